Context: an optimization exercise on an open-source flow, tuned for a short achievable clock period and few clock cycles. The choices shown serve that exercise and are no tape-out recipe. RTL that was checked went through simulation tests only; none was proved equivalent to the original. The runs stand in the order in which they began. Some may have run side by side, so a run need not build on the results above it, and the first need not be the original design. The series may have gaps, and a smaller design here may also do less where the tests do not look. The RTL of runs 1 to 3 was laid out without a check of its function.

`flow/config.mk`:
```
export PLATFORM = sky130hd
export DESIGN_NAME = MIPS
export DESIGN_NICKNAME = MIPS
export VERILOG_FILES = /design/flow/design.v
export SDC_FILE = /design/flow/constraint.sdc
export NUM_CORES = 4
export LEC_CHECK = 0
export CAP_MARGIN = 20
export CORE_MARGIN = 2
export CORE_UTILIZATION = 40
export SLEW_MARGIN = 20
```
`flow/constraint.sdc`:
```
create_clock -name core_clock -period 100.0 [get_ports {clk}]
set_input_delay 20.0000 -clock core_clock [delete_from_list [all_inputs] [get_ports {clk}]]
set_output_delay 20.0000 -clock core_clock [all_outputs]
set_load 0.01 [all_outputs]
```
`flow/design.v`:
```
module MUX #(parameter busSIZE=4) (input [busSIZE-1:0] in1, in2, in3, in4, input [1:0] select, output reg [busSIZE-1:0] out);
	always @ (select, in1, in2, in3, in4) begin 
		case(select)
		2'b00: out<=in1;
		2'b01: out<=in2;
		2'b10: out<=in3;
		2'b11: out<=in4;
		default: out<=in1;
		endcase
	end 
endmodule 
module MUX2input #(parameter busSIZE=5) (input [busSIZE-1:0] in1, in2, input select, output [busSIZE-1:0] out);
	assign out = select == 1'b0 ? in1 : in2;
endmodule 
module adder #(parameter SIZE = 32) (input [SIZE-1:0] a, b, output [SIZE-1:0] out, output c);
	assign {c, out}  = a + b;
endmodule  
module shiftLeft #(parameter SIZE = 16, parameter SIZEOUT = 32)(input [SIZE-1:0] val, input [4:0] sh, output [SIZEOUT-1:0] result);
	assign result = val<<sh;
endmodule 
module signExtend #(parameter SIZE = 16) (input [SIZE-1:0] val, output [31:0] extended);
  assign extended = { {(32-SIZE){val[SIZE-1]}} ,val[SIZE-1:0]};
endmodule
module register #(parameter SIZE=32) (input [SIZE-1:0] val, input clk, rst, ld, output reg[SIZE-1:0] out);
  always @ (posedge clk, posedge rst) begin 
    if(rst ==1'b1) out<={(SIZE){1'b0}};
    else if(ld ==1'b1) out <= val;
    else out<={(SIZE){1'b0}};
  end 
endmodule
module registerfile(
  input clk,
	input [4:0] readReg1, readReg2, writeReg, 
	input [31:0] writeData,
	input regWrite, 
	output [31:0] readData1, readData2);
	reg [31:0] regfile [1:31];
	always @(posedge clk) begin 
		if(regWrite == 1'b1 && writeReg != 5'd0)
  		  regfile[writeReg] <= writeData; 
	end 
	assign readData1 = (readReg1 == 5'd0) ? 32'b0 : regfile[readReg1];
	assign readData2 = (readReg2 == 5'd0) ? 32'b0 : regfile[readReg2];
endmodule
module ALU(input clk, hiloWrite,
     input [31:0] a, b, 
     input [3:0] ALUOp,
  output reg [31:0] result,
  output Zero);
  reg  [31:0]hiReg , loReg;
  always @ (ALUOp, a, b, hiReg, loReg) begin 
    case(ALUOp) 
      4'b0000: result = a + b;
      4'b0001: result = a-b; 
      4'b0010: result = a | b;
      4'b0011: result = a & b;      
      4'b0100: result = a ^ b;
      4'b0101: result = (a>b)? 32'b01: 32'b0;
      4'b0111: result = hiReg;
      4'b1000: result = loReg;
      default: result = 32'b0;
    endcase 
  end 
  always @ (posedge clk) begin
    if (hiloWrite) begin
      if (ALUOp == 4'b0110) {hiReg, loReg} <= a * b;
      else if (ALUOp == 4'b1001) {hiReg, loReg} <= (b == 32'b0) ? {32'hFFFFFFFF, a} : {a / b, a % b};
    end
  end
  assign Zero = (result==32'b0)? 1'b1: 1'b0;
endmodule
module controller( input [5:0] opcode,func,
        input zero,
        output reg RegDst, Branch, MemRead, MemWrite, MemToReg, ALUsrc, regWrite, IsJal,IsLui,
        output reg [1:0]PCselect,
        output reg [3:0] ALUop
        );
always @ (opcode , func, zero) begin
  RegDst <=0;
  Branch <=0; 
  MemRead<=1; 
  MemWrite<=0;
  MemToReg <=0; 
  ALUsrc<=0; 
  regWrite<=0; 
  IsJal<=0; 
  IsLui<=0; 
  PCselect<=2'b0;
  ALUop<=4'b0;
	case (opcode) 
		0 : case (func) 
				32 : begin 
					 	regWrite <=1;
					 	ALUsrc <=1;
					 	PCselect<=2'b00;
					 	RegDst <= 1;
					 	ALUop<=4'b0;
					 	MemToReg<=0;
					 	IsJal<=0; 
            			IsLui<=0; 
					 end	
				34 : begin
						 regWrite <=1;
					 	 ALUsrc <=1;
					   	 ALUop<=4'b0001;
					   	 PCselect<=2'b00;
					   	 RegDst <= 1;
					 	 MemToReg<=0;
					 	 IsJal<=0; 
					 	 IsLui<=0; 
					 end
				36 : begin
						regWrite <=1;
						RegDst <= 1;
					 	ALUsrc <=1;
					 	ALUop<=4'b0011;
					 	PCselect<=2'b00;
					 	MemToReg<=0;
					 	IsJal<=0; 
           			 	IsLui<=0; 
					 end	 	
				37 : begin
					 	regWrite <=1;
					 	ALUsrc <=1;
					 	RegDst <= 1;
					 	ALUop<=4'b0010;
					 	PCselect<=2'b00;
					 	MemToReg<=0;
					 	IsJal<=0; 
            			IsLui<=0; 
					 end
				38 : begin
						regWrite <=1;
						PCselect<=2'b00;
					 	ALUsrc <=1;
					 	ALUop<=4'b0100;
					 	MemToReg<=0;
					 	IsJal<=0; 
					 	RegDst <= 1;
            			IsLui<=0; 
					 end
				42 : begin
						regWrite <=1;
						RegDst <=1;
					 	ALUsrc <=1;
					 	ALUop<=4'b0101;
					 	MemToReg<=0;
					 	IsJal<=0; 
            			IsLui<=0; 
            			PCselect <= 2'b00;
					 end
				24 : begin
						regWrite <=0;
					 	ALUsrc <=1;
					 	RegDst <= 0;
					 	PCselect<=2'b00;
					 	ALUop<=4'b0110;
					 	MemToReg<=0;
					 	IsJal<=0; 
            			IsLui<=0; 
					 end
				26 : begin
						regWrite <=0;
					 	ALUsrc <=1;
					 	PCselect<=2'b00;
					 	RegDst <= 0;
					 	ALUop<=4'b1001;
					 	MemToReg<=0;
					 	IsJal<=0; 
            			IsLui<=0; 
					 end 
				8  : begin
					 PCselect <= 2'b10;
				  end 
				18 : begin
						 regWrite <=1;
					 	 ALUsrc <=1;
					 	 RegDst <= 1;
					 	 PCselect<=2'b00;
					 	 ALUop<=4'b1000;
					 	 MemToReg<=0;
					 	 IsJal<=0; 
             			 IsLui<=0; 
					 end
				16 : begin
						 regWrite <=1;
					 	ALUsrc <=1;
					 	ALUop<=4'b0111;
					 	MemToReg<=0;
					 	IsJal<=0;
					 	RegDst <= 1;
					 	PCselect<=2'b00; 
            			IsLui<=0; 
					 end	
		endcase
		35 : begin
						 regWrite <=1;
					 	ALUsrc <=0;
					 	ALUop<=4'b0000;
					 	MemToReg<=1;
					 	MemRead <=1;
					 	IsJal<=0; 
					 	PCselect<=2'b00;
            			IsLui<=0; 
			 end
		43 : begin
				  		regWrite <=0;
					 	ALUsrc <=0;
					 	ALUop<=4'b0000;
					 	MemToReg<=1;
					 	PCselect<=2'b00;
					 	MemWrite<=1;
					 	IsJal<=0; 
            			IsLui<=0;  
			 end
			10 : begin
						regWrite <=1;
					 	ALUsrc <=0;
					 	RegDst <=0;
					 	ALUop<=4'b0101;
					 	MemToReg<=0;
					 	IsJal<=0; 
            			IsLui<=0; 
            			PCselect <=2'b00;
					 end	 
		15 : begin
				 regWrite <=1;
				 RegDst <=0;
				 ALUsrc <= 0;
				 MemToReg <= 0;
				IsJal<=0; 
          		IsLui<=1; 
			 end	 
	     	2 : begin 
	     	   regWrite <=0;
			   PCselect <= 2'b11;
	     	  end
		    3 : begin
			 	   regWrite <=1;
				   PCselect <= 2'b11;
					IsJal<=1; 
            		IsLui<=0;
            		RegDst <= 0; 
     			 end
	     	 8 : begin
				    regWrite <=1;
					 	ALUsrc <=0;
					 	ALUop<=4'b0;
					 	RegDst <=0;
					 	PCselect <= 2'b00;
					 	MemToReg<=0;
					 	IsJal<=0; 
            			IsLui<=0; 
			      end 
		4  : begin 
				RegDst <= 0;
				ALUsrc <= 1;
				ALUop<=4'b1;
				 if(zero) PCselect <= 2'b01;
				 else PCselect <= 2'b00;
			 end
		5  : begin
				RegDst <= 0;
				ALUsrc <= 1;
				ALUop<=4'b1;
				 if(~zero) PCselect <= 2'b01;
				 else PCselect <= 2'b00;
			 end
	endcase
 end
endmodule
module datapath(
    input RegDst, Branch, MemRead, MemWrite, MemToReg, ALUsrc, regWrite, IsJal,IsLui,
    input [1:0]PCselect,
    input [3:0] ALUOp, 
    input clk, rst,
    output zero,
    output [31:0] Instruction,
    output [31:0] imem_addr,
    input  [31:0] imem_rdata,
    output [31:0] dmem_addr,
    output [31:0] dmem_wdata,
    output dmem_we,
    input  [31:0] dmem_rdata
  );
  wire [31:0] A, B, ResultALU;
  wire [31:0] PCprev, PCcurr, PC4, PCbeq, beqoffset, BeqAddress;
  wire junk1, junk2;
  wire [1:0] writeRegMuxSelect,writeRegDataSelect;
  wire [4:0] writeRegister;
  wire [31:0] regReadData1, regReadData2, regWriteData;
  wire [31:0] memReadData;
  wire [31:0] ALUMemResult;
  wire [27:0] J4;
  wire [31:0] Jaddress;
  wire [31:0] luiValue; 
  assign imem_addr = PCcurr;
  assign Instruction = imem_rdata;
  assign dmem_addr = ResultALU;
  assign dmem_wdata = regReadData2;
  assign dmem_we = MemWrite & ~rst;
  assign memReadData = dmem_rdata;
  MUX2input #(32) memoutMUX(ResultALU, memReadData, MemToReg, ALUMemResult); 
  assign writeRegDataSelect = {IsJal, IsLui};
  assign writeRegMuxSelect = {RegDst, IsJal};
  MUX #(5) writeRegMUX(Instruction[20:16],5'b11111 ,Instruction[15:11], 5'b0, writeRegMuxSelect, writeRegister);
  MUX #(32) regWriteDataMux(ALUMemResult, luiValue, PC4, 32'b0, writeRegDataSelect, regWriteData);
  registerfile regfile(clk,Instruction[25:21], Instruction[20:16], writeRegister, regWriteData, regWrite & ~rst, regReadData1, regReadData2);
  ALU alu(clk, ~rst, A, B, ALUOp, ResultALU, zero);
  assign A = regReadData1;
  MUX2input #(32) aluMUX(BeqAddress, regReadData2, ALUsrc, B);
  signExtend #(16) SE(Instruction[15:0], BeqAddress);
  shiftLeft #(32, 32) sl(BeqAddress, 5'd2, beqoffset);
  adder beqAdder (PC4, beqoffset, PCbeq, junk2);
  register PCregister(PCprev, clk, rst , 1'b1, PCcurr); 
  adder PCAdder (PCcurr, 32'b100, PC4, junk1);
  MUX #(32) PCMux( PC4,PCbeq, regReadData1, Jaddress, PCselect, PCprev);
  shiftLeft #(26, 28) slJ(Instruction[25:0], 5'd2, J4);
  assign Jaddress = {PC4[31:28] , J4};
  shiftLeft #(16, 32) lowerHalf(Instruction[15:0], 5'd16, luiValue);
endmodule
module MIPS(
	input clk, rst,
	output [31:0] imem_addr,
	input  [31:0] imem_rdata,
	output [31:0] dmem_addr,
	output [31:0] dmem_wdata,
	output dmem_we,
	input  [31:0] dmem_rdata);
	wire Zero; 
	wire [31:0] Instruction;
	wire [3:0] ALUop;
	wire [5:0] opcode, func;  
	wire [1:0] PCselect;	 
	wire RegDst, Branch, MemRead, MemWrite, MemToReg, ALUsrc, regWrite, IsJal, IsLui;
  assign opcode = {Instruction[31:26]};
  assign func = {Instruction[5:0]};
	datapath cpuDP(RegDst, Branch, MemRead, MemWrite, MemToReg, ALUsrc, regWrite, IsJal,IsLui, PCselect, ALUop, clk, rst, Zero, Instruction,
		imem_addr, imem_rdata, dmem_addr, dmem_wdata, dmem_we, dmem_rdata);
	controller cpuControl(opcode,func,Zero, RegDst, Branch, MemRead, MemWrite, MemToReg, ALUsrc, regWrite, IsJal,IsLui, PCselect,ALUop);
endmodule
```
`flow/run.sh`:
```
#!/bin/bash
# synth_recipe.tcl (not shown) runs the flow's synth.tcl, then flattens the netlist and writes it again
# the make line also repeats each setting of config.mk as NAME=value (left out here)
make -C /OpenROAD-flow-scripts/flow DESIGN_CONFIG=/design/flow/config.mk WORK_HOME=/design/flow/orfs CLKGATE_MAP_FILE= SYNTH_SCRIPT=/design/flow/synth_recipe.tcl finish
```
==> out/metrics.csv, run 1 <==
stage;metric;value;unit
run_status;outcome;finished clean;
die;start_util;40.12;%
sta;finalCriticalPeriod;96120;ps
placement;post-place-ws;-2166;ps
setup_path;r2r_end;cpuDP.alu.loReg[27];
route;wl_per_cell;32.41;um
sta;tightestPinTransition;1412;ps
setup_path;crit_top_cell;o21a_1;
die;coreArea;299000;sq um
cells_and_area;nNetsFinal;14410;
clocking;clk_pin_slew_worst_paths;70;ps
clocking;cts.sinks;1088;
cells_and_area;drive_gt1_share;14.51;%
grt;grt_pass1_wl;756.4;mm
logic_synthesis;syn_avg_cell_area;9.877;sq um
placement;gp_congestion;1.038;
flow_run;drv_cap;0;
route;vias_per_cell;6.341;
clocking;numCtsBuffers;109;
setup_path;critPathKind;primary input to flip-flop;
logic_synthesis;synth-edff-count;1056;
setup_path;critPathLaunchType;primary input;
sta;hold_slack;551.8;ps
grt;grt_usage;34.82;%
setup_path;worst_path_largest_cell_delay;720;ps
clocking;cts_tree;done;
logic_synthesis;yosys_most_used_dff;edfxtp_1;
sta;slew_headroom;5.478;%
setup_path;crit_buf_inv;36;
logic_synthesis;synth-seq-cells;1088;
logic_synthesis;yosysUniqueCellTypes;123;
setup_path;r2r_setup_slack;23300;ps
grt;grt_pass1_vias;101900;
setup_path;worstRegToRegCells;354;
sta;fmax;0.01040;GHz
clocking;clock_path_buffers;3;
min_path;holdPathEnd;cpuDP.PCregister.out[0];
die;die_area;304300;sq um
sta;slew_violations;0;
setup_path;end_kind;flip-flop;
route;dr.pass1.iters;6;
setup_path;cp.arrival;96760;ps
route;wl;538.0;mm
clocking;ctsHtreeMaxLevel;3;
die;num_rows;201;
logic_synthesis;synth-seq-area-share;27.10;%
min_path;holdCritStartpoint;cpuDP.PCregister.out[0];
sta;setup_viol;0;
sta;hold_violations;0;
sta;period_share;96.12;%
die;die_h;551.6;um
logic_synthesis;syn_area;120000;sq um
clocking;cts_root_buffer;clkbuf_16;
logic_synthesis;synth-async-reset-ratio;2.941;%
setup_path;cp.required;100640;ps
setup_path;critPathTopFamily;compound AO/OA/AOI/OAI gates;
grt;grt_overflow;0;
min_path;holdPathStages;2;
route;route.detailed.drc;0;
grt;grt_antenna_before_repair;35;
cells_and_area;final_area;135000;sq um
min_path;min_path_type;flip-flop to flip-flop;
setup_path;slowest_stage;o41ai_2;
clocking;postCtsHoldBufs;0;
route;vias;105200;
sta;setup_slack;3876;ps
placement;placed_cell_area;130200;sq um
grt;grt_max_degree;66;
cells_and_area;area_growth;12.53;%
logic_synthesis;syn_inst;12150;
die;ios;163;
placement;dpl.hpwl;401.8;mm
placement;portBuffers;162;
route;ant_nets;0;
setup_path;rr_startpoint;cpuDP.regfile.regfile[15][18];
logic_synthesis;ys_warn_count;6;
setup_path;path_max_fanout;27;
sta;finalClockSkew;53.31;ps
die;die_w;551.6;um
route;detail_route.iter0.violations;13740;
clocking;clk_latency;790;ps
==> timing repair <==
item	4_1_cts	5_1_grt
resized for setup	24	175
cloned	0	0
setup buffers	3	27
pin swaps	1	30
endpoints found under the setup margin	33	34
==> cells by family (layout without fill, tap and decap cells) <==
| group | count (synthesis) | in the layout | share of synthesized area (%) |
|---|---|---|---|
| buffers and inverters | 1905 | 2375 | 6.346 |
| AND/OR/NAND/NOR | 3514 | 3514 | 13.26 |
| AO/OA/AOI/OAI | 2563 | 2563 | 14.70 |
| adder cells (fa/ha/maj) | 1820 | 1820 | 24.61 |
| XOR/XNOR | 452 | 452 | 3.300 |
| flip-flops | 1088 | 1088 | 27.10 |
| other | 0 | 24 | 0 |
| multiplexers | 804 | 804 | 10.68 |
==> through the flow <==
step | utilization [%] | setup TNS [ps] | std cells
after global routing | 45.13 | -5286 | 16570
after global placement | 43.53 | -13390 | 16340
final | 45.15 | 0 | 16600
after detailed placement | 43.54 | -63950 | 16340
after CTS | 44.80 | 0 | 16540
after floorplan | - | 0 | 12150
==> flip-flops by register name, summed over array words and instances, names as in the netlist <==
name	cells
cpuDP.PCregister.out	32
cpuDP.alu.hiReg	32
cpuDP.alu.loReg	32
cpuDP.regfile.regfile	992
==> synthesized netlist by cell type (all sizes together) (31+ instances only) <==
| master | count | share of area, % |
|---|---|---|
| inv | 1272 | 4.0 |
| a221o | 34 | 0.28 |
| nand4 | 82 | 0.45 |
| a21o | 227 | 1.4 |
| xnor2 | 269 | 2.0 |
| mux4 | 369 | 6.9 |
| fa | 900 | 15 |
| a21oi | 577 | 2.4 |
| o31ai | 67 | 0.47 |
| nor2 | 914 | 2.9 |
| o21bai | 44 | 0.28 |
| buf | 216 | 1.1 |
| dfrtp | 32 | 0.67 |
| mux2i | 329 | 2.7 |
| nand3 | 174 | 0.75 |
| o21a | 192 | 1.2 |
| o22ai | 92 | 0.48 |
| and2 | 65 | 0.34 |
| o21ai | 426 | 1.8 |
| mux2 | 106 | 0.99 |
| a22o | 60 | 0.44 |
| nand2b | 85 | 0.44 |
| a211oi | 113 | 0.74 |
| o221ai | 39 | 0.31 |
| or3 | 93 | 0.49 |
| clkbuf | 403 | 1.3 |
| and3 | 70 | 0.37 |
| nor2b | 76 | 0.40 |
| edfxtp | 1056 | 26 |
| or2 | 53 | 0.28 |
| a22oi | 110 | 0.69 |
| a31oi | 109 | 0.60 |
| nor4 | 55 | 0.31 |
| a21boi | 31 | 0.19 |
| ha | 920 | 9.6 |
| xor2 | 183 | 1.3 |
| a221oi | 49 | 0.37 |
| nor3 | 269 | 1.1 |
| nand2 | 1453 | 4.5 |
| o211ai | 84 | 0.55 |
==> layer usage <==
| metal | vias up | track usage [%] | part of all wire (%) |
|---|---|---|---|
| met5 | - | 0 | 0.062 |
| met4 | 28 | 23.24 | 8.3 |
| met3 | 1658 | 8.505 | 11 |
| met2 | 6524 | 53.70 | 44 |
| met1 | 52760 | 43.36 | 37 |
| li1 | 44280 | - | - |
==> tightest hold or removal path, stage by stage, from the launching register on <==
cell	delay, ps
dfrtp_1	380
nand3_1	70
o21ai_0	70
==> worst max path at each step <==
stage	cells past startpoint	slack, ps	from	endpoint
after floorplan	391	20	imem_rdata[16]	cpuDP.alu.loReg[20]
after global placement	361	-710	imem_rdata[20]	cpuDP.alu.loReg[17]
after detailed placement	357	-2170	imem_rdata[20]	cpuDP.alu.loReg[17]
after CTS	367	20	imem_rdata[30]	cpuDP.alu.loReg[27]
after global routing	374	-340	imem_rdata[30]	cpuDP.alu.loReg[31]
final	360	3880	imem_rdata[20]	cpuDP.alu.loReg[27]
==> cells in the final DEF, fill, tap and decap left out, drive strengths merged, types with 135 or more instances in the layout <==
master         instances
nand3                174
mux2i                329
clkdlybuf4s50        152
nor2                 914
buf                  734
a21oi                577
mux4                 369
inv                 1276
nor3                 269
fa                   900
o21ai                426
edfxtp              1056
xnor2                269
nand2               1453
a21o                 227
xor2                 183
ha                   920
o21a                 192
clkbuf               135
==> layout make-up <==
cell class                 instances  area, sq um
antenna                           24        60.06
clock buffer                     134         2843
clock inverter                    68        819.5
fill                           28440       164000
inverter                        1286         4830
multi-input combinational       9153        81590
sequential                      1088        32510
tap                             3958         4952
timing repair buffer             887         7390
Power of run 1 is not shown: default switching activity piles up to over one toggle a cycle in this logic, so the estimate is an artifact.
==> run 2: changes to the inputs <==
--- a/flow/design.v
+++ b/flow/design.v
@@ -329,13 +329,224 @@
 	input  [31:0] dmem_rdata);
-	wire Zero; 
-	wire [31:0] Instruction;
-	wire [3:0] ALUop;
-	wire [5:0] opcode, func;  
-	wire [1:0] PCselect;	 
-	wire RegDst, Branch, MemRead, MemWrite, MemToReg, ALUsrc, regWrite, IsJal, IsLui;
-  assign opcode = {Instruction[31:26]};
-  assign func = {Instruction[5:0]};
-	datapath cpuDP(RegDst, Branch, MemRead, MemWrite, MemToReg, ALUsrc, regWrite, IsJal,IsLui, PCselect, ALUop, clk, rst, Zero, Instruction,
-		imem_addr, imem_rdata, dmem_addr, dmem_wdata, dmem_we, dmem_rdata);
-	controller cpuControl(opcode,func,Zero, RegDst, Branch, MemRead, MemWrite, MemToReg, ALUsrc, regWrite, IsJal,IsLui, PCselect,ALUop);
+  reg [31:0] e_pc, e_pc4;
+  reg        e_rw, e_we, e_beq, e_bne, e_jmp, e_jr, e_mult, e_div, e_hilo;
+  reg [31:0] e_a, e_b, e_imm, e_tgt;
+  reg [4:0]  e_rd;
+  reg        e_useimm, e_add, e_sub, e_and, e_or, e_xor, e_sgt, e_lui, e_link, e_hi, e_lo, e_load;
+  reg [31:0] hi, lo;
+  wire       dv_busy;
+  wire [31:0] dv_q, dv_r;
+  wire       dv_done;
+  wire stall = e_hilo & dv_busy;
+  wire eq    = (e_a == e_b);
+  wire taken = e_jmp | (e_beq & eq) | (e_bne & ~eq);
+  assign imem_addr = taken ? e_tgt : e_jr ? e_a : stall ? e_pc : e_pc4;
+  assign dmem_addr  = e_a + e_imm;
+  assign dmem_wdata = e_b;
+  assign dmem_we    = e_we;
+  wire [31:0] op2 = e_useimm ? e_imm : e_b;
+  wire [31:0] alu =
+      ({32{e_add}}  & (e_a + op2))
+    | ({32{e_sub}}  & (e_a - op2))
+    | ({32{e_and}}  & (e_a & op2))
+    | ({32{e_or}}   & (e_a | op2))
+    | ({32{e_xor}}  & (e_a ^ op2))
+    | ({32{e_sgt}}  & {31'b0, (e_a > op2)})
+    | ({32{e_lui}}  & {e_imm[15:0], 16'b0})
+    | ({32{e_link}} & e_pc4)
+    | ({32{e_hi}}   & hi)
+    | ({32{e_lo}}   & lo);
+  wire [31:0] result = e_load ? dmem_rdata : alu;
+  wire        wr_en  = e_rw & ~stall;
+  reg [31:0] rf [1:31];
+  always @(posedge clk) begin
+    if (wr_en) rf[e_rd] <= result;
+  end
+  wire [63:0] prod;
+  mul32 u_mul(.a(e_a), .b(e_b), .p(prod));
+  always @(posedge clk) begin
+    if (e_mult & ~dv_busy) {hi, lo} <= prod;
+    else if (dv_done) begin hi <= dv_q; lo <= dv_r; end
+  end
+  div32 u_div(.clk(clk), .rst(rst), .start(e_div & ~dv_busy), .a(e_a), .b(e_b),
+              .busy(dv_busy), .done(dv_done), .q(dv_q), .r(dv_r));
+  wire [31:0] ir = imem_rdata;
+  wire [5:0] op = ir[31:26];
+  wire [5:0] fn = ir[5:0];
+  wire [4:0] rs = ir[25:21];
+  wire [4:0] rt = ir[20:16];
+  wire [4:0] rd = ir[15:11];
+  wire isR    = (op == 6'd0);
+  wire d_add  = isR & (fn == 6'd32);
+  wire d_sub  = isR & (fn == 6'd34);
+  wire d_and  = isR & (fn == 6'd36);
+  wire d_or   = isR & (fn == 6'd37);
+  wire d_xor  = isR & (fn == 6'd38);
+  wire d_slt  = isR & (fn == 6'd42);
+  wire d_mult = isR & (fn == 6'd24);
+  wire d_div  = isR & (fn == 6'd26);
+  wire d_mfhi = isR & (fn == 6'd16);
+  wire d_mflo = isR & (fn == 6'd18);
+  wire d_jr   = isR & (fn == 6'd8);
+  wire d_addi = (op == 6'd8);
+  wire d_slti = (op == 6'd10);
+  wire d_lui  = (op == 6'd15);
+  wire d_lw   = (op == 6'd35);
+  wire d_sw   = (op == 6'd43);
+  wire d_beq  = (op == 6'd4);
+  wire d_bne  = (op == 6'd5);
+  wire d_j    = (op == 6'd2);
+  wire d_jal  = (op == 6'd3);
+  wire d_writes = d_add | d_sub | d_and | d_or | d_xor | d_slt | d_mfhi | d_mflo
+                | d_addi | d_slti | d_lui | d_lw | d_jal;
+  wire [4:0] d_dest = d_jal ? 5'd31 : isR ? rd : rt;
+  wire [31:0] d_pc4 = imem_addr + 32'd4;
+  wire [31:0] d_tgt = (d_j | d_jal) ? {d_pc4[31:28], ir[25:0], 2'b00}
+                                    : d_pc4 + {{14{ir[15]}}, ir[15:0], 2'b00};
+  wire [31:0] rf_a = (rs == 5'd0) ? 32'b0 : rf[rs];
+  wire [31:0] rf_b = (rt == 5'd0) ? 32'b0 : rf[rt];
+  wire [31:0] d_a  = (wr_en && e_rd == rs) ? result : rf_a;
+  wire [31:0] d_b  = (wr_en && e_rd == rt) ? result : rf_b;
+  always @(posedge clk) begin
+    e_a      <= d_a;
+    e_b      <= d_b;
+    e_imm    <= {{16{ir[15]}}, ir[15:0]};
+    e_tgt    <= d_tgt;
+    e_rd     <= d_dest;
+    e_useimm <= d_addi | d_slti | d_lw | d_sw;
+    e_add    <= d_add | d_addi;
+    e_sub    <= d_sub;
+    e_and    <= d_and;
+    e_or     <= d_or;
+    e_xor    <= d_xor;
+    e_sgt    <= d_slt | d_slti;
+    e_lui    <= d_lui;
+    e_link   <= d_jal;
+    e_hi     <= d_mfhi;
+    e_lo     <= d_mflo;
+    e_load   <= d_lw;
+  end
+  always @(posedge clk or posedge rst) begin
+    if (rst) begin
+      e_pc   <= 32'b0;
+      e_pc4  <= 32'b0;
+      e_rw   <= 1'b0;
+      e_we   <= 1'b0;
+      e_beq  <= 1'b0;
+      e_bne  <= 1'b0;
+      e_jmp  <= 1'b0;
+      e_jr   <= 1'b0;
+      e_mult <= 1'b0;
+      e_div  <= 1'b0;
+      e_hilo <= 1'b0;
+    end else begin
+      e_pc   <= imem_addr;
+      e_pc4  <= d_pc4;
+      e_rw   <= d_writes & (d_dest != 5'd0);
+      e_we   <= d_sw;
+      e_beq  <= d_beq;
+      e_bne  <= d_bne;
+      e_jmp  <= d_j | d_jal;
+      e_jr   <= d_jr;
+      e_mult <= d_mult;
+      e_div  <= d_div;
+      e_hilo <= d_mult | d_div | d_mfhi | d_mflo;
+    end
+  end
+endmodule
+module mul32(input [31:0] a, input [31:0] b, output [63:0] p);
+  wire [63:0] pp [0:31];
+  genvar i;
+  generate
+    for (i = 0; i < 32; i = i + 1) begin : g_pp
+      assign pp[i] = {32'b0, a & {32{b[i]}}} << i;
+    end
+  endgenerate
+  wire [63:0] l1 [0:21];
+  wire [63:0] l2 [0:14];
+  wire [63:0] l3 [0:9];
+  wire [63:0] l4 [0:6];
+  wire [63:0] l5 [0:4];
+  wire [63:0] l6 [0:3];
+  wire [63:0] l7 [0:2];
+  wire [63:0] l8 [0:1];
+  generate
+    for (i = 0; i < 10; i = i + 1) begin : g_l1
+      csa u(pp[3*i], pp[3*i+1], pp[3*i+2], l1[2*i], l1[2*i+1]);
+    end
+    assign l1[20] = pp[30];
+    assign l1[21] = pp[31];
+    for (i = 0; i < 7; i = i + 1) begin : g_l2
+      csa u(l1[3*i], l1[3*i+1], l1[3*i+2], l2[2*i], l2[2*i+1]);
+    end
+    assign l2[14] = l1[21];
+    for (i = 0; i < 5; i = i + 1) begin : g_l3
+      csa u(l2[3*i], l2[3*i+1], l2[3*i+2], l3[2*i], l3[2*i+1]);
+    end
+    for (i = 0; i < 3; i = i + 1) begin : g_l4
+      csa u(l3[3*i], l3[3*i+1], l3[3*i+2], l4[2*i], l4[2*i+1]);
+    end
+    assign l4[6] = l3[9];
+    for (i = 0; i < 2; i = i + 1) begin : g_l5
+      csa u(l4[3*i], l4[3*i+1], l4[3*i+2], l5[2*i], l5[2*i+1]);
+    end
+    assign l5[4] = l4[6];
+    csa u6(l5[0], l5[1], l5[2], l6[0], l6[1]);
+    assign l6[2] = l5[3];
+    assign l6[3] = l5[4];
+    csa u7(l6[0], l6[1], l6[2], l7[0], l7[1]);
+    assign l7[2] = l6[3];
+    csa u8(l7[0], l7[1], l7[2], l8[0], l8[1]);
+  endgenerate
+  assign p = l8[0] + l8[1];
+endmodule
+module csa(input [63:0] x, y, z, output [63:0] s, c);
+  assign s = x ^ y ^ z;
+  assign c = {((x & y) | (x & z) | (y & z)), 1'b0} ;
+endmodule
+module div32 #(parameter STEPS = 8) (
+  input clk, rst, start,
+  input [31:0] a, b,
+  output reg busy,
+  output done,
+  output [31:0] q, r);
+  localparam CYC = (32 + STEPS - 1) / STEPS;
+  reg [31:0] sq, sr, sd;
+  reg [5:0]  cnt;
+  wire [31:0] q0 = busy ? sq : a;
+  wire [31:0] r0 = busy ? sr : 32'b0;
+  wire [31:0] d  = busy ? sd : b;
+  reg  [31:0] qn, rn;
+  reg  [32:0] t;
+  integer k;
+  always @* begin
+    qn = q0;
+    rn = r0;
+    for (k = 0; k < STEPS; k = k + 1) begin
+      t  = {rn, qn[31]} - {1'b0, d};
+      rn = t[32] ? {rn[30:0], qn[31]} : t[31:0];
+      qn = {qn[30:0], ~t[32]};
+    end
+  end
+  assign q = qn;
+  assign r = rn;
+  assign done = busy ? (cnt == CYC - 1) : (start && CYC == 1);
+  always @(posedge clk) begin
+    if (busy | start) begin
+      sq <= qn;
+      sr <= rn;
+      if (start) sd <= b;
+    end
+  end
+  always @(posedge clk or posedge rst) begin
+    if (rst) begin
+      busy <= 1'b0;
+      cnt  <= 6'd0;
+    end else if (start) begin
+      busy <= (CYC > 1);
+      cnt  <= 6'd1;
+    end else if (busy) begin
+      busy <= (cnt != CYC - 1);
+      cnt  <= cnt + 6'd1;
+    end
+  end
 endmodule
==> run 2 against run 1 <==
Critical path depth down 226. Utilization fell by 0.73 points. Via count down 18%. First-iteration DRC count is 38% lower. Critical endpoint is now lo[21].
==> out/metrics.csv, run 2 <==
stage;metric;value;unit
setup_path;critPathKind;flip-flop to flip-flop;
cells_and_area;area_growth;10.53;%
clocking;ctsHtreeMaxLevel;4;
grt;grt_max_degree;154;
route;vias_per_cell;5.986;
setup_path;r2r_end;lo[21];
cells_and_area;nNetsFinal;12200;
logic_synthesis;synth_compound_area_share;10.57;%
cells_and_area;largest_reg_flops;992;
die;die_area;290800;sq um
clocking;postCtsHoldBufs;0;
min_path;holdPathEnd;u_div.sd[9];
clocking;cts_tree;done;
route;ant_nets;0;
logic_synthesis;syn_area;114600;sq um
setup_path;critPathLaunchType;flip-flop;
min_path;min_path_type;flip-flop to flip-flop;
flow_run;drv_cap;0;
die;num_rows;196;
die;die_h;539.3;um
sta;period_share;37.26;%
logic_synthesis;ys_warn_count;3;
clocking;cts.sinks;1359;
placement;portBuffers;162;
grt;grt_antenna_before_repair;27;
sta;tns;0;ps
cells_and_area;final_cell_mix;1203 x inv_1, 1152 x edfxtp_1, 920 x fa_1;
logic_synthesis;synth-edff-count;1152;
logic_synthesis;syn_avg_cell_area;10.95;sq um
logic_synthesis;yosysUniqueCellTypes;96;
route;dr.pass1.iters;6;
sta;tightestPinTransition;1271;ps
cells_and_area;final_common_cell;inv_1;
sta;slew_violations;0;
setup_path;rr_startpoint;u_div.busy;
logic_synthesis;yosysTopAreaCellShare;30.18;%
setup_path;cp.required;100490;ps
logic_synthesis;yosysMostFrequentCell;inv_1;
setup_path;path_max_fanout;153;
grt;grt_usage;28.67;%
die;start_util;40.19;%
cells_and_area;final_area;126700;sq um
setup_path;cp.arrival;37750;ps
clocking;clk_latency;840;ps
logic_synthesis;synth_top_family_by_area;adder cells;
logic_synthesis;netlist_top_cells_area;edfxtp_1 30%, fa_1 16%, mux4_2 8.0%;
route;detail_route.iter0.violations;8453;
cells_and_area;register_area;39160;sq um
grt;grt_pass1_vias;87710;
setup_path;worstRegToRegCells;134;
logic_synthesis;synth-seq-area-share;34.14;%
placement;gp_congestion;1.019;
sta;finalClockSkew;98.61;ps
cells_and_area;final_util;44.42;%
die;coreArea;285200;sq um
setup_path;worst_path_largest_cell_delay;640;ps
logic_synthesis;synthXorXnorAreaFrac;2.989;%
sta;rsz0062_at_grt;false;
cells_and_area;multiInputGateArea;69310;sq um
logic_synthesis;synth_common_cells;1205 x inv_1, 1152 x edfxtp_1, 920 x fa_1;
placement;dpl.hpwl;302.4;mm
logic_synthesis;synth-simple-area-share;10.33;%
setup_path;r2r_setup_slack;62740;ps
clocking;clk_pin_slew_worst_paths;60;ps
sta;slew_headroom;14.66;%
route;vias;86330;
min_path;holdPathStages;0;
route;wl_per_cell;29.28;um
clocking;cts_resized;0;
logic_synthesis;synthAdderAreaFrac;23.60;%
clocking;cts_root_buffer;clkbuf_16;
die;die_w;539.3;um
logic_synthesis;yosys_most_used_dff;edfxtp_1;
clocking;postCtsSetupBuffers;0;
run_status;outcome;finished clean;
grt;grt_pass1_wl;608.5;mm
sta;hold_violations;0;
grt;grt_overflow;0;
logic_synthesis;synth-seq-cells;1359;
logic_synthesis;synth-async-reset-ratio;5.740;%
route;route.detailed.drc;0;
sta;finalCriticalPeriod;37260;ps
setup_path;slowest_stage;a31oi_1;
cells_and_area;drive_gt1_share;11.90;%
cells_and_area;nFillCells;26300;
clocking;numCtsBuffers;148;
sta;setup_viol;0;
setup_path;crit_top_cell;o21ai_0;
logic_synthesis;synth_mux_area_share;12.58;%
die;ios;163;
clocking;clock_path_buffers;3;
placement;placed_cell_area;121700;sq um
logic_synthesis;syn_inst;10470;
sta;fmax;0.02684;GHz
min_path;holdCritStartpoint;e_b[9];
sta;hold_slack;478.7;ps
setup_path;end_kind;flip-flop;
logic_synthesis;yosysTopAreaCell;edfxtp_1;
route;wl;422.4;mm
cells_and_area;largest_register;rf;
[run 2: area by class of cell]
type	instances	area share (%)
multi-input cells	7346	54.70
flip-flops and latches	1359	30.91
well taps	3762	3.715
inverters	1208	3.580
clock buffers	189	3.149
repair buffers	465	3.135
clock inverters	86	0.7940
diodes	8	0.01580
[run 2: how the worst max path moves through the flow]
stage / start / to / slack, ps / depth (start not counted)
final: u_div.busy / lo[21] / 62740 / 134
after detailed placement: u_div.busy / lo[4] / 63210 / 134
after global placement: u_div.busy / lo[8] / 63620 / 134
after floorplan: u_div.busy / lo[29] / 67860 / 145
after global routing: u_div.busy / lo[21] / 60510 / 134
after CTS: u_div.busy / lo[21] / 63070 / 134
[run 2: logic make-up after synthesis]
| kind of cell | Yosys count |
|---|---|
| flops | 1359 |
| mux | 908 |
| xor+xnor | 389 |
| fa+ha+maj | 1610 |
| simple gates | 2548 |
| compound gates | 1891 |
| buf+inv | 1766 |
[run 2: stage by stage]
stage	std cells	setup slack, ps
4_1_cts	14420	63070
5_1_grt	14420	60510
3_3_place_gp	14140	63620
2_1_floorplan	10470	67860
6_report	14420	62740
3_5_place_dp	14140	63210
[run 2: per-layer routing]
metal	part of all wire (%)	up-vias	GRT usage [%]
met4	7.8	14	18.93
li1	-	36820	-
met5	0.025	-	0
met1	38	44440	35.92
met2	46	4056	45.89
met3	7.8	1005	4.634
[run 2: worst max-delay path, delay by kind of cell (launching register included)]
family	cells	cell delay (ps)
AO/OA/AOI/OAI	74	18390
buffers and inverters	12	5120
AND/OR/NAND/NOR	26	4740
multiplexers	11	4070
adder cells (fa/ha/maj)	8	3150
flip-flops	1	530
XOR/XNOR	3	520
Power of run 2 is left out for the same reason.
==> run 3: changes to the inputs <==
--- a/flow/config.mk
+++ b/flow/config.mk
@@ -7,2 +7,3 @@
 export LEC_CHECK = 0
+export ABC_CLOCK_PERIOD_IN_PS = 1000
 export CAP_MARGIN = 20
==> run 3 against run 2 <==
Still clean. Area after synthesis unchanged. Non-clock buffer count unchanged. Count of clock-buffer cells in the layout unchanged. Final cell count unchanged. Synthesized cell count unchanged. Sequential cell count unchanged. Clock skew unchanged. Sequential share of layout area unchanged. Critical endpoint unchanged.
==> out/metrics.csv, run 3 <==
stage;metric;value;unit
placement;gp_congestion;1.019;
die;die_w;539.3;um
logic_synthesis;synth-seq-area-share;34.14;%
logic_synthesis;yosysTopAreaCellShare;30.18;%
logic_synthesis;netlist_top_cells_area;edfxtp_1 30%, fa_1 16%, mux4_2 8.0%;
min_path;holdPathEnd;u_div.sd[9];
route;wl;422.4;mm
clocking;clock_path_buffers;3;
logic_synthesis;synth-async-reset-ratio;5.740;%
setup_path;end_kind;flip-flop;
setup_path;critPathKind;flip-flop to flip-flop;
setup_path;path_max_fanout;153;
cells_and_area;final_area;126700;sq um
logic_synthesis;ys_warn_count;3;
route;ant_nets;0;
die;start_util;40.19;%
sta;tightestPinTransition;1271;ps
run_status;outcome;finished clean;
grt;grt_antenna_before_repair;27;
setup_path;r2r_end;lo[21];
clocking;cts_root_buffer;clkbuf_16;
logic_synthesis;yosys_most_used_dff;edfxtp_1;
placement;placed_cell_area;121700;sq um
cells_and_area;final_cell_mix;1203 x inv_1, 1152 x edfxtp_1, 920 x fa_1;
clocking;cts.sinks;1359;
setup_path;r2r_setup_slack;62740;ps
cells_and_area;nFillCells;26300;
clocking;cts_tree;done;
cells_and_area;area_growth;10.53;%
route;vias;86330;
setup_path;slowest_stage;a31oi_1;
clocking;postCtsSetupBuffers;0;
route;vias_per_cell;5.986;
clocking;ctsHtreeMaxLevel;4;
clocking;clk_pin_slew_worst_paths;60;ps
grt;grt_usage;28.67;%
min_path;holdCritStartpoint;e_b[9];
die;ios;163;
logic_synthesis;syn_inst;10470;
sta;finalClockSkew;98.61;ps
grt;grt_pass1_wl;608.5;mm
cells_and_area;final_common_cell;inv_1;
clocking;clk_latency;840;ps
clocking;numCtsBuffers;148;
setup_path;crit_top_cell;o21ai_0;
sta;finalCriticalPeriod;37260;ps
logic_synthesis;yosysMostFrequentCell;inv_1;
die;die_h;539.3;um
logic_synthesis;syn_area;114600;sq um
clocking;cts_resized;0;
logic_synthesis;synth-edff-count;1152;
logic_synthesis;syn_avg_cell_area;10.95;sq um
die;num_rows;196;
route;route.detailed.drc;0;
grt;grt_overflow;0;
setup_path;worst_path_largest_cell_delay;640;ps
clocking;postCtsHoldBufs;0;
sta;setup_viol;0;
sta;period_share;37.26;%
die;coreArea;285200;sq um
sta;tns;0;ps
logic_synthesis;synth_common_cells;1205 x inv_1, 1152 x edfxtp_1, 920 x fa_1;
route;wl_per_cell;29.28;um
sta;slew_headroom;14.66;%
setup_path;worstRegToRegCells;134;
setup_path;cp.arrival;37750;ps
die;die_area;290800;sq um
route;detail_route.iter0.violations;8453;
min_path;holdPathStages;0;
cells_and_area;drive_gt1_share;11.90;%
setup_path;rr_startpoint;u_div.busy;
placement;dpl.hpwl;302.4;mm
logic_synthesis;yosysUniqueCellTypes;96;
min_path;min_path_type;flip-flop to flip-flop;
sta;hold_violations;0;
route;dr.pass1.iters;6;
logic_synthesis;yosysTopAreaCell;edfxtp_1;
placement;portBuffers;162;
cells_and_area;nNetsFinal;12200;
cells_and_area;largest_register;rf;
cells_and_area;largest_reg_flops;992;
sta;fmax;0.02684;GHz
grt;grt_pass1_vias;87710;
setup_path;critPathLaunchType;flip-flop;
sta;rsz0062_at_grt;false;
logic_synthesis;synth-seq-cells;1359;
flow_run;drv_cap;0;
sta;slew_violations;0;
grt;grt_max_degree;154;
setup_path;cp.required;100490;ps
run 3: cell counts after synthesis:
No cell type changed its count.
run 3: metrics by stage:
step | util, % | std cells | worst slack [ps] | hold WS (ps)
CTS | 44.41 | 14420 | 63070 | 473.7
finish | 44.42 | 14420 | 62740 | 478.7
floorplan | - | 10470 | 67860 | 453.0
global placement | 42.64 | 14140 | 63620 | 468.2
detailed placement | 42.66 | 14140 | 63210 | 461.9
global route | 44.42 | 14420 | 60510 | 487.3
run 3: cells by family after synthesis:
kind of cell             Yosys count  synth area share (%)
flip-flops                      1359                 34.14
adder cells (fa/ha/maj)         1610                 23.60
AND/OR/NAND/NOR                 2548                 10.33
AO/OA/AOI/OAI                   1891                 10.57
buffers and inverters           1766                 5.795
XOR/XNOR                         389                 2.989
multiplexers                     908                 12.58
run 3: metal layers:
metal / up-vias / global-route usage (%) / wire length (um)
li1: 36820 / - / -
met1: 44440 / 35.92 / 162000
met2: 4056 / 45.89 / 194400
met3: 1005 / 4.634 / 32920
met4: 14 / 18.93 / 32860
met5: - / 0 / 106
run 3: worst max-delay path by stage:
stage                from     end  slack (ps)
2_1_floorplan  u_div.busy  lo[29]       67860
6_report       u_div.busy  lo[21]       62740
3_3_place_gp   u_div.busy   lo[8]       63620
4_1_cts        u_div.busy  lo[21]       63070
5_1_grt        u_div.busy  lo[21]       60510
3_5_place_dp   u_div.busy   lo[4]       63210
run 3: worst max-delay path, delay by kind of cell (launching register included):
family / cells / cell delay, ps
compound gates: 74 / 18390
xor+xnor: 3 / 520
fa+ha+maj: 8 / 3150
buf+inv: 12 / 5120
flops: 1 / 530
mux: 11 / 4070
simple gates: 26 / 4740
run 3: cell type report:
class	instances	area [sq um]	share of cell area (%)
multi-input cells	7346	69310	54.70
repair buffers	465	3971	3.135
flip-flops and latches	1359	39160	30.91
well taps	3762	4707	3.715
clock inverters	86	1006	0.7940
clock buffers	189	3990	3.149
inverters	1208	4536	3.580
diodes	8	20.02	0.01580
Power of run 3 is left out for the same reason.
==> run 4: changes to the inputs <==
--- a/flow/design.v
+++ b/flow/design.v
@@ -329,44 +329,34 @@
 	input  [31:0] dmem_rdata);
-  reg [31:0] e_pc, e_pc4;
-  reg        e_rw, e_we, e_beq, e_bne, e_jmp, e_jr, e_mult, e_div, e_hilo;
-  reg [31:0] e_a, e_b, e_imm, e_tgt;
+  genvar gi;
+  integer i;
+  reg [31:0] pc;        
+  reg [31:0] pc_out;    
+  reg        e_rw, e_we, e_mult, e_div;
+  reg [31:0] e_a, e_b, e_op2, e_imm, e_addr, e_pc4;
   reg [4:0]  e_rd;
-  reg        e_useimm, e_add, e_sub, e_and, e_or, e_xor, e_sgt, e_lui, e_link, e_hi, e_lo, e_load;
-  reg [31:0] hi, lo;
-  wire       dv_busy;
-  wire [31:0] dv_q, dv_r;
-  wire       dv_done;
-  wire stall = e_hilo & dv_busy;
-  wire eq    = (e_a == e_b);
-  wire taken = e_jmp | (e_beq & eq) | (e_bne & ~eq);
-  assign imem_addr = taken ? e_tgt : e_jr ? e_a : stall ? e_pc : e_pc4;
-  assign dmem_addr  = e_a + e_imm;
+  reg        e_add, e_sub, e_and, e_or, e_xor, e_sgt, e_lui, e_link, e_hi, e_lo, e_load;
+  wire [31:0] hi, lo;
+  wire [31:0] rf [0:31];
+  assign imem_addr  = pc_out;
+  assign dmem_addr  = e_addr;
   assign dmem_wdata = e_b;
   assign dmem_we    = e_we;
-  wire [31:0] op2 = e_useimm ? e_imm : e_b;
-  wire [31:0] alu =
-      ({32{e_add}}  & (e_a + op2))
-    | ({32{e_sub}}  & (e_a - op2))
-    | ({32{e_and}}  & (e_a & op2))
-    | ({32{e_or}}   & (e_a | op2))
-    | ({32{e_xor}}  & (e_a ^ op2))
-    | ({32{e_sgt}}  & {31'b0, (e_a > op2)})
-    | ({32{e_lui}}  & {e_imm[15:0], 16'b0})
-    | ({32{e_link}} & e_pc4)
-    | ({32{e_hi}}   & hi)
-    | ({32{e_lo}}   & lo);
+  wire [31:0] alu;
+  alu32 u_alu(.a(e_a), .b(e_op2), .imm(e_imm[15:0]), .pc4(e_pc4), .hi(hi), .lo(lo),
+              .s_add(e_add), .s_sub(e_sub), .s_and(e_and), .s_or(e_or), .s_xor(e_xor),
+              .s_sgt(e_sgt), .s_lui(e_lui), .s_link(e_link), .s_hi(e_hi), .s_lo(e_lo),
+              .y(alu));
   wire [31:0] result = e_load ? dmem_rdata : alu;
-  wire        wr_en  = e_rw & ~stall;
-  reg [31:0] rf [1:31];
-  always @(posedge clk) begin
-    if (wr_en) rf[e_rd] <= result;
-  end
-  wire [63:0] prod;
-  mul32 u_mul(.a(e_a), .b(e_b), .p(prod));
-  always @(posedge clk) begin
-    if (e_mult & ~dv_busy) {hi, lo} <= prod;
-    else if (dv_done) begin hi <= dv_q; lo <= dv_r; end
-  end
-  div32 u_div(.clk(clk), .rst(rst), .start(e_div & ~dv_busy), .a(e_a), .b(e_b),
-              .busy(dv_busy), .done(dv_done), .q(dv_q), .r(dv_r));
+  assign rf[0] = 32'b0;
+  generate
+    for (gi = 1; gi < 32; gi = gi + 1) begin : g_rf
+      reg [31:0] q;
+      always @(posedge clk)
+        if (e_rw && e_rd == gi) q <= result;
+      assign rf[gi] = q;
+    end
+  endgenerate
+  wire md_busy, md_last;
+  muldiv u_md(.clk(clk), .rst(rst), .start_mul(e_mult), .start_div(e_div),
+              .a(e_a), .b(e_op2), .busy(md_busy), .last(md_last), .hi(hi), .lo(lo));
   wire [31:0] ir = imem_rdata;
@@ -401,53 +391,180 @@
   wire [4:0] d_dest = d_jal ? 5'd31 : isR ? rd : rt;
-  wire [31:0] d_pc4 = imem_addr + 32'd4;
-  wire [31:0] d_tgt = (d_j | d_jal) ? {d_pc4[31:28], ir[25:0], 2'b00}
-                                    : d_pc4 + {{14{ir[15]}}, ir[15:0], 2'b00};
-  wire [31:0] rf_a = (rs == 5'd0) ? 32'b0 : rf[rs];
-  wire [31:0] rf_b = (rt == 5'd0) ? 32'b0 : rf[rt];
-  wire [31:0] d_a  = (wr_en && e_rd == rs) ? result : rf_a;
-  wire [31:0] d_b  = (wr_en && e_rd == rt) ? result : rf_b;
-  always @(posedge clk) begin
-    e_a      <= d_a;
-    e_b      <= d_b;
-    e_imm    <= {{16{ir[15]}}, ir[15:0]};
-    e_tgt    <= d_tgt;
-    e_rd     <= d_dest;
-    e_useimm <= d_addi | d_slti | d_lw | d_sw;
-    e_add    <= d_add | d_addi;
-    e_sub    <= d_sub;
-    e_and    <= d_and;
-    e_or     <= d_or;
-    e_xor    <= d_xor;
-    e_sgt    <= d_slt | d_slti;
-    e_lui    <= d_lui;
-    e_link   <= d_jal;
-    e_hi     <= d_mfhi;
-    e_lo     <= d_mflo;
-    e_load   <= d_lw;
+  wire busy_next = (md_busy & ~md_last) | e_mult | e_div;
+  wire stall = (d_mult | d_div | d_mfhi | d_mflo) & busy_next;
+  wire [31:0] simm = {{16{ir[15]}}, ir[15:0]};
+  reg [31:0] rf_a, rf_b;
+  always @* begin
+    rf_a = 32'b0;
+    rf_b = 32'b0;
+    for (i = 1; i < 32; i = i + 1) begin
+      rf_a = rf_a | ({32{rs == i}} & rf[i]);
+      rf_b = rf_b | ({32{rt == i}} & rf[i]);
+    end
+  end
+  wire byp_a = e_rw && (e_rd == rs);
+  wire byp_b = e_rw && (e_rd == rt);
+  wire [31:0] d_a = byp_a ? result : rf_a;
+  wire [31:0] d_b = byp_b ? result : rf_b;
+  wire [31:0] addr_rf, addr_byp;
+  ksadd #(32) u_addr(.a(rf_a), .b(simm), .cin(1'b0), .s(addr_rf), .cout());
+  ksadd #(32) u_addb(.a(result), .b(simm), .cin(1'b0), .s(addr_byp), .cout());
+  wire [31:0] d_addr = byp_a ? addr_byp : addr_rf;
+  wire [31:0] pc4 = pc + 32'd4;
+  wire [15:0] bt_lo;
+  wire        bt_c;
+  wire [13:0] bt_h  = pc4[31:18];
+  wire [13:0] bt_hp = bt_h + 14'd1;
+  wire [13:0] bt_hm = bt_h - 14'd1;
+  ksadd #(16) u_btgt(.a(pc4[17:2]), .b(ir[15:0]), .cin(1'b0), .s(bt_lo), .cout(bt_c));
+  wire [31:0] btgt = {(bt_c & ~ir[15]) ? bt_hp : (~bt_c & ir[15]) ? bt_hm : bt_h, bt_lo, 2'b00};
+  wire [31:0] jtgt = {pc4[31:28], ir[25:0], 2'b00};
+  reg  [3:0]  jb_v;
+  reg  [1:0]  jb_ptr;
+  wire [3:0]  jb_m, jb_k;
+  wire [29:0] jb_t [0:3];
+  wire        jb_ins = d_j & ~(|jb_k);
+  generate
+    for (gi = 0; gi < 4; gi = gi + 1) begin : g_jb
+      reg [29:0] tag, tgt;
+      always @(posedge clk)
+        if (jb_ins && jb_ptr == gi) begin
+          tag <= pc[31:2];
+          tgt <= jtgt[31:2];
+        end
+      assign jb_m[gi] = jb_v[gi] && tag == pc4[31:2];
+      assign jb_k[gi] = jb_v[gi] && tag == pc[31:2];
+      assign jb_t[gi] = {30{jb_m[gi]}} & tgt;
+    end
+  endgenerate
+  wire        jb_hit = |jb_m;
+  wire [29:0] jb_hit_tgt = jb_t[0] | jb_t[1] | jb_t[2] | jb_t[3];
+  always @(posedge clk or posedge rst) begin
+    if (rst) begin
+      jb_v   <= 4'b0;
+      jb_ptr <= 2'd0;
+    end else if (jb_ins) begin
+      jb_v[jb_ptr] <= 1'b1;
+      jb_ptr <= jb_ptr + 2'd1;
+    end
   end
+  wire [31:0] pc_ft = jb_hit ? {jb_hit_tgt, 2'b00} : pc4;
+  wire [31:0] pc_fast = stall ? pc : (d_j | d_jal) ? jtgt : pc_ft;
+  wire eq_rr = (rf_a == rf_b);
+  wire eq_xb = (result == rf_b);
+  wire eq_ax = (rf_a == result);
+  wire eq = byp_a ? (byp_b | eq_xb) : (byp_b ? eq_ax : eq_rr);
+  wire [31:0] pc_nt = d_jr ? d_a : pc_fast;
+  wire [31:0] pc_eq = d_beq ? btgt : pc_nt;
+  wire [31:0] pc_ne = d_bne ? btgt : pc_nt;
+  wire [31:0] pc_next = eq ? pc_eq : pc_ne;
   always @(posedge clk or posedge rst) begin
     if (rst) begin
-      e_pc   <= 32'b0;
-      e_pc4  <= 32'b0;
+      pc     <= 32'b0;
       e_rw   <= 1'b0;
       e_we   <= 1'b0;
-      e_beq  <= 1'b0;
-      e_bne  <= 1'b0;
-      e_jmp  <= 1'b0;
-      e_jr   <= 1'b0;
       e_mult <= 1'b0;
       e_div  <= 1'b0;
-      e_hilo <= 1'b0;
     end else begin
-      e_pc   <= imem_addr;
-      e_pc4  <= d_pc4;
-      e_rw   <= d_writes & (d_dest != 5'd0);
+      pc     <= pc_next;
+      e_rw   <= d_writes & (d_dest != 5'd0) & ~stall;
       e_we   <= d_sw;
-      e_beq  <= d_beq;
-      e_bne  <= d_bne;
-      e_jmp  <= d_j | d_jal;
-      e_jr   <= d_jr;
-      e_mult <= d_mult;
-      e_div  <= d_div;
-      e_hilo <= d_mult | d_div | d_mfhi | d_mflo;
+      e_mult <= d_mult & ~stall;
+      e_div  <= d_div & ~stall;
+    end
+  end
+  always @(posedge clk) begin
+    pc_out <= rst ? 32'b0 : pc_next;
+    e_a    <= d_a;
+    e_b    <= d_b;
+    e_op2  <= (d_addi | d_slti) ? simm : d_b;
+    e_imm  <= simm;
+    e_addr <= d_addr;
+    e_pc4  <= pc4;
+    e_rd   <= d_dest;
+    e_add  <= d_add | d_addi;
+    e_sub  <= d_sub;
+    e_and  <= d_and;
+    e_or   <= d_or;
+    e_xor  <= d_xor;
+    e_sgt  <= d_slt | d_slti;
+    e_lui  <= d_lui;
+    e_link <= d_jal;
+    e_hi   <= d_mfhi;
+    e_lo   <= d_mflo;
+    e_load <= d_lw;
+  end
+endmodule
+module alu32(input [31:0] a, b, input [15:0] imm, input [31:0] pc4, hi, lo,
+  input s_add, s_sub, s_and, s_or, s_xor, s_sgt, s_lui, s_link, s_hi, s_lo,
+  output [31:0] y);
+  assign y =
+      ({32{s_add}}  & (a + b))
+    | ({32{s_sub}}  & (a - b))
+    | ({32{s_and}}  & (a & b))
+    | ({32{s_or}}   & (a | b))
+    | ({32{s_xor}}  & (a ^ b))
+    | ({32{s_sgt}}  & {31'b0, (a > b)})
+    | ({32{s_lui}}  & {imm, 16'b0})
+    | ({32{s_link}} & pc4)
+    | ({32{s_hi}}   & hi)
+    | ({32{s_lo}}   & lo);
+endmodule
+module muldiv #(parameter STEPS = 8) (
+  input clk, rst, start_mul, start_div,
+  input [31:0] a, b,
+  output reg busy,
+  output last,
+  output reg [31:0] hi, lo);
+  localparam CYC = (32 + STEPS - 1) / STEPS;
+  reg        is_div;
+  reg [31:0] sq, sr, sd;
+  reg [5:0]  cnt;
+  wire [63:0] prod;
+  mul32 u_mul(.a(sq), .b(sd), .p(prod));
+  wire [31:0] qs [0:STEPS];
+  wire [31:0] rs [0:STEPS];
+  assign qs[0] = sq;
+  assign rs[0] = sr;
+  genvar k;
+  generate
+    for (k = 0; k < STEPS; k = k + 1) begin : g_step
+      wire [32:0] t;
+      wire ge;
+      ksadd #(33) u(.a({rs[k], qs[k][31]}), .b(~{1'b0, sd}), .cin(1'b1), .s(t), .cout(ge));
+      assign rs[k+1] = ge ? t[31:0] : {rs[k][30:0], qs[k][31]};
+      assign qs[k+1] = {qs[k][30:0], ge};
+    end
+  endgenerate
+  assign last = busy & (~is_div | (cnt == CYC - 1));
+  always @(posedge clk) begin
+    if (start_mul | start_div) begin
+      sq <= a;
+      sr <= 32'b0;
+      sd <= b;
+    end else if (busy) begin
+      sq <= qs[STEPS];
+      sr <= rs[STEPS];
+    end
+    if (last) begin
+      if (is_div) begin
+        hi <= qs[STEPS];
+        lo <= rs[STEPS];
+      end else begin
+        hi <= prod[63:32];
+        lo <= prod[31:0];
+      end
+    end
+  end
+  always @(posedge clk or posedge rst) begin
+    if (rst) begin
+      busy   <= 1'b0;
+      is_div <= 1'b0;
+      cnt    <= 6'd0;
+    end else if (start_mul | start_div) begin
+      busy   <= 1'b1;
+      is_div <= start_div;
+      cnt    <= 6'd0;
+    end else if (busy) begin
+      busy <= ~last;
+      cnt  <= cnt + 6'd1;
     end
@@ -455,2 +572,26 @@
 endmodule
+module ksadd #(parameter W = 32) (input [W-1:0] a, b, input cin, output [W-1:0] s, output cout);
+  localparam L = (W <= 2) ? 1 : (W <= 4) ? 2 : (W <= 8) ? 3 : (W <= 16) ? 4 : (W <= 32) ? 5 : (W <= 64) ? 6 : 7;
+  wire [W-1:0] g [0:L];
+  wire [W-1:0] p [0:L];
+  wire [W-1:0] x = a ^ b;
+  assign g[0] = (a & b) | {{(W-1){1'b0}}, x[0] & cin};
+  assign p[0] = x;
+  genvar l, k;
+  generate
+    for (l = 0; l < L; l = l + 1) begin : g_lvl
+      for (k = 0; k < W; k = k + 1) begin : g_bit
+        if (k >= (1 << l)) begin : g_op
+          assign g[l+1][k] = g[l][k] | (p[l][k] & g[l][k - (1 << l)]);
+          assign p[l+1][k] = p[l][k] & p[l][k - (1 << l)];
+        end else begin : g_pass
+          assign g[l+1][k] = g[l][k];
+          assign p[l+1][k] = p[l][k];
+        end
+      end
+    end
+  endgenerate
+  assign s = x ^ {g[L][W-2:0], cin};
+  assign cout = g[L][W-1];
+endmodule
 module mul32(input [31:0] a, input [31:0] b, output [63:0] p);
@@ -499,3 +640,3 @@
   endgenerate
-  assign p = l8[0] + l8[1];
+  ksadd #(64) u_fin(.a(l8[0]), .b(l8[1]), .cin(1'b0), .s(p), .cout());
 endmodule
@@ -503,50 +644,3 @@
   assign s = x ^ y ^ z;
-  assign c = {((x & y) | (x & z) | (y & z)), 1'b0} ;
-endmodule
-module div32 #(parameter STEPS = 8) (
-  input clk, rst, start,
-  input [31:0] a, b,
-  output reg busy,
-  output done,
-  output [31:0] q, r);
-  localparam CYC = (32 + STEPS - 1) / STEPS;
-  reg [31:0] sq, sr, sd;
-  reg [5:0]  cnt;
-  wire [31:0] q0 = busy ? sq : a;
-  wire [31:0] r0 = busy ? sr : 32'b0;
-  wire [31:0] d  = busy ? sd : b;
-  reg  [31:0] qn, rn;
-  reg  [32:0] t;
-  integer k;
-  always @* begin
-    qn = q0;
-    rn = r0;
-    for (k = 0; k < STEPS; k = k + 1) begin
-      t  = {rn, qn[31]} - {1'b0, d};
-      rn = t[32] ? {rn[30:0], qn[31]} : t[31:0];
-      qn = {qn[30:0], ~t[32]};
-    end
-  end
-  assign q = qn;
-  assign r = rn;
-  assign done = busy ? (cnt == CYC - 1) : (start && CYC == 1);
-  always @(posedge clk) begin
-    if (busy | start) begin
-      sq <= qn;
-      sr <= rn;
-      if (start) sd <= b;
-    end
-  end
-  always @(posedge clk or posedge rst) begin
-    if (rst) begin
-      busy <= 1'b0;
-      cnt  <= 6'd0;
-    end else if (start) begin
-      busy <= (CYC > 1);
-      cnt  <= 6'd1;
-    end else if (busy) begin
-      busy <= (cnt != CYC - 1);
-      cnt  <= cnt + 6'd1;
-    end
-  end
+  assign c = {((x[62:0] & y[62:0]) | (x[62:0] & z[62:0]) | (y[62:0] & z[62:0])), 1'b0};
 endmodule
==> flow/flow/run.sh (new file) <==
#!/bin/bash
# The standard layout (standard.sh, unchanged synthesis), with these
# differences in how timing repair works; the clock period and constraints
# are the design's:
#  - the repair steps are asked to leave a setup margin well above zero, so
#    they keep improving the paths to and from the ports;
#  - the port buffers are buf_8 cells, and repair may resize cells across
#    footprints.
# make's full output goes to standard_make.log here; ORFS keeps each step's
# own log under orfs/logs.
set -euo pipefail
bash standard.sh SETUP_SLACK_MARGIN=78.5 MATCH_CELL_FOOTPRINT=0 \
  "BUFFER_PORTS_ARGS=-buffer_cell sky130_fd_sc_hd__buf_8" finish > standard_make.log 2>&1
==> flow/standard.sh (new file) <==
#!/bin/bash
# synth_recipe.tcl (not shown) runs the flow's synth.tcl, then flattens the netlist and writes it again
# the make line also repeats each setting of config.mk as NAME=value (left out here)
make -C /OpenROAD-flow-scripts/flow DESIGN_CONFIG=/design/flow/config.mk WORK_HOME=/design/flow/orfs CLKGATE_MAP_FILE= SYNTH_SCRIPT=/design/flow/synth_recipe.tcl "${@:-finish}"
--- a/flow/config.mk
+++ b/flow/config.mk
@@ -7,6 +7,6 @@
 export LEC_CHECK = 0
-export ABC_CLOCK_PERIOD_IN_PS = 1000
 export CAP_MARGIN = 20
 export CORE_MARGIN = 2
-export CORE_UTILIZATION = 40
+export CORE_UTILIZATION = 55
 export SLEW_MARGIN = 20
+export SYNTH_HIERARCHICAL = 1
removed: flow/run.sh
==> run 4 against run 3 <==
The flow now stops in global routing. Area after synthesis rose by 32%. Synthesized cell count up 27%.
==> out/metrics.csv, run 4 <==
stage;metric;value;unit
clocking;cts.sinks;1666;
clocking;clock_path_buffers;4;
run_status;outcome;aborted with a tool error;
run_status;haltStage;global routing;
grt;grt_max_degree;70;
clocking;cts_root_buffer;clkbuf_16;
die;die_h;528.6;um
placement;dpl.hpwl;452.1;mm
die;start_util;55.32;%
logic_synthesis;syn_area;151400;sq um
die;ios;163;
logic_synthesis;ys_warn_count;13;
clocking;numCtsBuffers;178;
clocking;postCtsHoldBufs;0;
logic_synthesis;syn_avg_cell_area;11.36;sq um
placement;gp_congestion;1.057;
grt;grt_usage;50.94;%
logic_synthesis;syn_inst;13330;
die;num_rows;192;
clocking;ctsHtreeMaxLevel;4;
run_status;toolErrorMsg;[ERROR GRT-0232] Routing congestion too high. Check the congestion heatmap in the GUI.;
placement;portBuffers;162;
die;die_w;528.6;um
grt;grt_overflow;1;
==> run 4: worst min-delay path by stage <==
stage	depth (start not counted)	endpoint
CTS	0	e_pc4[1]
detailed placement	0	e_pc4[1]
global placement	0	e_pc4[1]
floorplan	0	e_pc4[0]
==> run 4: timing repair <==
item,in CTS
endpoints found under the setup margin,520
setup buffers,427
resized for setup,913
hold endpoints to repair,0
pin swaps,196
cloned,87
==> run 4: layer usage <==
metal | global-route usage (%) | GRT overflow
met1 | 60.53 | 0
met2 | 68.40 | 0
met3 | 27.89 | 1
met4 | 35.23 | 0
met5 | 15.26 | 0
==> run 4: through the flow <==
| stage | std cells | worst slack (ps) | instance area (sq um) | hold slack [ps] | util, % |
|---|---|---|---|---|---|
| 2_1_floorplan | 14370 | 76490 | 157500 | 347.4 | - |
| 3_3_place_gp | 17610 | 74180 | 162600 | 402.6 | 59.42 |
| 3_5_place_dp | 17610 | 73770 | 162600 | 404.9 | 59.44 |
| 4_1_cts | 18450 | 76480 | 178100 | 409.1 | 65.09 |
Testbench counts for the RTL of run 4, summed over its fixed seeds: cycles 28,997.
==> run 5: changes to the inputs <==
--- a/flow/design.v
+++ b/flow/design.v
@@ -331,6 +331,10 @@
   integer i;
-  reg [31:0] pc;        
-  reg [31:0] pc_out;    
+  reg [31:0] pa, pb;            
+  reg [7:0]  pq;                
+  reg [31:0] pa_o, pb_o;        
+  reg [31:0] pq_o;              
   reg        e_rw, e_we, e_mult, e_div;
-  reg [31:0] e_a, e_b, e_op2, e_imm, e_addr, e_pc4;
+  reg [31:0] e_a, e_b, e_op2, e_imm, e_pc4;
+  reg [15:0] e_alo, e_ahi0, e_ahi1;   
+  reg        e_ac, e_ac2;             
   reg [4:0]  e_rd;
@@ -339,4 +343,10 @@
   wire [31:0] rf [0:31];
-  assign imem_addr  = pc_out;
-  assign dmem_addr  = e_addr;
+  wire [31:0] pc = (&pq) ? pa : pb;
+  genvar gb;
+  generate
+    for (gb = 0; gb < 4; gb = gb + 1) begin : g_ia
+      assign imem_addr[8*gb+7:8*gb] = (&pq_o[8*gb+7:8*gb]) ? pa_o[8*gb+7:8*gb] : pb_o[8*gb+7:8*gb];
+    end
+  endgenerate
+  assign dmem_addr  = {e_ac2 ? e_ahi1[15:8] : e_ahi0[15:8], e_ac ? e_ahi1[7:0] : e_ahi0[7:0], e_alo};
   assign dmem_wdata = e_b;
@@ -394,19 +404,23 @@
   wire [31:0] simm = {{16{ir[15]}}, ir[15:0]};
-  reg [31:0] rf_a, rf_b;
-  always @* begin
-    rf_a = 32'b0;
-    rf_b = 32'b0;
-    for (i = 1; i < 32; i = i + 1) begin
-      rf_a = rf_a | ({32{rs == i}} & rf[i]);
-      rf_b = rf_b | ({32{rt == i}} & rf[i]);
+  wire [31:0] rv [1:31];
+  generate
+    for (gi = 1; gi < 32; gi = gi + 1) begin : g_rv
+      assign rv[gi] = (e_rw && e_rd == gi) ? result : rf[gi];
     end
-  end
-  wire byp_a = e_rw && (e_rd == rs);
-  wire byp_b = e_rw && (e_rd == rt);
-  wire [31:0] d_a = byp_a ? result : rf_a;
-  wire [31:0] d_b = byp_b ? result : rf_b;
-  wire [31:0] addr_rf, addr_byp;
-  ksadd #(32) u_addr(.a(rf_a), .b(simm), .cin(1'b0), .s(addr_rf), .cout());
-  ksadd #(32) u_addb(.a(result), .b(simm), .cin(1'b0), .s(addr_byp), .cout());
-  wire [31:0] d_addr = byp_a ? addr_byp : addr_rf;
+  endgenerate
+  wire [31:0] rf_a, rf_b;
+  rfsel u_sela(.sel(rs), .rf0(32'b0), .rfv({rv[31], rv[30], rv[29], rv[28], rv[27], rv[26], rv[25], rv[24],
+               rv[23], rv[22], rv[21], rv[20], rv[19], rv[18], rv[17], rv[16], rv[15], rv[14], rv[13], rv[12],
+               rv[11], rv[10], rv[9], rv[8], rv[7], rv[6], rv[5], rv[4], rv[3], rv[2], rv[1]}), .y(rf_a));
+  rfsel u_selb(.sel(rt), .rf0(32'b0), .rfv({rv[31], rv[30], rv[29], rv[28], rv[27], rv[26], rv[25], rv[24],
+               rv[23], rv[22], rv[21], rv[20], rv[19], rv[18], rv[17], rv[16], rv[15], rv[14], rv[13], rv[12],
+               rv[11], rv[10], rv[9], rv[8], rv[7], rv[6], rv[5], rv[4], rv[3], rv[2], rv[1]}), .y(rf_b));
+  wire [31:0] d_a = rf_a;
+  wire [31:0] d_b = rf_b;
+  wire [15:0] d_alo;
+  wire        d_ac;
+  ksadd #(16) u_addr(.a(d_a[15:0]), .b(ir[15:0]), .cin(1'b0), .s(d_alo), .cout(d_ac));
+  wire        d_ac2 = (d_a[15] & ir[15]) | ((d_a[15] ^ ir[15]) & ~d_alo[15]);
+  wire [15:0] d_ahi0, d_ahi1;
+  hisel #(16) u_ahi(.h(d_a[31:16]), .s(ir[15]), .h0(d_ahi0), .h1(d_ahi1));
   wire [31:0] pc4 = pc + 32'd4;
@@ -414,7 +428,5 @@
   wire        bt_c;
-  wire [13:0] bt_h  = pc4[31:18];
-  wire [13:0] bt_hp = bt_h + 14'd1;
-  wire [13:0] bt_hm = bt_h - 14'd1;
   ksadd #(16) u_btgt(.a(pc4[17:2]), .b(ir[15:0]), .cin(1'b0), .s(bt_lo), .cout(bt_c));
-  wire [31:0] btgt = {(bt_c & ~ir[15]) ? bt_hp : (~bt_c & ir[15]) ? bt_hm : bt_h, bt_lo, 2'b00};
+  wire [13:0] bt_h0, bt_h1;    
+  hisel #(14) u_bhi(.h(pc4[31:18]), .s(ir[15]), .h0(bt_h0), .h1(bt_h1));
   wire [31:0] jtgt = {pc4[31:28], ir[25:0], 2'b00};
@@ -451,13 +463,25 @@
   wire [31:0] pc_fast = stall ? pc : (d_j | d_jal) ? jtgt : pc_ft;
-  wire eq_rr = (rf_a == rf_b);
-  wire eq_xb = (result == rf_b);
-  wire eq_ax = (rf_a == result);
-  wire eq = byp_a ? (byp_b | eq_xb) : (byp_b ? eq_ax : eq_rr);
+  wire [31:0] bit_eq = ~(d_a ^ d_b);
+  wire [7:0]  d_pq;
+  wire [31:0] d_pq_o;
+  wire [63:0] bit_eq2 = {bit_eq, bit_eq};
+  generate
+    for (gi = 0; gi < 8; gi = gi + 1) begin : g_eq
+      assign d_pq[gi]   = bit_eq[gi] & bit_eq[gi + 8] & bit_eq[gi + 16] & bit_eq[gi + 24];
+      for (gb = 0; gb < 4; gb = gb + 1) begin : g_eqo
+        assign d_pq_o[8 * gb + gi] = &bit_eq2[4 * gi + gb + 3 : 4 * gi + gb];
+      end
+    end
+  endgenerate
   wire [31:0] pc_nt = d_jr ? d_a : pc_fast;
-  wire [31:0] pc_eq = d_beq ? btgt : pc_nt;
-  wire [31:0] pc_ne = d_bne ? btgt : pc_nt;
-  wire [31:0] pc_next = eq ? pc_eq : pc_ne;
+  wire [13:0] pc_eq_h0 = d_beq ? bt_h0 : pc_nt[31:18];
+  wire [13:0] pc_eq_h1 = d_beq ? bt_h1 : pc_nt[31:18];
+  wire [13:0] pc_ne_h0 = d_bne ? bt_h0 : pc_nt[31:18];
+  wire [13:0] pc_ne_h1 = d_bne ? bt_h1 : pc_nt[31:18];
+  wire [31:0] pc_eq = {bt_c ? pc_eq_h1 : pc_eq_h0, d_beq ? {bt_lo, pc4[1:0]} : pc_nt[17:0]};
+  wire [31:0] pc_ne = {bt_c ? pc_ne_h1 : pc_ne_h0, d_bne ? {bt_lo, pc4[1:0]} : pc_nt[17:0]};
   always @(posedge clk or posedge rst) begin
     if (rst) begin
-      pc     <= 32'b0;
+      pa     <= 32'b0;
+      pb     <= 32'b0;
       e_rw   <= 1'b0;
@@ -467,3 +491,4 @@
     end else begin
-      pc     <= pc_next;
+      pa     <= pc_eq;
+      pb     <= pc_ne;
       e_rw   <= d_writes & (d_dest != 5'd0) & ~stall;
@@ -475,3 +500,6 @@
   always @(posedge clk) begin
-    pc_out <= rst ? 32'b0 : pc_next;
+    pq     <= d_pq;
+    pa_o   <= rst ? 32'b0 : pc_eq;
+    pb_o   <= rst ? 32'b0 : pc_ne;
+    pq_o   <= d_pq_o;
     e_a    <= d_a;
@@ -480,3 +508,7 @@
     e_imm  <= simm;
-    e_addr <= d_addr;
+    e_alo  <= d_alo;
+    e_ac   <= d_ac;
+    e_ac2  <= d_ac2;
+    e_ahi0 <= d_ahi0;
+    e_ahi1 <= d_ahi1;
     e_pc4  <= pc4;
@@ -496,2 +528,21 @@
 endmodule
+module rfsel(input [4:0] sel, input [31:0] rf0, input [32*31-1:0] rfv, output [31:0] y);
+  wire [31:0] r [0:31];
+  assign r[0] = rf0;
+  genvar g;
+  generate
+    for (g = 1; g < 32; g = g + 1) begin : g_r
+      assign r[g] = rfv[32*g-1 : 32*(g-1)];
+    end
+  endgenerate
+  wire [31:0] m [0:7];
+  generate
+    for (g = 0; g < 8; g = g + 1) begin : g_m
+      assign m[g] = sel[1] ? (sel[0] ? r[4*g+3] : r[4*g+2]) : (sel[0] ? r[4*g+1] : r[4*g]);
+    end
+  endgenerate
+  wire [7:0] oh = 8'b1 << sel[4:2];
+  assign y = ({32{oh[0]}} & m[0]) | ({32{oh[1]}} & m[1]) | ({32{oh[2]}} & m[2]) | ({32{oh[3]}} & m[3])
+           | ({32{oh[4]}} & m[4]) | ({32{oh[5]}} & m[5]) | ({32{oh[6]}} & m[6]) | ({32{oh[7]}} & m[7]);
+endmodule
 module alu32(input [31:0] a, b, input [15:0] imm, input [31:0] pc4, hi, lo,
@@ -573,8 +624,20 @@
 module ksadd #(parameter W = 32) (input [W-1:0] a, b, input cin, output [W-1:0] s, output cout);
+  wire [W-1:0] g, t, x;
+  ks_gt  #(W) u_gt(.a(a), .b(b), .g(g), .t(t));
+  ks_x   #(W) u_x(.a(a), .b(b), .x(x));
+  ks_pre #(W) u_pre(.g(g), .t(t), .x(x), .cin(cin), .s(s), .cout(cout));
+endmodule
+module ks_gt #(parameter W = 32) (input [W-1:0] a, b, output [W-1:0] g, t);
+  assign g = a & b;
+  assign t = a | b;
+endmodule
+module ks_x #(parameter W = 32) (input [W-1:0] a, b, output [W-1:0] x);
+  assign x = a ^ b;
+endmodule
+module ks_pre #(parameter W = 32) (input [W-1:0] g, t, x, input cin, output [W-1:0] s, output cout);
   localparam L = (W <= 2) ? 1 : (W <= 4) ? 2 : (W <= 8) ? 3 : (W <= 16) ? 4 : (W <= 32) ? 5 : (W <= 64) ? 6 : 7;
-  wire [W-1:0] g [0:L];
-  wire [W-1:0] p [0:L];
-  wire [W-1:0] x = a ^ b;
-  assign g[0] = (a & b) | {{(W-1){1'b0}}, x[0] & cin};
-  assign p[0] = x;
+  wire [W-1:0] gg [0:L];
+  wire [W-1:0] pp [0:L];
+  assign gg[0] = g | {{(W-1){1'b0}}, t[0] & cin};
+  assign pp[0] = t;
   genvar l, k;
@@ -584,7 +647,7 @@
         if (k >= (1 << l)) begin : g_op
-          assign g[l+1][k] = g[l][k] | (p[l][k] & g[l][k - (1 << l)]);
-          assign p[l+1][k] = p[l][k] & p[l][k - (1 << l)];
+          assign gg[l+1][k] = gg[l][k] | (pp[l][k] & gg[l][k - (1 << l)]);
+          assign pp[l+1][k] = pp[l][k] & pp[l][k - (1 << l)];
         end else begin : g_pass
-          assign g[l+1][k] = g[l][k];
-          assign p[l+1][k] = p[l][k];
+          assign gg[l+1][k] = gg[l][k];
+          assign pp[l+1][k] = pp[l][k];
         end
@@ -593,4 +656,10 @@
   endgenerate
-  assign s = x ^ {g[L][W-2:0], cin};
-  assign cout = g[L][W-1];
+  assign s = x ^ {gg[L][W-2:0], cin};
+  assign cout = gg[L][W-1];
+endmodule
+module hisel #(parameter W = 16) (input [W-1:0] h, input s, output [W-1:0] h0, h1);
+  wire [W-1:0] hp = h + 1'b1;
+  wire [W-1:0] hm = h - 1'b1;
+  assign h0 = s ? hm : h;
+  assign h1 = s ? h : hp;
 endmodule
==> flow/run.sh (new file) <==
#!/bin/bash
# synth_recipe.tcl (not shown) runs the flow's synth.tcl, then flattens the netlist and writes it again
# the make line also repeats each setting of config.mk as NAME=value (left out here)
make -C /OpenROAD-flow-scripts/flow DESIGN_CONFIG=/design/flow/config.mk WORK_HOME=/design/flow/orfs CLKGATE_MAP_FILE= SYNTH_SCRIPT=/design/flow/synth_recipe.tcl finish
--- a/flow/config.mk
+++ b/flow/config.mk
@@ -7,6 +7,6 @@
 export LEC_CHECK = 0
-export CAP_MARGIN = 20
+export CAP_MARGIN = 40
 export CORE_MARGIN = 2
-export CORE_UTILIZATION = 55
-export SLEW_MARGIN = 20
+export CORE_UTILIZATION = 40
+export SLEW_MARGIN = 30
 export SYNTH_HIERARCHICAL = 1
removed: flow/flow/run.sh
removed: flow/standard.sh
==> run 5 against run 4 <==
The run now finishes clean. Area after synthesis increased by 8.5%. Synthesized cell count increased by 28%.
==> out/metrics.csv, run 5 <==
stage;metric;value;unit
logic_synthesis;syn_avg_cell_area;9.650;sq um
setup_path;crit_top_cell;buf_4;
route;wl_per_cell;27.42;um
grt;grt_usage;30.48;%
route;dr.pass1.iters;7;
sta;finalCriticalPeriod;26020;ps
route;wl;645.5;mm
clocking;cts.sinks;1788;
grt;grt_antenna_before_repair;34;
setup_path;critPathKind;flip-flop to flip-flop;
clocking;clock_path_buffers;4;
cells_and_area;multiInputGateArea;123000;sq um
route;vias;135500;
cells_and_area;largest_register;g_rf.q;
sta;setup_slack;73980;ps
setup_path;crit_buf_inv;13;
cells_and_area;nNetsFinal;19960;
clocking;postCtsHoldBufs;0;
setup_path;cp.arrival;26670;ps
min_path;holdCritStartpoint;e_op2[30];
grt;grt_overflow;0;
sta;rsz0062_at_grt;false;
route;ant_nets;0;
clocking;cts_tree;done;
clocking;clk_pin_slew_worst_paths;60;ps
clocking;cts_root_buffer;clkbuf_16;
setup_path;critPathLaunchType;flip-flop;
cells_and_area;largest_registers;g_rf.q: 992 flops, g_jb.tag: 120 flops, g_jb.tgt: 120 flops;
die;num_rows;235;
setup_path;critPathTopFamily;compound AO/OA/AOI/OAI gates;
sta;tightestPinTransition;1089;ps
setup_path;cp.required;100660;ps
clocking;cts_resized;0;
cells_and_area;final_cell_mix;1892 x fa_1, 1336 x dfxtp_1, 1193 x a21oi_1;
logic_synthesis;syn_area;164200;sq um
setup_path;path_max_fanout;67;
clocking;numCtsBuffers;199;
placement;portBuffers;162;
clocking;clk_latency;980;ps
route;vias_per_cell;5.756;
placement;dpl.hpwl;483.0;mm
clocking;ctsHtreeMaxLevel;4;
min_path;holdPathEnd;u_md.sd[30];
cells_and_area;final_area;183500;sq um
setup_path;rr_startpoint;u_md.sd[7];
die;die_w;644.7;um
min_path;min_path_type;flip-flop to flip-flop;
setup_path;worstRegToRegCells;81;
sta;slew_headroom;27.39;%
grt;grt_pass1_vias;133700;
setup_path;r2r_end;u_md.lo[25];
grt;grt_pass1_wl;932.3;mm
min_path;holdPathStages;0;
sta;tns;0;ps
die;die_area;415600;sq um
sta;hold_violations;0;
placement;post-place-ws;74640;ps
clocking;postCtsSetupBuffers;0;
cells_and_area;largest_reg_flops;992;
cells_and_area;area_growth;11.79;%
cells_and_area;drive_gt1_share;10.89;%
cells_and_area;final_util;44.84;%
logic_synthesis;syn_inst;17010;
run_status;outcome;finished clean;
placement;gp_congestion;1.049;
sta;finalClockSkew;146.8;ps
setup_path;worst_path_largest_cell_delay;940;ps
cells_and_area;nFillCells;39610;
sta;period_share;26.02;%
die;start_util;40.11;%
setup_path;end_kind;flip-flop;
sta;setup_viol;0;
cells_and_area;final_common_cell;fa_1;
sta;slew_violations;0;
sta;fmax;0.03844;GHz
setup_path;r2r_setup_slack;73980;ps
setup_path;slowest_stage;o31ai_1;
route;detail_route.iter0.violations;14420;
die;ios;163;
grt;grt_max_degree;123;
cells_and_area;register_area;39890;sq um
placement;placed_cell_area;176200;sq um
logic_synthesis;ys_warn_count;13;
die;die_h;644.7;um
die;coreArea;409300;sq um
flow_run;drv_cap;0;
route;route.detailed.drc;0;
run 5: routing by layer:
metal  GRT usage (%)  routed length [um]
met1           38.77              255400
met2           47.72              287200
met3           4.941               50620
met4           20.64               52080
met5               0                 172
run 5: stage by stage:
step / cells / hold WS [ps]
after floorplan: 18140 / 434.2
after global placement: 23060 / 450.7
after detailed placement: 23120 / 461.7
after CTS: 23480 / 473.4
after global routing: 23520 / 484.8
final: 23540 / 475.3
run 5: worst max-delay path by stage:
stage,from,end,slack [ps],cells after the start
after floorplan,imem_rdata[29],g_jb[1].tag[0],76550,5
after global placement,imem_rdata[22],e_ac2,73800,14
after detailed placement,dmem_rdata[2],e_ac2,74640,16
after CTS,u_md.sd[7],u_md.lo[31],74550,81
after global routing,u_md.sd[7],u_md.lo[23],72980,83
final,u_md.sd[7],u_md.lo[25],73980,81
run 5: worst reg2reg max path: cells and delay by family, from the launching register on:
family	cells	cell delay, ps
AO/OA/AOI/OAI	50	13380
buffers and inverters	13	5410
AND/OR/NAND/NOR	14	4650
multiplexers	4	1940
flip-flops	1	330
run 5: cell type report:
cell class,count,share of cell area (%)
multi-input cells,14980,67.03
flip-flops and latches,1788,21.74
well taps,5451,3.716
clock buffers,267,3.119
repair buffers,638,3.092
clock inverters,94,0.6722
inverters,287,0.5883
diodes,37,0.05045
Testbench counts for the RTL of run 5, summed over its fixed seeds: cycles 28,997.
Power of run 5 is left out for the same reason.
==> run 6: changes to the inputs <==
--- a/flow/design.v
+++ b/flow/design.v
@@ -334,7 +334,8 @@
   reg [31:0] pa_o, pb_o;        
-  reg [31:0] pq_o;              
+  reg [15:0] pq_o;              
   reg        e_rw, e_we, e_mult, e_div;
   reg [31:0] e_a, e_b, e_op2, e_imm, e_pc4;
-  reg [15:0] e_alo, e_ahi0, e_ahi1;   
-  reg        e_ac, e_ac2;             
+  reg [7:0]  e_alo, e_am0, e_am1;
+  reg        e_c8, e_c8b, e_c16_0, e_c16_1;
+  reg [15:0] e_ahi0, e_ahi1;
   reg [4:0]  e_rd;
@@ -347,6 +348,7 @@
     for (gb = 0; gb < 4; gb = gb + 1) begin : g_ia
-      assign imem_addr[8*gb+7:8*gb] = (&pq_o[8*gb+7:8*gb]) ? pa_o[8*gb+7:8*gb] : pb_o[8*gb+7:8*gb];
+      assign imem_addr[8*gb+7:8*gb] = (&pq_o[4*gb+3:4*gb]) ? pa_o[8*gb+7:8*gb] : pb_o[8*gb+7:8*gb];
     end
   endgenerate
-  assign dmem_addr  = {e_ac2 ? e_ahi1[15:8] : e_ahi0[15:8], e_ac ? e_ahi1[7:0] : e_ahi0[7:0], e_alo};
+  wire a_c16 = e_c8b ? e_c16_1 : e_c16_0;
+  assign dmem_addr  = {a_c16 ? e_ahi1 : e_ahi0, e_c8 ? e_am1 : e_am0, e_alo};
   assign dmem_wdata = e_b;
@@ -419,6 +421,8 @@
   wire [31:0] d_b = rf_b;
-  wire [15:0] d_alo;
-  wire        d_ac;
-  ksadd #(16) u_addr(.a(d_a[15:0]), .b(ir[15:0]), .cin(1'b0), .s(d_alo), .cout(d_ac));
-  wire        d_ac2 = (d_a[15] & ir[15]) | ((d_a[15] ^ ir[15]) & ~d_alo[15]);
+  wire [7:0]  d_alo, d_am0, d_am1;
+  wire        d_c8, d_c16_0, d_c16_1;
+  ksadd #(8) u_addr(.a(d_a[7:0]), .b(ir[7:0]), .cin(1'b0), .s(d_alo), .cout(d_c8));
+  ksadd #(8) u_am0(.a(d_a[15:8]), .b(ir[15:8]), .cin(1'b0), .s(d_am0), .cout(d_c16_0));
+  ksadd #(8) u_am1(.a(d_a[15:8]), .b(ir[15:8]), .cin(1'b1), .s(d_am1), .cout(d_c16_1));
+  wire        d_c8b = (d_a[7] & ir[7]) | ((d_a[7] ^ ir[7]) & ~d_alo[7]);
   wire [15:0] d_ahi0, d_ahi1;
@@ -465,3 +469,3 @@
   wire [7:0]  d_pq;
-  wire [31:0] d_pq_o;
+  wire [15:0] d_pq_o;
   wire [63:0] bit_eq2 = {bit_eq, bit_eq};
@@ -470,4 +474,6 @@
       assign d_pq[gi]   = bit_eq[gi] & bit_eq[gi + 8] & bit_eq[gi + 16] & bit_eq[gi + 24];
-      for (gb = 0; gb < 4; gb = gb + 1) begin : g_eqo
-        assign d_pq_o[8 * gb + gi] = &bit_eq2[4 * gi + gb + 3 : 4 * gi + gb];
+    end
+    for (gi = 0; gi < 4; gi = gi + 1) begin : g_eqo
+      for (gb = 0; gb < 4; gb = gb + 1) begin : g_eqb
+        assign d_pq_o[4 * gb + gi] = &bit_eq2[8 * gi + 2 * gb + 7 : 8 * gi + 2 * gb];
       end
@@ -509,4 +515,8 @@
     e_alo  <= d_alo;
-    e_ac   <= d_ac;
-    e_ac2  <= d_ac2;
+    e_am0  <= d_am0;
+    e_am1  <= d_am1;
+    e_c8   <= d_c8;
+    e_c8b  <= d_c8b;
+    e_c16_0 <= d_c16_0;
+    e_c16_1 <= d_c16_1;
     e_ahi0 <= d_ahi0;
@@ -543,3 +553,4 @@
   endgenerate
-  wire [7:0] oh = 8'b1 << sel[4:2];
+  wire [7:0] oh;
+  dec3 u_dec(.s(sel[4:2]), .oh(oh));
   assign y = ({32{oh[0]}} & m[0]) | ({32{oh[1]}} & m[1]) | ({32{oh[2]}} & m[2]) | ({32{oh[3]}} & m[3])
@@ -547,2 +558,5 @@
 endmodule
+module dec3(input [2:0] s, output [7:0] oh);
+  assign oh = 8'b1 << s;
+endmodule
 module alu32(input [31:0] a, b, input [15:0] imm, input [31:0] pc4, hi, lo,
==> flow/flow/run.sh (new file) <==
#!/bin/bash
# The standard layout (standard.sh, unchanged synthesis), with these
# differences in how timing repair works; the clock period and constraints
# are the design's:
#  - the repair steps are asked to leave a setup margin well above zero, so
#    they keep improving the paths to and from the ports;
#  - the port buffers are buf_8 cells, and repair may resize cells across
#    footprints.
# make's full output goes to standard_make.log here; ORFS keeps each step's
# own log under orfs/logs.
set -euo pipefail
bash standard.sh SETUP_SLACK_MARGIN=78.5 MATCH_CELL_FOOTPRINT=0 \
  "BUFFER_PORTS_ARGS=-buffer_cell sky130_fd_sc_hd__buf_8" finish > standard_make.log 2>&1
==> flow/standard.sh (new file) <==
#!/bin/bash
# synth_recipe.tcl (not shown) runs the flow's synth.tcl, then flattens the netlist and writes it again
# the make line also repeats each setting of config.mk as NAME=value (left out here)
make -C /OpenROAD-flow-scripts/flow DESIGN_CONFIG=/design/flow/config.mk WORK_HOME=/design/flow/orfs CLKGATE_MAP_FILE= SYNTH_SCRIPT=/design/flow/synth_recipe.tcl "${@:-finish}"
--- a/flow/config.mk
+++ b/flow/config.mk
@@ -9,3 +9,3 @@
 export CORE_MARGIN = 2
-export CORE_UTILIZATION = 40
+export CORE_UTILIZATION = 45
 export SLEW_MARGIN = 30
removed: flow/run.sh
==> run 6 against run 5 <==
Setup slack improved by 3800 ps. Clock skew decreased by 60 ps. Synthesized cell count is 2.1% lower. Die area shrank 12%. Critical endpoint is now e_c8b.
==> out/metrics.csv, run 6 <==
stage;metric;value;unit
die;die_w;604.4;um
grt;grt_antenna_before_repair;26;
cells_and_area;drive_gt1_share;18.85;%
die;num_rows;220;
grt;grt_max_degree;68;
cells_and_area;largest_register;g_rf.q;
cells_and_area;largest_reg_flops;992;
logic_synthesis;syn_inst;16660;
route;wl_met3;57.13;mm
setup_path;critPathLaunchType;primary input;
setup_path;crit_buf_inv;8;
setup_path;slowest_stage;nor4_2;
die;die_h;604.4;um
sta;tns;0;ps
route;route.detailed.drc;0;
setup_path;path_cells;buf_16 -> buf_16 -> buf_16 -> buf_16 -> buf_12 -> buf_6 -> mux2i_1 -> o22ai_1 -> nor4_2 -> nand3_1 -> buf_8 -> and2_4 -> a21o_1 -> a21o_1 -> a41o_1 -> xor2_2 -> inv_1 -> a21o_1;
setup_path;path_max_fanout;8;
sta;period_share;22.26;%
placement;dpl.hpwl;456.0;mm
grt;grt_pass1_vias;136200;
setup_path;cp.required;100720;ps
sta;hold_violations;0;
sta;finalClockSkew;86.98;ps
die;ios;163;
grt;grt_usage;35.28;%
clocking;cts.sinks;1782;
setup_path;end_kind;flip-flop;
clocking;clk_pin_slew_worst_paths;60;ps
route;wl_per_cell;28.52;um
placement;portBuffers;162;
logic_synthesis;syn_avg_cell_area;9.739;sq um
cells_and_area;final_common_cell;fa_1;
logic_synthesis;ys_warn_count;14;
die;start_util;45.20;%
cells_and_area;final_cell_mix;1892 x fa_1, 1320 x dfxtp_1, 1162 x conb_1;
die;coreArea;358900;sq um
route;highest_layer;met5;
clocking;cts_root_buffer;clkbuf_16;
route;vias;137800;
route;ant_nets;0;
route;detail_route.iter0.violations;14470;
setup_path;critPathTopFamily;buffers and inverters;
cells_and_area;area_growth;20.72;%
cells_and_area;nFillCells;31960;
grt;grt_overflow;0;
sta;tightestPinTransition;971.0;ps
clocking;numCtsBuffers;191;
setup_path;cp.arrival;22980;ps
clocking;clock_path_buffers;4;
clocking;cts_tree;done;
route;routed-wl-met2;295.2;mm
clocking;ctsHtreeMaxLevel;4;
grt;grt_pass1_wl;946.9;mm
die;die_area;365400;sq um
sta;rsz0062_at_grt;true;
placement;gp_congestion;1.020;
sta;slew_violations;0;
sta;fmax;0.04493;GHz
cells_and_area;nNetsFinal;20270;
logic_synthesis;syn_area;162200;sq um
sta;slew_headroom;33.42;%
sta;setup_viol;0;
route;wl_met1;256.3;mm
min_path;min_path_type;flip-flop to flip-flop;
setup_path;worst_path_largest_cell_delay;400;ps
route;vias_per_cell;5.956;
route;dr.pass1.iters;8;
sta;finalCriticalPeriod;22260;ps
run_status;outcome;finished clean;
setup_path;critPathKind;primary input to flip-flop;
clocking;clk_latency;910;ps
flow_run;drv_cap;0;
setup_path;crit_top_cell;buf_16;
cells_and_area;largest_registers;g_rf.q: 992 flops, g_jb.tag: 120 flops, g_jb.tgt: 120 flops;
clocking;postCtsHoldBufs;0;
route;wl;660.1;mm
## run 6: final timing paths
kind                       depth (start not counted)      startpoint        endpoint  slack (ps)
max in group asynchronous                          4             rst          pb[24]       79570
min in group asynchronous                          2             rst     u_md.cnt[5]       19250
hold / removal                                     2  g_rf[18].q[22]  g_rf[18].q[22]         460
setup reg to reg                                  85      u_md.sd[3]     u_md.lo[26]       78900
setup / recovery                                  18  imem_rdata[22]           e_c8b       77740
hold reg to reg                                    2  g_rf[18].q[22]  g_rf[18].q[22]         460
## run 6: metrics by stage
| stage | utilization (%) | instances | setup WS (ps) | cell area [sq um] | hold slack [ps] |
|---|---|---|---|---|---|
| finish | 54.57 | 23140 | 77740 | 195900 | 456.8 |
| global route | 54.55 | 23120 | 77650 | 195800 | 481.0 |
| CTS | 53.21 | 22900 | 77720 | 191000 | 459.2 |
| detailed placement | 48.62 | 22080 | 74180 | 174500 | 442.8 |
| global placement | 48.38 | 22040 | 74090 | 173700 | 445.3 |
| floorplan | - | 17790 | 77670 | 168000 | 429.0 |
## run 6: final cells by class
| cell class | instances | area (sq um) | share of cell area, % |
|---|---|---|---|
| flip-flops and latches | 1782 | 39790 | 20.31 |
| repair buffers | 1219 | 15830 | 8.084 |
| well taps | 4773 | 5972 | 3.049 |
| diodes | 24 | 60.06 | 0.03066 |
| multi-input cells | 14700 | 126800 | 64.74 |
| clock inverters | 65 | 545.5 | 0.2785 |
| repair inverters | 2 | 20.02 | 0.01022 |
| clock buffers | 274 | 5610 | 2.864 |
| inverters | 308 | 1225 | 0.6254 |
## run 6: worst register-to-register path: cells and delay by family, from the launching register on
family                 cells  cell delay (ps)
AOI/OAI and AO/OA         46            11270
buffers and inverters     14             2530
DFF                        1              400
muxes                      4             1600
and+or+nand+nor           21             4990
## run 6: metal layers
layer  vias up  track usage [%]
li1      60110                -
met1     68930            45.06
met2      6976            55.45
met3      1827            6.081
met4        12            22.60
met5         -                0
## run 6: repair_timing
| item | 4_1_cts | 5_1_grt |
|---|---|---|
| pin swaps | 270 | 267 |
| endpoints found under the setup margin | 678 | 482 |
| gates resized for setup | 1060 | 606 |
| gates cloned | 85 | 15 |
| setup buffers | 392 | 192 |
Testbench counts for the RTL of run 6, summed over its fixed seeds: cycles 28,997.
Power of run 6 is left out for the same reason.
==> run 7: changes to the inputs <==
--- a/flow/design.v
+++ b/flow/design.v
@@ -576,3 +576,3 @@
 endmodule
-module muldiv #(parameter STEPS = 8) (
+module muldiv (
   input clk, rst, start_mul, start_div,
@@ -582,10 +582,13 @@
   output reg [31:0] hi, lo);
-  localparam CYC = (32 + STEPS - 1) / STEPS;
+  localparam R4 = 6;
   reg        is_div;
   reg [31:0] sq, sr, sd;
-  reg [5:0]  cnt;
+  reg [33:0] sd3;
+  reg [1:0]  cnt;
   wire [63:0] prod;
   mul32 u_mul(.a(sq), .b(sd), .p(prod));
-  wire [31:0] qs [0:STEPS];
-  wire [31:0] rs [0:STEPS];
+  wire [33:0] d3_new;
+  ksadd #(34) u_d3(.a({2'b0, b}), .b({1'b0, b, 1'b0}), .cin(1'b0), .s(d3_new), .cout());
+  wire [31:0] qs [0:R4];
+  wire [31:0] rs [0:R4];
   assign qs[0] = sq;
@@ -594,19 +597,23 @@
   generate
-    for (k = 0; k < STEPS; k = k + 1) begin : g_step
-      wire [32:0] t;
-      wire ge;
-      ksadd #(33) u(.a({rs[k], qs[k][31]}), .b(~{1'b0, sd}), .cin(1'b1), .s(t), .cout(ge));
-      assign rs[k+1] = ge ? t[31:0] : {rs[k][30:0], qs[k][31]};
-      assign qs[k+1] = {qs[k][30:0], ge};
+    for (k = 0; k < R4; k = k + 1) begin : g_step
+      wire [33:0] x = {rs[k], qs[k][31:30]};
+      wire [33:0] t1, t2, t3;
+      wire ge1, ge2, ge3;
+      ksadd #(34) u1(.a(x), .b(~{2'b0, sd}), .cin(1'b1), .s(t1), .cout(ge1));
+      ksadd #(34) u2(.a(x), .b(~{1'b0, sd, 1'b0}), .cin(1'b1), .s(t2), .cout(ge2));
+      ksadd #(34) u3(.a(x), .b(~sd3), .cin(1'b1), .s(t3), .cout(ge3));
+      assign rs[k+1] = ge3 ? t3[31:0] : ge2 ? t2[31:0] : ge1 ? t1[31:0] : x[31:0];
+      assign qs[k+1] = {qs[k][29:0], ge2, ge3 | (ge1 & ~ge2)};
     end
   endgenerate
-  assign last = busy & (~is_div | (cnt == CYC - 1));
+  assign last = busy & (~is_div | (cnt == 2'd2));
   always @(posedge clk) begin
     if (start_mul | start_div) begin
-      sq <= a;
-      sr <= 32'b0;
-      sd <= b;
+      sq  <= a;
+      sr  <= 32'b0;
+      sd  <= b;
+      sd3 <= d3_new;
     end else if (busy) begin
-      sq <= qs[STEPS];
-      sr <= rs[STEPS];
+      sq <= qs[R4];
+      sr <= rs[R4];
     end
@@ -614,4 +621,4 @@
       if (is_div) begin
-        hi <= qs[STEPS];
-        lo <= rs[STEPS];
+        hi <= qs[4];
+        lo <= rs[4];
       end else begin
@@ -626,3 +633,3 @@
       is_div <= 1'b0;
-      cnt    <= 6'd0;
+      cnt    <= 2'd0;
     end else if (start_mul | start_div) begin
@@ -630,6 +637,6 @@
       is_div <= start_div;
-      cnt    <= 6'd0;
+      cnt    <= 2'd0;
     end else if (busy) begin
       busy <= ~last;
-      cnt  <= cnt + 6'd1;
+      cnt  <= cnt + 2'd1;
     end
==> run 7 against run 6 <==
Sequential share of layout area fell by 1.8 points. First-iteration DRC count rose by 26%. Register-to-register slack improved by 320 ps. Final cell count rose by 18%. Routed wire length rose by 22%. Critical path depth fell by 4. Largest cell class unchanged. Area after synthesis rose by 13%. Global-route usage rose by 2.4 points.
==> out/metrics.csv, run 7 <==
stage;metric;value;unit
sta;tns;0;ps
setup_path;path_max_fanout;32;
setup_path;critPathLaunchType;primary input;
grt;grt_usage;37.65;%
route;route.detailed.drc;0;
setup_path;critPathKind;primary input to flip-flop;
clocking;cts_tree;done;
sta;finalCriticalPeriod;22360;ps
setup_path;crit_start;imem_rdata[23];
sta;finalClockSkew;137.9;ps
die;ios;163;
cells_and_area;drive_gt1_share;18.11;%
grt;grt_max_degree;66;
sta;slew_violations;0;
min_path;min_path_type;flip-flop to flip-flop;
placement;portBuffers;162;
placement;gp_congestion;1.027;
setup_path;rr_startpoint;u_md.sd[3];
die;die_h;642.9;um
sta;setup_slack;77640;ps
clocking;cts_root_buffer;clkbuf_16;
route;wl;803.2;mm
sta;setup_viol;0;
clocking;numCtsBuffers;206;
clocking;clk_pin_slew_worst_paths;60;ps
grt;use_met2;59.14;%
setup_path;cp.required;100710;ps
cells_and_area;largest_register;g_rf.q;
grt;grt_pass1_vias;162200;
die;start_util;45.20;%
placement;placed_cell_area;198300;sq um
setup_path;worstRegToRegCells;85;
cells_and_area;largest_reg_flops;992;
route;dr.pass1.iters;9;
sta;rsz0062_at_grt;true;
grt;grt_overflow;0;
grt;grt-busiest-layer;met2;
sta;fmax;0.04471;GHz
cells_and_area;register_area;40780;sq um
placement;dpl.hpwl;556.3;mm
sta;hold_violations;0;
die;die_area;413300;sq um
cells_and_area;final_common_cell;fa_1;
die;num_rows;234;
sta;hold_slack;462.2;ps
grt;grt_use_met1;46.80;%
route;vias_per_cell;6.038;
cells_and_area;final_cell_mix;1892 x fa_1, 1390 x a21oi_1, 1294 x dfxtp_1;
route;detail_route.iter0.violations;18210;
route;wl_per_cell;29.53;um
clocking;clock_path_buffers;4;
grt;met3_usage;6.400;%
die;coreArea;406400;sq um
route;ant_nets;0;
grt;grt_pass1_wl;1142;mm
grt;grt_antenna_before_repair;58;
logic_synthesis;syn_avg_cell_area;9.251;sq um
logic_synthesis;syn_area;183700;sq um
setup_path;cp.arrival;23070;ps
cells_and_area;largest_registers;g_rf.q: 992 flops, g_jb.tag: 120 flops, g_jb.tgt: 120 flops;
clocking;postCtsHoldBufs;0;
cells_and_area;nNetsFinal;23630;
die;die_w;642.9;um
cells_and_area;final_area;220600;sq um
min_path;holdCritStartpoint;g_rf[9].q[26];
route;vias;164200;
cells_and_area;nFillCells;36570;
clocking;clk_latency;950;ps
cells_and_area;area_growth;20.11;%
sta;tightestPinTransition;995.4;ps
min_path;holdPathStages;2;
placement;post-place-ws;75080;ps
setup_path;end_kind;flip-flop;
logic_synthesis;syn_inst;19860;
cells_and_area;multiInputGateArea;147200;sq um
sta;slew_headroom;33.35;%
flow_run;drv_cap;0;
clocking;cts.sinks;1812;
logic_synthesis;ys_warn_count;14;
run_status;outcome;finished clean;
clocking;ctsHtreeMaxLevel;4;
sta;period_share;22.36;%
==> run 7: worst paths after layout <==
path | slack, ps | end
max in group asynchronous | 79300 | pb[25]
setup / recovery | 77640 | e_c8b
setup reg to reg | 79220 | u_md.sr[20]
min in group asynchronous | 19240 | u_md.is_div
hold / removal | 460 | g_rf[9].q[26]
hold reg to reg | 460 | g_rf[9].q[26]
==> run 7: layer usage <==
layer / vias to the layer above / wire length, um
met1: 81590 / 304800
li1: 71370 / -
met2: 8783 / 357000
met4: 38 / 71910
met3: 2461 / 69350
met5: - / 238
==> run 7: critical path, cell delays in order <==
cell and delay, ps:
buf_12 130, nor3b_4 170, nand2_2 80, buf_8 420, o22ai_1 240, nor4_4 430, nand3_4 290, or2_1 330
a21o_1 170, a21o_1 160, a41o_1 240, xor2_2 140, inv_1 50, a21o_1 140
==> run 7: layout make-up <==
type                       count  share of cell area (%)
multi-input combinational  17620                   66.71
sequential                  1812                   18.48
timing repair buffer        1365                   7.612
tap                         5428                   3.079
clock buffer                 305                   2.716
inverter                     557                  0.9670
clock inverter                74                  0.3919
antenna                       38                 0.04310
==> run 7: per-stage QoR <==
stage | utilization (%) | cells
floorplan | - | 21050
global placement | 48.59 | 26040
detailed placement | 48.80 | 26100
CTS | 53.30 | 26980
global route | 54.26 | 27170
finish | 54.29 | 27200
==> run 7: what timing repair did <==
item	in CTS	in global routing
pin swaps	268	223
endpoints found under the setup margin	652	329
buffers inserted	418	156
gates resized for setup	1219	504
gates cloned	86	17
Testbench counts for the RTL of run 7, summed over its fixed seeds: cycles 28,907.
Power of run 7 is left out for the same reason.

-- afterwards: timing with drivers on the ports --
No port has a modelled driver above. Below, the same layouts with a new extraction and two added sets of constraints. Step 1, drivers: a clkbuf_16 drives clk and a buf_2 each remaining input, both assumed. Step 2 also shifts input and output timing later by t, the mid clock arrival at the registers, as if the neighbouring blocks saw the same clock. Slacks: ideal / step 1 / step 2; pairs: ideal / step 1.
run | t, ns | setup slack, ns | slew at the worst register clock pin (ns) | pins driven straight from the clock port
run 1 | 0.847 | 3.876 / 3.759 / 2.912 | 0.07 / 0.07 | 1
run 2 | 0.888 | 62.741 / 62.741 / 62.741 | 0.07 / 0.07 | 1
run 3 | 0.888 | 62.741 / 62.741 / 62.741 | 0.07 / 0.07 | 1
run 5 | 0.994 | 73.983 / 73.983 / 73.983 | 0.07 / 0.07 | 1
run 6 | 0.960 | 77.741 / 77.457 / 76.498 | 0.07 / 0.07 | 1
run 7 | 0.993 | 77.635 / 77.472 / 76.479 | 0.07 / 0.07 | 1
After both steps setup and hold are still met in every run listed. The setup slack of run 6, which loses most, moves by -0.284 ns with the drivers and by -1.243 ns with both steps.
